Context: an optimization exercise on an open-source flow, tuned for small area, a short achievable clock period and few clock cycles per item. The choices shown serve that exercise and are no tape-out recipe.
At most, simulation tests tie the RTL to the original design; equivalence was not proved.
The runs stand in the order in which they began. Some may have run side by side, so a run need not build on the results above it, and the first need not be the original design.
Not every run is shown, and edits may drop behaviour that the tests do not exercise.
The RTL of runs 2 and 3 was laid out without a check of its function.
Power figures rest on the tool's default switching activity, not on a simulated workload.

--- flow/run.sh ---
#!/bin/bash
# synth_recipe.tcl (not shown) runs the flow's synth.tcl, then flattens the netlist and writes it again
# the make line also repeats each setting of config.mk as NAME=value (left out here)
make -C /OpenROAD-flow-scripts/flow DESIGN_CONFIG=/design/flow/config.mk WORK_HOME=/design/flow/orfs CLKGATE_MAP_FILE= SYNTH_SCRIPT=/design/flow/synth_recipe.tcl finish
--- flow/config.mk ---
export PLATFORM = sky130hd
export DESIGN_NAME = axilite_s_v
export DESIGN_NICKNAME = axilite_s_v
export VERILOG_FILES = /design/flow/design.v
export SDC_FILE = /design/flow/constraint.sdc
export NUM_CORES = 4
export LEC_CHECK = 0
export CAP_MARGIN = 20
export CORE_MARGIN = 2
export CORE_UTILIZATION = 45
export SLEW_MARGIN = 20
export SYNTH_MEMORY_MAX_BITS = 8192
--- flow/constraint.sdc ---
create_clock -name core_clock -period 5.0 [get_ports {s_axi_aclk}]
set_input_delay 1.0000 -clock core_clock [delete_from_list [all_inputs] [get_ports {s_axi_aclk}]]
set_output_delay 1.0000 -clock core_clock [all_outputs]
set_load 0.01 [all_outputs]
--- flow/design.v ---
`timescale 1ns / 1ps
module axilite_s_v(
    input  wire         s_axi_aclk,
    input  wire         s_axi_aresetn,
    input  wire         s_axi_awvalid,
    output reg          s_axi_awready,
    input  wire [31: 0] s_axi_awaddr,
    input  wire         s_axi_wvalid,
    output reg          s_axi_wready,
    input  wire [31: 0] s_axi_wdata,
    output reg          s_axi_bvalid,
    input  wire         s_axi_bready,
    output reg  [1: 0]  s_axi_bresp,
    input  wire         s_axi_arvalid,
    output reg          s_axi_arready,
    input  wire [31: 0] s_axi_araddr,
    output reg          s_axi_rvalid,
    input  wire         s_axi_rready,
    output reg [31: 0]  s_axi_rdata,
    output reg  [1: 0]  s_axi_rresp
);
localparam idle            = 0, 
           send_wready     = 1,
           send_wdata      = 2,
           update_mem      = 3,
           send_wr_resp    = 4,
           send_wr_err     = 5,
           check_araddr    = 6,
           pop_data        = 7,
           send_rd_err     = 8;
reg [3:0] state;
reg [1:0] count;
integer i;
reg [31:0] waddr, raddr, wdata, rdata;
reg [31:0] mem [0:127];
always @(posedge s_axi_aclk) begin
    if (s_axi_aresetn == 1'b0) begin
        state <= idle;
        for (i = 0; i < 128; i=i+1) begin
            mem[i] <= 0;
        end
        s_axi_awready <= 0;
        s_axi_wready  <= 0;
        s_axi_bvalid  <= 0;
        s_axi_bresp   <= 0;
        s_axi_arready <= 0;
        s_axi_rvalid  <= 0;
        s_axi_rdata   <= 0;
        s_axi_rresp   <= 0;
        waddr         <= 0;
        raddr         <= 0;
        wdata         <= 0;
        rdata         <= 0;
    end else begin
        case (state)
            idle: begin
                s_axi_awready <= 0;
                s_axi_wready  <= 0;
                s_axi_bvalid  <= 0;
                s_axi_bresp   <= 0;
                s_axi_arready <= 0;
                s_axi_rvalid  <= 0;
                s_axi_rdata   <= 0;
                s_axi_rresp   <= 0;
                waddr         <= 0;
                raddr         <= 0;
                wdata         <= 0;
                rdata         <= 0;
                count         <= 0;
                s_axi_rvalid  <= 1'b0;
                if (s_axi_awvalid == 1'b1) begin
                    state         <= send_wready;
                    waddr         <= s_axi_awaddr;
                    s_axi_awready <= 1'b1;
                end else if (s_axi_arvalid == 1'b1) begin
                    state         <= check_araddr;
                    raddr         <= s_axi_araddr;
                    s_axi_arready <= 1'b1;
                end else begin
                    state         <= idle;
                end
            end
            send_wready: begin
                s_axi_awready <= 1'b0;
                if (s_axi_wvalid) begin
                    wdata        <= s_axi_wdata;
                    s_axi_wready <= 1'b1;
                    state        <= send_wdata;
                end else begin
                    state        <= send_wready;
                end
            end
            send_wdata: begin
                s_axi_wready <= 1'b0;
                if (waddr < 128) begin
                    state      <= update_mem;
                    mem[waddr] <= wdata;
                end else begin
                    state        <= send_wr_err;
                    s_axi_bresp  <= 2'b11;
                    s_axi_bvalid <= 1'b1;
                end
            end
            update_mem: begin
                mem[waddr] <= wdata;
                state      <= send_wr_resp;
            end
            send_wr_resp: begin
                s_axi_bresp  <= 2'b00;
                s_axi_bvalid <= 1'b1;
                if (s_axi_bvalid && s_axi_bready) begin
                    s_axi_bvalid <= 1'b0;
                    state <= idle;
                end else begin
                    state <= send_wr_resp;
                end
            end
            send_wr_err: begin
                if (s_axi_bready) begin
                    s_axi_bvalid <= 1'b0;
                    state <= idle;
                end else begin
                    state <= send_wr_err;
                end
            end
            check_araddr: begin
                s_axi_arready <= 1'b0;
                if (raddr < 128) begin
                    state <= pop_data;
                end else begin
                    s_axi_rvalid <= 1'b1;  
                    state        <= send_rd_err;
                    s_axi_rdata  <= 0;
                    s_axi_rresp  <= 2'b11;
                end
            end
            pop_data: begin
                if (count < 2) begin
                    rdata <= mem[raddr];
                    state <= pop_data;
                    count <= count + 1;
                end else begin
                    s_axi_rvalid <= 1'b1;  
                    s_axi_rdata  <= rdata; 
                    s_axi_rresp  <= 2'b00;
                    if (s_axi_rvalid && s_axi_rready) begin
                        s_axi_rvalid <= 1'b0;
                        s_axi_rdata  <= 0;
                        state <= idle;
                    end else begin
                        state <= pop_data;
                    end
                end
            end
            send_rd_err: begin
                if (s_axi_rready) begin
                    s_axi_rvalid <= 1'b0;
                    state <= idle;
                end else begin
                    state <= send_rd_err;
                end
            end
            default: state <= idle;
        endcase
    end
end
endmodule
==> results of run 1 <==
final cells by class:
| cell class | instances | area, um2 |
|---|---|---|
| flip-flops and latches | 4276 | 127000 |
| inverters | 7 | 27.5 |
| multi-input cells | 7452 | 62000 |
| diodes | 11 | 27.5 |
| fillers | 35325 | 210000 |
| clock buffers | 579 | 12200 |
| clock inverters | 259 | 2380 |
| repair buffers | 685 | 6280 |
| well taps | 5687 | 7120 |
registers in the layout, summed over array words and instances (netlist names), named ones only:
name,cells
s_axi_bresp,1
rdata,32
s_axi_rvalid,1
s_axi_bvalid,1
wdata,32
s_axi_rdata,32
count,2
s_axi_wready,1
raddr,32
state,4
s_axi_awready,1
waddr,32
mem,4096
s_axi_arready,1
s_axi_rresp,1
cell families (layout without fill, tap and decap cells):
logic type,count (synthesis),after routing,share of synthesized area
buf+inv,1369,1530,0.0302
simple gates,4993,4993,0.157
mux,1458,1458,0.121
flops,4276,4276,0.657
other cells,0,11,0
compound gates,1000,1000,0.0348
xor+xnor,1,1,0.0000454
cell usage after synthesis, types with 49 or more instances:
library cell     n
nand3_1        268
o21ai_0        163
nor2_2          49
mux2i_1        753
and2_1        4102
edfxtp_1      4098
buf_2          211
mux4_2         703
buf_4           53
nor2_1         181
clkbuf_1       968
a21oi_1        136
clkbuf_2        94
a22oi_1        483
nand4_1         50
o22ai_1         84
nand2_1        179
dfxtp_1        178
placed cells by master (no fill, tap or decap), types with 27 or more instances in the layout:
cell type	netlist	final
nand2_1	179	175
a211oi_1	29	29
o22ai_1	84	84
buf_4	53	479
clkdlybuf4s50_1	0	142
mux4_2	703	703
clkinv_1	1	107
a21oi_1	136	135
nand4_1	50	50
nor4_1	34	32
clkinv_2	0	79
bufinv_16	0	34
o21ai_4	0	121
mux2i_1	753	751
a31oi_1	27	27
o21ai_0	163	37
nand3_1	268	267
dfxtp_4	0	37
nor2_1	181	127
nor2_2	49	100
a22oi_1	483	483
clkbuf_16	0	466
edfxtp_1	4098	4098
dfxtp_1	178	141
and2_1	4102	4098
buf_12	0	62
clkbuf_1	968	101
per-layer routing:
metal / GRT usage / part of all wire
met5: 0 / 0.00020
met4: 0.117 / 0.048
met3: 0.0528 / 0.092
met2: 0.440 / 0.47
met1: 0.372 / 0.39
final timing paths:
path	end	cells after the start	slack, ns	start
setup reg to reg	rdata[3]	8	0.30	flip-flop
hold / removal	s_axi_rvalid	3	0.44	s_axi_aresetn
setup / recovery	rdata[3]	8	0.30	flip-flop
hold reg to reg	waddr[18]	2	0.46	waddr[18]
metrics by stage:
stage | std cells | worst slack [ns] | power (mW) | instance area [um2]
CTS | 18944 | 0.382 | 82.4 | 217000
global route | 18946 | 0.236 | 84.2 | 217000
floorplan | 13097 | 0.477 | 45.8 | 193000
global placement | 18105 | 0.371 | 49.3 | 202000
detailed placement | 18106 | 0.415 | 49.5 | 202000
finish | 18956 | 0.305 | 82.2 | 217000
critical path: stages (launching register included):
cell	delay [ns]
dfxtp_4	0.88
buf_4	0.61
buf_4	0.59
mux2i_1	0.30
a22oi_1	0.09
nand3_1	0.22
nand4_1	0.44
a22oi_1	1.13
nand3_1	0.21
report_power, final:
group	leakage, nW	internal, mW	total (mW)	switching, mW
clock network	7.10	19.0	33.4	14.4
logic	24.0	2.25	7.59	5.34
registers	43.8	40.4	41.2	0.840
==> results.json, run 1 <==
{
  "worstPathRequired_ns": 5.82,
  "hold_class": "input pin to flip-flop",
  "antenna_found_initial": 47,
  "wl_per_cell_um": 32.0,
  "leakagePower_nw": 74.9,
  "yosysWarningCount": 1,
  "place.gp.congestion": 0.865,
  "die_h_um": 658,
  "grt_pass1_wl_um": 856000,
  "ys_ff_latch": 4276,
  "syn_nets": 13200,
  "synth_edf_count": 4098,
  "synthArstFlopShare": 0,
  "ir_drop_v": 0.000309,
  "run_status": "finished clean",
  "insertion_delay_ns": 1.01,
  "final_layout_size_suffix_gt1_frac": 0.166,
  "synth_cells": 13097,
  "final_core_util": 0.508,
  "synth_top_area_frac": 0.638,
  "finalSetupViolations": 0,
  "ys_seq_area_frac": 0.657,
  "core_area_um2": 427000,
  "dieArea_um2": 434000,
  "crit_type": "flip-flop to flip-flop",
  "grt_pass1_vias": 113612,
  "routed_wl_um": 607000,
  "die_w_um": 658,
  "clock.fmax_ghz": 0.213,
  "grt_max_degree": 130,
  "finalSetupTns_ns": 0,
  "vias": 113031,
  "hold_viol": 0,
  "syn_area_per_cell_um2": 14.7,
  "finalNetCount": 12981,
  "synth_area_um2": 193000,
  "finalClockSkew_ns": 0.0487,
  "cts_hold_buffers": 0,
  "clk_pin_slew_ns": 0.06,
  "ios": 144,
  "fin_crit_sh": 0.939,
  "ant_nets": 0,
  "max-slew-margin-rel": 0.121,
  "cts_max_path_buffers": 4,
  "cts-resized-gates": 0,
  "power.density_nw_per_um2": 379,
  "drt_iter0_drc": 14509,
  "cp-start-kind": "flip-flop",
  "area_growth_pct": 12.5,
  "crit_fanout": 34,
  "period_needed_ns": 4.70,
  "whs_ns": 0.440,
  "clock_sinks": 4276,
  "viasPerCell": 5.96,
  "synth-main-ff-cell": "edfxtp_1",
  "rsz0062_at_grt": "false",
  "io_buffers": 143,
  "dp_hpwl_um": 362000,
  "h-tree-depth": 5,
  "maxCapViolations": 0,
  "drc": 0,
  "drt_pass1_iterations": 7,
  "grtUsageTotal": 0.276,
  "grt-ovfl-total": 0,
  "synthTopCellsByArea": "edfxtp_1, and2_1, mux4_2, mux2i_1, clkbuf_1",
  "critical_path_arrival_ns": 5.52,
  "synth_top_cell_by_area": "edfxtp_1",
  "cts_root_buf": "clkbuf_16",
  "rows": 240,
  "max_slew.worst_pin.slew_ns": 1.28,
  "cts_setup_buffers": 0,
  "initial_core_util": 0.451,
  "cts_tree": "yes",
  "ys_types": 63,
  "finalMaxSlewViolations": 0,
  "crit_path_end_kind": "flip-flop",
  "numCtsBuffers": 456
}
Testbench counts, summed over its fixed seeds: cycles 96,000, items 16,000.
==> run 2: changes to the inputs <==
==> flow/design.v (replaced) <==
`timescale 1ns / 1ps
module axilite_s_v(
    input  wire         s_axi_aclk,
    input  wire         s_axi_aresetn,
    input  wire         s_axi_awvalid,
    output reg          s_axi_awready,
    input  wire [31: 0] s_axi_awaddr,
    input  wire         s_axi_wvalid,
    output reg          s_axi_wready,
    input  wire [31: 0] s_axi_wdata,
    output reg          s_axi_bvalid,
    input  wire         s_axi_bready,
    output reg  [1: 0]  s_axi_bresp,
    input  wire         s_axi_arvalid,
    output reg          s_axi_arready,
    input  wire [31: 0] s_axi_araddr,
    output reg          s_axi_rvalid,
    input  wire         s_axi_rready,
    output reg [31: 0]  s_axi_rdata,
    output reg  [1: 0]  s_axi_rresp
);
wire rst = ~s_axi_aresetn;
reg  rst_q;                       
reg        awb_v;                 
reg  [6:0] awb_a;
reg        awb_oob;
reg        wb_v;                  
reg [31:0] wb_d;
reg        c_v;                   
reg  [6:0] c_a;
reg [31:0] c_d;
reg        b1_v;                  
reg        b1_err;
wire aw_hs  = s_axi_awvalid & s_axi_awready;
wire w_hs   = s_axi_wvalid  & s_axi_wready;
wire aw_oob = |s_axi_awaddr[31:7];
wire have_aw = awb_v | aw_hs;
wire have_w  = wb_v  | w_hs;
wire b_pop   = s_axi_bvalid & s_axi_bready;
wire b_room  = ~b1_v;             
wire pair    = have_aw & have_w & b_room;
wire        p_oob = awb_v ? awb_oob : aw_oob;
wire  [6:0] p_a   = awb_v ? awb_a   : s_axi_awaddr[6:0];
wire [31:0] p_d   = wb_v  ? wb_d    : s_axi_wdata;
always @(posedge s_axi_aclk) begin
    rst_q <= rst;
    if (rst) begin
        awb_v <= 1'b0;
        wb_v  <= 1'b0;
        c_v   <= 1'b0;
        s_axi_bvalid <= 1'b0;
        b1_v  <= 1'b0;
        s_axi_awready <= 1'b0;
        s_axi_wready  <= 1'b0;
    end else begin
        awb_v <= have_aw & ~pair;
        wb_v  <= have_w  & ~pair;
        s_axi_awready <= ~(have_aw & ~pair);
        s_axi_wready  <= ~(have_w  & ~pair);
        c_v   <= pair & ~p_oob;
        if (~s_axi_bvalid | b_pop) begin
            if (b1_v) begin
                s_axi_bvalid <= 1'b1;
                b1_v <= pair;
            end else begin
                s_axi_bvalid <= pair;
            end
        end else if (pair) begin
            b1_v <= 1'b1;
        end
    end
    if (aw_hs) begin
        awb_a   <= s_axi_awaddr[6:0];
        awb_oob <= aw_oob;
    end
    if (w_hs) wb_d <= s_axi_wdata;
    if (pair) begin
        c_a <= p_a;
        c_d <= p_d;
    end
    if (~s_axi_bvalid | b_pop) begin
        if (b1_v) s_axi_bresp <= {2{b1_err}};
        else      s_axi_bresp <= {2{p_oob}};
    end
    if (pair) b1_err <= p_oob;
end
reg  [4095:0] mem;
wire   [31:0] col_d = rst_q ? 32'd0 : c_d;
genvar g;
generate
    for (g = 0; g < 128; g = g + 1) begin : word
        always @(posedge s_axi_aclk)
            if (rst_q | (c_v & (c_a == g))) mem[g*32 +: 32] <= col_d;
    end
endgenerate
reg        q0_v, q1_v;            
reg  [6:0] q0_a, q1_a;
reg        q0_oob, q1_oob;
wire ar_hs  = s_axi_arvalid & s_axi_arready;
wire ar_oob = |s_axi_araddr[31:7];
wire r_take = q0_v & (~s_axi_rvalid | s_axi_rready);
wire [31:0] rd_word = mem[q0_a*32 +: 32];
always @(posedge s_axi_aclk) begin
    if (rst) begin
        q0_v <= 1'b0;
        q1_v <= 1'b0;
        s_axi_rvalid  <= 1'b0;
        s_axi_arready <= 1'b0;
    end else begin
        if (r_take)
            s_axi_rvalid <= 1'b1;
        else if (s_axi_rready)
            s_axi_rvalid <= 1'b0;
        if (r_take) begin
            q0_v <= q1_v | ar_hs;
            q1_v <= q1_v & ar_hs;
        end else begin
            q0_v <= q0_v | ar_hs;
            q1_v <= q1_v | (q0_v & ar_hs);
        end
        s_axi_arready <= r_take ? ~(q1_v & ar_hs) : ~(q1_v | (q0_v & ar_hs));
    end
    if (r_take) begin
        s_axi_rdata <= q0_oob ? 32'd0 : rd_word;
        s_axi_rresp <= {2{q0_oob}};
    end
    if (r_take) begin
        if (q1_v) begin
            q0_a <= q1_a; q0_oob <= q1_oob;
        end else begin
            q0_a <= s_axi_araddr[6:0]; q0_oob <= ar_oob;
        end
    end else if (~q0_v) begin
        q0_a <= s_axi_araddr[6:0]; q0_oob <= ar_oob;
    end
    if (ar_hs & (r_take ? q1_v : q0_v)) begin
        q1_a <= s_axi_araddr[6:0]; q1_oob <= ar_oob;
    end
end
endmodule
==> results.json, run 2 <==
{
  "synthTopCellsByArea": "edfxtp_1, mux4_2, mux2i_1, a22oi_1, nand2_1",
  "cts_tree": "yes",
  "insertion_delay_ns": 0.99,
  "antenna_found_initial": 22,
  "cts_max_path_buffers": 4,
  "die_h_um": 602,
  "period_needed_ns": 4.56,
  "r2r_setup_slack_ns": 0.44,
  "run_status": "finished clean",
  "cts_setup_buffers": 0,
  "ys_seq_area_frac": 0.789,
  "area_growth_pct": 14.6,
  "ys_ff_latch": 4238,
  "rsz0062_at_grt": "false",
  "cp-start-kind": "flip-flop",
  "dieArea_um2": 363000,
  "maxCapViolations": 0,
  "holdPathStages": 0,
  "min_to": "s_axi_rresp[0]",
  "p_int_mw": 60.9,
  "core_area_um2": 356000,
  "max_slew.worst_pin.slew_ns": 1.18,
  "synth_common_cells": "edfxtp_1, mux4_2, a22oi_1, mux2i_1, nand2_1",
  "synth_edf_count": 4226,
  "largest_register": "mem",
  "crit_type": "flip-flop to flip-flop",
  "synth-main-ff-cell": "edfxtp_1",
  "drt_iter0_drc": 11126,
  "fin_crit_sh": 0.911,
  "fillers": 27801,
  "synth.most_common_cell": "edfxtp_1",
  "max_stage_delay_ns": 0.99,
  "finalNetCount": 8035,
  "wl_per_cell_um": 34.4,
  "power_frac_comb": 0.067,
  "finalMaxSlewViolations": 0,
  "power.density_nw_per_um2": 423,
  "largest_register_ffs": 4096,
  "die_w_um": 602,
  "grt_pass1_wl_um": 625000,
  "swShare": 0.220,
  "cts_hold_buffers": 0,
  "worstHoldStart": "q0_oob",
  "dp_hpwl_um": 262000,
  "h-tree-depth": 5,
  "io_buffers": 143,
  "viasPerCell": 6.20,
  "clkPwrFrac": 0.396,
  "grt_max_degree": 129,
  "initial_core_util": 0.452,
  "final_common_cell": "edfxtp_1",
  "clock_sinks": 4238,
  "drc": 0,
  "multiInputGateArea_um2": 32500,
  "synth_cells": 7381,
  "grtUsageTotal": 0.245,
  "clock.fmax_ghz": 0.219,
  "ir_drop_v": 0.000275,
  "r2r_cells": 9,
  "clk_pin_slew_ns": 0.06,
  "hold_class": "flip-flop to flip-flop",
  "path_cells": "buf_12, buf_4, buf_12, mux4_2, a22oi_1, nand4_1, nor3_2, buf_4, a31oi_1",
  "place_ws_ns": 0.516,
  "ys_types": 58,
  "crit_path_end_kind": "flip-flop",
  "numCtsBuffers": 421,
  "critical_path_arrival_ns": 5.23,
  "worstPathRequired_ns": 5.68,
  "final_layout_size_suffix_gt1_frac": 0.240,
  "final_cell_mix": "edfxtp_1, mux4_2, a22oi_1",
  "r2r-start": "q0_a[0]",
  "grt-ovfl-total": 0,
  "vias": 80869,
  "regArea_um2": 127000,
  "fin_ws_ns": 0.443,
  "syn_nets": 7484,
  "max-slew-margin-rel": 0.213,
  "hold_viol": 0,
  "switchingPower_mw": 17.2,
  "place.gp.congestion": 0.870,
  "synth_area_um2": 161000,
  "seqPwrFrac": 0.537,
  "ant_nets": 0,
  "crit_fanout": 32,
  "synth_top_cell_by_area": "edfxtp_1",
  "yosysWarningCount": 1,
  "ios": 144,
  "rows": 219,
  "routed_wl_um": 449000,
  "r2r_end": "s_axi_rdata[20]",
  "synthArstFlopShare": 0,
  "finalSetupTns_ns": 0,
  "finalSetupViolations": 0,
  "worst_path_max_delay_cell": "nor3_2",
  "syn_area_per_cell_um2": 21.8,
  "grt_pass1_vias": 79440,
  "cts_root_buf": "clkbuf_16",
  "drt_pass1_iterations": 5,
  "cts-resized-gates": 0,
  "synth_top_area_frac": 0.788,
  "finalClockSkew_ns": 0.0378,
  "whs_ns": 0.450,
  "leakagePower_nw": 63.9
}
-- run 2: changes by cell type after synthesis, sizes merged, moves of 120 or more --
| cell | before | now |
|---|---|---|
| and2 | 4103 | 12 |
| clkbuf | 1062 | 159 |
| mux2i | 753 | 403 |
| nor2 | 243 | 42 |
| nand3 | 268 | 101 |
| dfxtp | 178 | 12 |
| edfxtp | 4098 | 4226 |
| o21ai | 163 | 38 |
| mux4 | 703 | 823 |
-- run 2: final cells by class --
cell class	count	area share
timing repair buffer	556	0.0297
inverter	7	0.000142
tap	4751	0.0322
antenna	13	0.000176
sequential	4238	0.689
clock inverter	253	0.0124
multi-input combinational	2708	0.176
clock buffer	524	0.0602
-- run 2: logic make-up after synthesis --
logic type             after synthesis  share of synthesized area
muxes                             1276                      0.144
AOI/OAI and AO/OA                  810                     0.0354
and+or+nand+nor                    622                     0.0189
DFF                               4238                      0.789
buffers and inverters              435                     0.0129
-- run 2: worst max path at each step --
stage / endpoint / from / cells past startpoint
2_1_floorplan: mem[0] / rst_q / 3
3_3_place_gp: s_axi_rdata[21] / q0_a[0] / 9
3_5_place_dp: s_axi_rdata[8] / q0_a[0] / 9
4_1_cts: s_axi_rdata[8] / q0_a[0] / 9
5_1_grt: s_axi_rdata[8] / q0_a[0] / 9
6_report: s_axi_rdata[20] / q0_a[0] / 9
-- run 2: metrics by stage --
stage	instance area (um2)	cells	util	power, mW
finish	185000	13050	0.518	78.1
floorplan	161000	7381	-	45.5
detailed placement	171000	12258	0.480	47.9
global route	185000	13047	0.518	80.2
global placement	171000	12258	0.480	47.7
CTS	184000	13035	0.518	78.5
-- run 2: power by group through the flow --
stage / logic, mW / clock network, mW / registers (mW)
detailed placement: 5.21 / 0 / 42.7
global route: 5.44 / 32.7 / 42.1
finish: 5.20 / 31.0 / 41.9
CTS: 5.22 / 31.4 / 41.9
floorplan: 2.97 / 0 / 42.5
global placement: 5.14 / 0 / 42.5
-- run 2: layer usage --
layer  share of wire  global-route usage  routed length (um)  vias to the layer above
met3           0.089              0.0395               39800                      599
met5        0.000087                   0                  39                        -
met1            0.39               0.345              177000                    43944
li1                -                   -                   -                    32326
met2            0.48               0.392              216000                     3994
met4           0.036              0.0807               16100                        6
-- run 2: critical path: cells and delay by family (launching register included) --
kind	cells	cell delay, ns
simple gates	2	1.55
mux	1	0.54
compound gates	2	0.54
flops	1	0.44
buf+inv	4	1.09
==> run 3: changes to the inputs <==
==> flow/design.v (replaced) <==
`timescale 1ns / 1ps
module axilite_s_v(
    input  wire         s_axi_aclk,
    input  wire         s_axi_aresetn,
    input  wire         s_axi_awvalid,
    output reg          s_axi_awready,
    input  wire [31: 0] s_axi_awaddr,
    input  wire         s_axi_wvalid,
    output reg          s_axi_wready,
    input  wire [31: 0] s_axi_wdata,
    output reg          s_axi_bvalid,
    input  wire         s_axi_bready,
    output reg  [1: 0]  s_axi_bresp,
    output reg          s_axi_arready,
    input  wire         s_axi_arvalid,
    input  wire [31: 0] s_axi_araddr,
    output reg          s_axi_rvalid,
    input  wire         s_axi_rready,
    output reg [31: 0]  s_axi_rdata,
    output reg  [1: 0]  s_axi_rresp
);
localparam NP = 7;                
wire rst = ~s_axi_aresetn;
reg  [2:0] t;                     
reg  [2:0] clr_cnt;               
wire       clearing = (clr_cnt != 3'd0);
wire [2:0] clr_next = rst ? 3'd4 : (clearing ? clr_cnt - 3'd1 : 3'd0);
wire       busy_next = (clr_next != 3'd0);
always @(posedge s_axi_aclk) begin
    t       <= rst ? 3'd0 : t + 3'd1;
    clr_cnt <= clr_next;
end
reg        awb_v;                 
reg  [6:0] awb_a;
reg        awb_oob;
reg        wb_v;                  
reg [31:0] wb_d;
reg        b1_v;                  
reg        b1_err;
reg  [NP-1:0] pv;                 
reg     [6:0] pa [0:NP-1];
reg    [31:0] pd [0:NP-1];
wire aw_hs  = s_axi_awvalid & s_axi_awready;
wire w_hs   = s_axi_wvalid  & s_axi_wready;
wire aw_oob = |s_axi_awaddr[31:7];
wire        p_oob = awb_v ? awb_oob : aw_oob;
wire  [6:0] p_a   = awb_v ? awb_a   : s_axi_awaddr[6:0];
wire [31:0] p_d   = wb_v  ? wb_d    : s_axi_wdata;
reg  [NP-1:0] hit;
reg  [NP-1:0] ins;
reg           free_seen;
integer e;
always @* begin
    for (e = 0; e < NP; e = e + 1)
        hit[e] = pv[e] & (pa[e] == p_a);
    free_seen = 1'b0;
    for (e = 0; e < NP; e = e + 1) begin
        ins[e] = (|hit) ? hit[e] : (~pv[e] & ~free_seen);
        free_seen = free_seen | ~pv[e];
    end
end
reg  [NP-1:0] ca, cb;
reg    [15:0] ra, rb;
reg  [31:0] ca_d, cb_d;
always @* begin
    ca_d = 32'd0;
    cb_d = 32'd0;
    for (e = 0; e < NP; e = e + 1) begin
        ca_d = ca_d | ({32{ca[e]}} & pd[e]);
        cb_d = cb_d | ({32{cb[e]}} & pd[e]);
    end
end
wire have_aw = awb_v | aw_hs;
wire have_w  = wb_v  | w_hs;
wire b_pop   = s_axi_bvalid & s_axi_bready;
wire b_room  = ~b1_v;             
wire pair    = have_aw & have_w & b_room & (p_oob | (|ins));
wire p_ins   = pair & ~p_oob;
wire [NP-1:0] pv_n = (pv & ~ca & ~cb) | ({NP{p_ins}} & ins);
wire [NP-1:0] pv_k = pv & ~ca & ~cb;
wire    [2:0] t_n  = t + 3'd1;
reg  [NP-1:0] ca_n, cb_n;
reg    [15:0] ra_n, rb_n;
reg           sa, sb;
always @* begin
    sa = 1'b0;
    sb = 1'b0;
    ra_n = 16'd0;
    rb_n = 16'd0;
    for (e = 0; e < NP; e = e + 1) begin
        ca_n[e] = pv_k[e] & (pa[e][2:0] == ~t_n) & ~sa;
        cb_n[e] = pv_k[e] & (pa[e][2:0] == (~t_n ^ 3'd4)) & ~sb;
        sa = sa | ca_n[e];
        sb = sb | cb_n[e];
        ra_n = ra_n | ({16{ca_n[e]}} & (16'd1 << pa[e][6:3]));
        rb_n = rb_n | ({16{cb_n[e]}} & (16'd1 << pa[e][6:3]));
    end
end
always @(posedge s_axi_aclk) begin
    if (rst) begin
        awb_v <= 1'b0;
        wb_v  <= 1'b0;
        s_axi_bvalid <= 1'b0;
        b1_v  <= 1'b0;
        s_axi_awready <= 1'b0;
        s_axi_wready  <= 1'b0;
        pv    <= {NP{1'b0}};
        ca    <= {NP{1'b0}};
        cb    <= {NP{1'b0}};
        ra    <= 16'd0;
        rb    <= 16'd0;
    end else begin
        awb_v <= have_aw & ~pair;
        wb_v  <= have_w  & ~pair;
        s_axi_awready <= ~(have_aw & ~pair) & ~busy_next;
        s_axi_wready  <= ~(have_w  & ~pair) & ~busy_next;
        if (~s_axi_bvalid | b_pop) begin
            if (b1_v) begin
                s_axi_bvalid <= 1'b1;
                b1_v <= pair;
            end else begin
                s_axi_bvalid <= pair;
            end
        end else if (pair) begin
            b1_v <= 1'b1;
        end
        pv <= pv_n;
        ca <= ca_n;
        cb <= cb_n;
        ra <= ra_n;
        rb <= rb_n;
    end
    if (aw_hs) begin
        awb_a   <= s_axi_awaddr[6:0];
        awb_oob <= aw_oob;
    end
    if (w_hs) wb_d <= s_axi_wdata;
    if (~s_axi_bvalid | b_pop) begin
        if (b1_v) s_axi_bresp <= {2{b1_err}};
        else      s_axi_bresp <= {2{p_oob}};
    end
    if (pair) b1_err <= p_oob;
end
genvar g;
generate
    for (g = 0; g < NP; g = g + 1) begin : pend
        always @(posedge s_axi_aclk)
            if (p_ins & ins[g]) begin
                pa[g] <= p_a;
                pd[g] <= p_d;
            end
    end
endgenerate
reg  [4095:0] mem;
wire   [31:0] bus_a = clearing ? 32'd0 : ca_d;
wire   [31:0] bus_b = clearing ? 32'd0 : cb_d;
generate
    for (g = 0; g < 16; g = g + 1) begin : ring
        always @(posedge s_axi_aclk) begin
            mem[(g*8+1)*32 +: 32] <= mem[(g*8+0)*32 +: 32];
            mem[(g*8+2)*32 +: 32] <= mem[(g*8+1)*32 +: 32];
            mem[(g*8+3)*32 +: 32] <= mem[(g*8+2)*32 +: 32];
            mem[(g*8+5)*32 +: 32] <= mem[(g*8+4)*32 +: 32];
            mem[(g*8+6)*32 +: 32] <= mem[(g*8+5)*32 +: 32];
            mem[(g*8+7)*32 +: 32] <= mem[(g*8+6)*32 +: 32];
            if (clearing | ra[g])
                mem[(g*8+0)*32 +: 32] <= bus_a;
            else
                mem[(g*8+0)*32 +: 32] <= mem[(g*8+7)*32 +: 32];
            if (clearing | rb[g])
                mem[(g*8+4)*32 +: 32] <= bus_b;
            else
                mem[(g*8+4)*32 +: 32] <= mem[(g*8+3)*32 +: 32];
        end
    end
endgenerate
reg        q0_v, q1_v;            
reg [127:0] q0_sel;               
reg  [6:0] q0_a, q1_a;
reg        q0_oob, q1_oob;
wire ar_hs  = s_axi_arvalid & s_axi_arready;
wire ar_oob = |s_axi_araddr[31:7];
reg        a_v;                   
reg [31:0] a_lo, a_hi;
reg        a_oob;
wire b_take = a_v & (~s_axi_rvalid | s_axi_rready);
wire r_take = q0_v & (~a_v | b_take);
wire q0_load = r_take | ~q0_v;
wire  [6:0] nq_a   = (r_take & q1_v) ? q1_a   : s_axi_araddr[6:0];
wire        nq_oob = (r_take & q1_v) ? q1_oob : ar_oob;
wire  [2:0] nq_s   = nq_a[2:0] + t + 3'd1;
wire [127:0] nq_sel = {127'd0, ~nq_oob} << {nq_a[6:3], nq_s};
reg [127:0] q0_rot;
integer k;
always @* begin
    for (k = 0; k < 16; k = k + 1)
        q0_rot[k*8 +: 8] = {q0_sel[k*8 +: 7], q0_sel[k*8 + 7]};
end
reg [31:0] rd_lo, rd_hi;
reg [31:0] fw_d;
reg        fw_hit;
always @* begin
    rd_lo = 32'd0;
    rd_hi = 32'd0;
    for (k = 0; k < 64; k = k + 1) begin
        rd_lo = rd_lo | ({32{q0_sel[k]}} & mem[k*32 +: 32]);
        rd_hi = rd_hi | ({32{q0_sel[k+64]}} & mem[(k+64)*32 +: 32]);
    end
    fw_d = 32'd0;
    fw_hit = 1'b0;
    for (e = 0; e < NP; e = e + 1) begin
        fw_d   = fw_d | ({32{pv[e] & (pa[e] == q0_a)}} & pd[e]);
        fw_hit = fw_hit | (pv[e] & (pa[e] == q0_a));
    end
end
always @(posedge s_axi_aclk) begin
    if (rst) begin
        q0_v <= 1'b0;
        q1_v <= 1'b0;
        a_v  <= 1'b0;
        s_axi_rvalid  <= 1'b0;
        s_axi_arready <= 1'b0;
    end else begin
        if (b_take)
            s_axi_rvalid <= 1'b1;
        else if (s_axi_rready)
            s_axi_rvalid <= 1'b0;
        if (r_take)
            a_v <= 1'b1;
        else if (b_take)
            a_v <= 1'b0;
        if (r_take) begin
            q0_v <= q1_v | ar_hs;
            q1_v <= q1_v & ar_hs;
        end else begin
            q0_v <= q0_v | ar_hs;
            q1_v <= q1_v | (q0_v & ar_hs);
        end
        s_axi_arready <= (r_take ? ~(q1_v & ar_hs) : ~(q1_v | (q0_v & ar_hs))) & ~busy_next;
    end
    if (r_take) begin
        a_lo  <= (fw_hit | q0_oob) ? 32'd0 : rd_lo;
        a_hi  <= (fw_hit & ~q0_oob) ? fw_d : rd_hi;
        a_oob <= q0_oob;
    end
    if (b_take) begin
        s_axi_rdata <= a_lo | a_hi;
        s_axi_rresp <= {2{a_oob}};
    end
    if (q0_load) begin
        q0_sel <= nq_sel; q0_a <= nq_a; q0_oob <= nq_oob;
    end else begin
        q0_sel <= q0_rot;
    end
    if (ar_hs & (r_take ? q1_v : q0_v)) begin
        q1_a <= s_axi_araddr[6:0]; q1_oob <= ar_oob;
    end
end
endmodule
--- a/flow/config.mk
+++ b/flow/config.mk
@@ -7,6 +7,10 @@
 export LEC_CHECK = 0
 export CAP_MARGIN = 20
 export CORE_MARGIN = 2
-export CORE_UTILIZATION = 45
+export CORE_UTILIZATION = 35
+export CTS_CLUSTER_DIAMETER = 70
+export CTS_CLUSTER_SIZE = 24
+export PLACE_DENSITY = 0.45
+export SETUP_SLACK_MARGIN = 2.4
 export SLEW_MARGIN = 20
 export SYNTH_MEMORY_MAX_BITS = 8192
==> results.json, run 3 <==
{
  "r2r_end": "pd[4][27]",
  "finalSetupTns_ns": 0,
  "ios": 144,
  "max-slew-margin-rel": 0.142,
  "cp-start-kind": "flip-flop",
  "io_buffers": 143,
  "finalNetCount": 11461,
  "numCtsBuffers": 240,
  "syn_area_per_cell_um2": 13.3,
  "crit_path_end_kind": "flip-flop",
  "ir_drop_v": 0.000386,
  "finalMaxSlewViolations": 0,
  "synthArstFlopShare": 0,
  "run_status": "finished clean",
  "drt_iter0_drc": 20937,
  "grt_max_degree": 73,
  "ys_seq_area_frac": 0.697,
  "grt_pass1_vias": 109600,
  "core_area_um2": 403000,
  "holdPathStages": 0,
  "drc": 0,
  "final_cell_mix": "dfxtp_1, a22o_1, a221oi_1",
  "h-tree-depth": 4,
  "synth_top_area_frac": 0.606,
  "synth-main-ff-cell": "dfxtp_1",
  "max_slew.worst_pin.slew_ns": 1.29,
  "die_w_um": 640,
  "finalClockSkew_ns": 0.0677,
  "ys_ff_latch": 4723,
  "r2r_cells": 16,
  "wl_per_cell_um": 49.8,
  "hold_viol": 0,
  "r2r_setup_slack_ns": 1.98,
  "antenna_found_initial": 116,
  "r2r-start": "awb_v",
  "final_layout_size_suffix_gt1_frac": 0.208,
  "largest_register": "mem",
  "crit_fanout": 5,
  "period_needed_ns": 3.02,
  "clk_pin_slew_ns": 0.10,
  "dp_hpwl_um": 456000,
  "drt_pass1_iterations": 10,
  "regArea_um2": 99500,
  "hold_class": "flip-flop to flip-flop",
  "critical_path_arrival_ns": 3.78,
  "multiInputGateArea_um2": 44100,
  "fillers": 36717,
  "whs_ns": 0.322,
  "place.gp.congestion": 0.957,
  "fin_crit_sh": 0.603,
  "min_to": "mem[1604]",
  "syn_nets": 10763,
  "synth_top_cell_by_area": "dfxtp_1",
  "cts_max_path_buffers": 4,
  "power.density_nw_per_um2": 367,
  "insertion_delay_ns": 1.07,
  "viasPerCell": 6.91,
  "dieArea_um2": 410000,
  "cts_tree": "yes",
  "ant_nets": 0,
  "cts_root_buf": "clkbuf_16",
  "ys_types": 88,
  "synth.most_common_cell": "dfxtp_1",
  "die_h_um": 640,
  "maxCapViolations": 0,
  "rows": 233,
  "largest_register_ffs": 4096,
  "final-instance-count-excl-fill": 16922,
  "crit_type": "flip-flop to flip-flop",
  "synthTopCellsByArea": "dfxtp_1, a22o_1, edfxtp_1, a221oi_1, a22oi_1",
  "clock_sinks": 4723,
  "routed_wl_um": 842000,
  "largestRegisters": "mem: 4096 flops, pd: 224 flops, q0_sel: 128 flops",
  "worstHoldStart": "mem[1572]",
  "grt-ovfl-total": 0,
  "placed_cells": 15709,
  "synth_cells": 10655,
  "grt_pass1_wl_um": 1080000,
  "clock.fmax_ghz": 0.332,
  "cts_hold_buffers": 0,
  "initial_core_util": 0.352,
  "synth_area_um2": 142000,
  "grtUsageTotal": 0.393,
  "worstPathRequired_ns": 5.76,
  "vias": 116993,
  "yosysWarningCount": 3,
  "rsz0062_at_grt": "true",
  "leakagePower_nw": 62.7,
  "finalSetupViolations": 0,
  "synth_common_cells": "dfxtp_1, a22o_1, a221oi_1, clkbuf_1, a22oi_1",
  "synth_edf_count": 429,
  "area_growth_pct": 22.7,
  "final_common_cell": "dfxtp_1"
}
[run 3: changes by cell type in the layout (fill, tap and decap cells not counted), moves of 400 or more]
cell and change:
dfxtp_1 +4100, edfxtp_1 -3797, a22o_1 +1960, mux4_2 -823, a221oi_1 +798, mux2i_1 -400
[run 3: critical path: stages (launching register included)]
cell	delay, ns
dfxtp_4	0.36
buf_8	0.14
mux2i_4	0.19
buf_12	0.13
buf_12	0.12
xor2_1	0.13
nand4_1	0.16
nor4_4	0.05
buf_6	0.13
buf_6	0.11
nor4_4	0.22
buf_4	0.18
nand4b_1	0.15
a21oi_4	0.21
buf_12	0.17
buf_12	0.12
buf_16	0.14
[run 3: power by group]
group	leakage (nW)	switching [mW]	internal [mW]
Sequential	38.6	0.0477	38.1
Combinational	20.6	2.06	0.767
Clock	3.50	13.3	9.51
[run 3: area by class of cell]
type	instances	area share
inverter	37	0.000950
sequential	4723	0.572
clock buffer	280	0.0366
antenna	61	0.000878
timing repair buffer	1360	0.0924
tap	5405	0.0389
clock inverter	65	0.00450
timing repair inverter	1	0.0000504
multi-input combinational	4990	0.254
[run 3: per-layer routing]
metal  global-route usage  share of wire
met1                0.479           0.36
met2                0.568           0.41
met3                0.139           0.13
met4                0.293          0.095
met5                    0        0.00090
[run 3: how the worst max path moves through the flow]
stage / start / endpoint / slack [ns] / cells after the start
2_1_floorplan: s_axi_awaddr[0] / pa[6][0] / 1.64 / 7
6_report: awb_v / pd[4][27] / 1.98 / 16
5_1_grt: awb_v / pd[4][9] / 1.90 / 15
4_1_cts: awb_v / pd[4][5] / 2.07 / 15
3_3_place_gp: s_axi_rready / q0_sel[87] / 0.77 / 11
3_5_place_dp: s_axi_rready / q0_sel[99] / 0.71 / 9
[run 3: kinds of logic (layout without fill, tap and decap cells)]
| family | Yosys count | after routing | share of synthesized area |
|---|---|---|---|
| flops | 4723 | 4723 | 0.697 |
| simple gates | 1061 | 1062 | 0.0410 |
| compound gates | 3756 | 3756 | 0.224 |
| buf+inv | 943 | 1743 | 0.0255 |
| fa+ha+maj | 5 | 5 | 0.000494 |
| other cells | 0 | 61 | 0 |
| mux | 47 | 47 | 0.00379 |
| xor+xnor | 120 | 120 | 0.00778 |
[run 3: timing repair]
| item | CTS | global route |
|---|---|---|
| gates resized for setup | 924 | 310 |
| gates cloned | 44 | 15 |
| buffers inserted | 581 | 167 |
| pin swaps | 254 | 180 |
| endpoints found under the setup margin | 1521 | 685 |
[run 3: stage by stage]
| step | setup WS [ns] | utilization | total power, mW | instance area, um2 |
|---|---|---|---|---|
| global route | 1.90 | 0.431 | 64.8 | 174000 |
| floorplan | 1.64 | - | 39.8 | 142000 |
| CTS | 2.07 | 0.423 | 63.4 | 170000 |
| global placement | 0.768 | 0.378 | 41.2 | 152000 |
| detailed placement | 0.709 | 0.378 | 41.2 | 152000 |
| finish | 1.98 | 0.432 | 63.8 | 174000 |
==> run 4: changes to the inputs <==
--- a/flow/design.v
+++ b/flow/design.v
@@ -55,7 +55,7 @@
         hit[e] = pv[e] & (pa[e] == p_a);
     free_seen = 1'b0;
     for (e = 0; e < NP; e = e + 1) begin
-        ins[e] = (|hit) ? hit[e] : (~pv[e] & ~free_seen);
+        ins[e] = ~pv[e] & ~free_seen;
         free_seen = free_seen | ~pv[e];
     end
 end
@@ -74,9 +74,9 @@
 wire have_w  = wb_v  | w_hs;
 wire b_pop   = s_axi_bvalid & s_axi_bready;
 wire b_room  = ~b1_v;             
-wire pair    = have_aw & have_w & b_room & (p_oob | (|ins));
+wire pair    = have_aw & have_w & b_room & (p_oob | free_seen);
 wire p_ins   = pair & ~p_oob;
-wire [NP-1:0] pv_n = (pv & ~ca & ~cb) | ({NP{p_ins}} & ins);
+wire [NP-1:0] pv_n = (pv & ~ca & ~cb & ~({NP{p_ins}} & hit)) | ({NP{p_ins}} & ins);
 wire [NP-1:0] pv_k = pv & ~ca & ~cb;
 wire    [2:0] t_n  = t + 3'd1;
 reg  [NP-1:0] ca_n, cb_n;
@@ -175,7 +175,8 @@
     end
 endgenerate
 reg        q0_v, q1_v;            
-reg [127:0] q0_sel;               
+reg  [15:0] q0_ring;              
+reg   [7:0] q0_slot;              
 reg  [6:0] q0_a, q1_a;
 reg        q0_oob, q1_oob;
 wire ar_hs  = s_axi_arvalid & s_axi_arready;
@@ -189,22 +190,24 @@
 wire  [6:0] nq_a   = (r_take & q1_v) ? q1_a   : s_axi_araddr[6:0];
 wire        nq_oob = (r_take & q1_v) ? q1_oob : ar_oob;
 wire  [2:0] nq_s   = nq_a[2:0] + t + 3'd1;
-wire [127:0] nq_sel = {127'd0, ~nq_oob} << {nq_a[6:3], nq_s};
-reg [127:0] q0_rot;
+wire [15:0] nq_ring = {15'd0, ~nq_oob} << nq_a[6:3];
+wire  [7:0] nq_slot = 8'd1 << nq_s;
 integer k;
-always @* begin
-    for (k = 0; k < 16; k = k + 1)
-        q0_rot[k*8 +: 8] = {q0_sel[k*8 +: 7], q0_sel[k*8 + 7]};
-end
+reg [31:0] ring_q [0:15];
 reg [31:0] rd_lo, rd_hi;
 reg [31:0] fw_d;
 reg        fw_hit;
 always @* begin
+    for (k = 0; k < 16; k = k + 1) begin
+        ring_q[k] = 32'd0;
+        for (e = 0; e < 8; e = e + 1)
+            ring_q[k] = ring_q[k] | ({32{q0_slot[e]}} & mem[(k*8+e)*32 +: 32]);
+    end
     rd_lo = 32'd0;
     rd_hi = 32'd0;
-    for (k = 0; k < 64; k = k + 1) begin
-        rd_lo = rd_lo | ({32{q0_sel[k]}} & mem[k*32 +: 32]);
-        rd_hi = rd_hi | ({32{q0_sel[k+64]}} & mem[(k+64)*32 +: 32]);
+    for (k = 0; k < 8; k = k + 1) begin
+        rd_lo = rd_lo | ({32{q0_ring[k]}} & ring_q[k]);
+        rd_hi = rd_hi | ({32{q0_ring[k+8]}} & ring_q[k+8]);
     end
     fw_d = 32'd0;
     fw_hit = 1'b0;
@@ -248,9 +251,9 @@
         s_axi_rresp <= {2{a_oob}};
     end
     if (q0_load) begin
-        q0_sel <= nq_sel; q0_a <= nq_a; q0_oob <= nq_oob;
+        q0_ring <= nq_ring; q0_slot <= nq_slot; q0_a <= nq_a; q0_oob <= nq_oob;
     end else begin
-        q0_sel <= q0_rot;
+        q0_slot <= {q0_slot[6:0], q0_slot[7]};
     end
     if (ar_hs & (r_take ? q1_v : q0_v)) begin
         q1_a <= s_axi_araddr[6:0]; q1_oob <= ar_oob;
==> results.json, run 4 <==
{
  "largest_register": "mem",
  "p_int_mw": 51.0,
  "worstHoldStart": "mem[1458]",
  "h-tree-depth": 5,
  "drt_iter0_drc": 13453,
  "hold_viol": 0,
  "synth_edf_count": 445,
  "die_w_um": 636,
  "fin_crit_sh": 0.615,
  "cp-start-kind": "flip-flop",
  "syn_nets": 10921,
  "crit_fanout": 33,
  "initial_core_util": 0.351,
  "die_h_um": 636,
  "clock.fmax_ghz": 0.325,
  "ios": 144,
  "rows": 232,
  "holdPathStages": 0,
  "power.density_nw_per_um2": 413,
  "ant_nets": 0,
  "dieArea_um2": 405000,
  "area_growth_pct": 20.5,
  "r2r_cells": 7,
  "finalMaxSlewViolations": 0,
  "crit_path_end_kind": "flip-flop",
  "cts_max_path_buffers": 4,
  "wl_per_cell_um": 37.9,
  "numCtsBuffers": 265,
  "synth_top_area_frac": 0.597,
  "crit_type": "flip-flop to flip-flop",
  "synthTopCellsByArea": "dfxtp_1, a22oi_1, edfxtp_1, a22o_1, nand4_1",
  "viasPerCell": 6.30,
  "synth_common_cells": "dfxtp_1, a22oi_1, a22o_1, clkbuf_1, nand4_1",
  "ys_types": 77,
  "leakagePower_nw": 58.7,
  "finalSetupViolations": 0,
  "clk_pin_slew_ns": 0.10,
  "switchingPower_mw": 18.7,
  "dp_hpwl_um": 334000,
  "grt_pass1_vias": 102930,
  "final_common_cell": "dfxtp_1",
  "syn_area_per_cell_um2": 12.9,
  "grt-ovfl-total": 0,
  "r2r-start": "q0_slot[0]",
  "clkPwrFrac": 0.355,
  "seqPwrFrac": 0.538,
  "rsz0062_at_grt": "true",
  "final_layout_size_suffix_gt1_frac": 0.177,
  "place.gp.congestion": 0.873,
  "core_area_um2": 399000,
  "finalNetCount": 11231,
  "cts_root_buf": "clkbuf_16",
  "synth.most_common_cell": "dfxtp_1",
  "drc": 0,
  "synth-main-ff-cell": "dfxtp_1",
  "run_status": "finished clean",
  "min_to": "mem[1490]",
  "insertion_delay_ns": 0.97,
  "hold_class": "flip-flop to flip-flop",
  "yosysWarningCount": 4,
  "routed_wl_um": 628000,
  "grt_pass1_wl_um": 848000,
  "largest_register_ffs": 4096,
  "r2r_end": "a_hi[31]",
  "clock_sinks": 4619,
  "synth_top_cell_by_area": "dfxtp_1",
  "power_frac_comb": 0.106,
  "ys_ff_latch": 4619,
  "maxCapViolations": 0,
  "synth_cells": 10813,
  "synthArstFlopShare": 0,
  "r2r_setup_slack_ns": 1.93,
  "drt_pass1_iterations": 12,
  "synth_area_um2": 140000,
  "period_needed_ns": 3.07,
  "antenna_found_initial": 44,
  "io_buffers": 143,
  "finalClockSkew_ns": 0.0847,
  "vias": 104455,
  "ys_seq_area_frac": 0.692,
  "whs_ns": 0.303,
  "final_cell_mix": "dfxtp_1, a22oi_1, a22o_1",
  "finalSetupTns_ns": 0,
  "largestRegisters": "mem: 4096 flops, pd: 224 flops, pa: 49 flops",
  "grt_max_degree": 107,
  "cts_tree": "yes",
  "grtUsageTotal": 0.294,
  "max-slew-margin-rel": 0.184,
  "swShare": 0.268,
  "max_slew.worst_pin.slew_ns": 1.22,
  "critical_path_arrival_ns": 3.78,
  "ir_drop_v": 0.000261,
  "worstPathRequired_ns": 5.71
}
[run 4: worst max-delay path by stage]
stage	end	cells after the start	start	slack (ns)
floorplan	pa[3][0]	6	s_axi_wvalid	1.21
global placement	pd[1][15]	8	s_axi_awaddr[24]	0.96
detailed placement	pd[3][16]	7	s_axi_awaddr[27]	1.10
CTS	a_hi[31]	9	q0_slot[2]	2.11
global route	a_hi[5]	9	q0_slot[5]	2.03
finish	a_hi[31]	7	q0_slot[0]	1.93
[run 4: final cells by class]
type	count	area, um2
multi-input cells	5197	42900
repair buffers	1006	13200
fillers	36446	230000
well taps	5265	6590
flip-flops and latches	4619	97100
inverters	33	153
diodes	21	52.6
clock inverters	114	1520
repair inverters	1	8.76
clock buffers	321	7190
[run 4: repair_timing]
| item | CTS | global route |
|---|---|---|
| endpoints found under the setup margin | 1348 | 159 |
| buffers inserted | 264 | 140 |
| resized for setup | 683 | 293 |
| gates cloned | 86 | 23 |
| pin swaps | 245 | 212 |
| hold buffers | 0 | 0 |
[run 4: cells by family (layout without fill, tap and decap cells)]
family | count (synthesis) | in the layout | synth area share
and+or+nand+nor | 1131 | 1133 | 0.0475
other | 0 | 21 | 0
muxes | 78 | 78 | 0.00616
buffers and inverters | 1000 | 1475 | 0.0272
DFF | 4619 | 4619 | 0.692
AOI/OAI and AO/OA | 3849 | 3850 | 0.217
xor gates and xnor gates | 131 | 131 | 0.00910
adders and majority gates | 5 | 5 | 0.000500
[run 4: metrics by stage]
| step | utilization | setup WS [ns] | total power, mW | area, um2 | cells |
|---|---|---|---|---|---|
| finish | 0.423 | 1.93 | 69.7 | 169000 | 16577 |
| global route | 0.423 | 2.03 | 71.2 | 169000 | 16557 |
| CTS | 0.415 | 2.11 | 69.3 | 166000 | 16393 |
| detailed placement | 0.374 | 1.10 | 43.2 | 149000 | 15608 |
| global placement | 0.374 | 0.963 | 43.2 | 149000 | 15604 |
| floorplan | - | 1.21 | 40.2 | 140000 | 10813 |
[run 4: worst max-delay path: stages (launching register included)]
cell and delay [ns]:
dfxtp_4 0.43, buf_12 0.18, buf_12 0.17, a22oi_1 0.23
nand4_1 0.13, a22oi_2 0.29, nand4_1 0.74, mux2_4 0.56
[run 4: power by group through the flow]
stage	Sequential [mW]	Clock [mW]	Combinational [mW]
2_1_floorplan	38.3	0	1.91
3_3_place_gp	38.5	0	4.72
3_5_place_dp	38.5	0	4.70
4_1_cts	37.5	25.1	6.74
5_1_grt	37.5	26.4	7.32
6_report	37.5	24.8	7.39
[run 4: per-layer routing]
metal	vias to the layer above	part of all wire	track usage
li1	42754	-	-
met5	-	0.00018	0
met1	54114	0.41	0.386
met2	6194	0.44	0.457
met4	14	0.059	0.146
met3	1379	0.093	0.0634
Testbench counts for the RTL of run 4, summed over its fixed seeds: cycles 9,673, items 16,000.
==> run 5: changes to the inputs <==
--- a/flow/design.v
+++ b/flow/design.v
@@ -181,11 +181,7 @@
 reg        q0_oob, q1_oob;
 wire ar_hs  = s_axi_arvalid & s_axi_arready;
 wire ar_oob = |s_axi_araddr[31:7];
-reg        a_v;                   
-reg [31:0] a_lo, a_hi;
-reg        a_oob;
-wire b_take = a_v & (~s_axi_rvalid | s_axi_rready);
-wire r_take = q0_v & (~a_v | b_take);
+wire r_take = q0_v & (~s_axi_rvalid | s_axi_rready);
 wire q0_load = r_take | ~q0_v;
 wire  [6:0] nq_a   = (r_take & q1_v) ? q1_a   : s_axi_araddr[6:0];
 wire        nq_oob = (r_take & q1_v) ? q1_oob : ar_oob;
@@ -194,7 +190,7 @@
 wire  [7:0] nq_slot = 8'd1 << nq_s;
 integer k;
 reg [31:0] ring_q [0:15];
-reg [31:0] rd_lo, rd_hi;
+reg [31:0] rd_word;
 reg [31:0] fw_d;
 reg        fw_hit;
 always @* begin
@@ -203,12 +199,9 @@
         for (e = 0; e < 8; e = e + 1)
             ring_q[k] = ring_q[k] | ({32{q0_slot[e]}} & mem[(k*8+e)*32 +: 32]);
     end
-    rd_lo = 32'd0;
-    rd_hi = 32'd0;
-    for (k = 0; k < 8; k = k + 1) begin
-        rd_lo = rd_lo | ({32{q0_ring[k]}} & ring_q[k]);
-        rd_hi = rd_hi | ({32{q0_ring[k+8]}} & ring_q[k+8]);
-    end
+    rd_word = 32'd0;
+    for (k = 0; k < 16; k = k + 1)
+        rd_word = rd_word | ({32{q0_ring[k]}} & ring_q[k]);
     fw_d = 32'd0;
     fw_hit = 1'b0;
     for (e = 0; e < NP; e = e + 1) begin
@@ -220,18 +213,13 @@
     if (rst) begin
         q0_v <= 1'b0;
         q1_v <= 1'b0;
-        a_v  <= 1'b0;
         s_axi_rvalid  <= 1'b0;
         s_axi_arready <= 1'b0;
     end else begin
-        if (b_take)
+        if (r_take)
             s_axi_rvalid <= 1'b1;
         else if (s_axi_rready)
             s_axi_rvalid <= 1'b0;
-        if (r_take)
-            a_v <= 1'b1;
-        else if (b_take)
-            a_v <= 1'b0;
         if (r_take) begin
             q0_v <= q1_v | ar_hs;
             q1_v <= q1_v & ar_hs;
@@ -242,13 +230,8 @@
         s_axi_arready <= (r_take ? ~(q1_v & ar_hs) : ~(q1_v | (q0_v & ar_hs))) & ~busy_next;
     end
     if (r_take) begin
-        a_lo  <= (fw_hit | q0_oob) ? 32'd0 : rd_lo;
-        a_hi  <= (fw_hit & ~q0_oob) ? fw_d : rd_hi;
-        a_oob <= q0_oob;
-    end
-    if (b_take) begin
-        s_axi_rdata <= a_lo | a_hi;
-        s_axi_rresp <= {2{a_oob}};
+        s_axi_rdata <= (fw_hit & ~q0_oob) ? fw_d : rd_word;
+        s_axi_rresp <= {2{q0_oob}};
     end
     if (q0_load) begin
         q0_ring <= nq_ring; q0_slot <= nq_slot; q0_a <= nq_a; q0_oob <= nq_oob;
--- a/flow/config.mk
+++ b/flow/config.mk
@@ -11,6 +11,6 @@
 export CTS_CLUSTER_DIAMETER = 70
 export CTS_CLUSTER_SIZE = 24
 export PLACE_DENSITY = 0.45
-export SETUP_SLACK_MARGIN = 2.4
+export SETUP_SLACK_MARGIN = 2.2
 export SLEW_MARGIN = 20
 export SYNTH_MEMORY_MAX_BITS = 8192
==> results.json, run 5 <==
{
  "finalSetupViolations": 0,
  "place_ws_ns": 1.03,
  "cts_root_buf": "clkbuf_16",
  "run_status": "finished clean",
  "maxCapViolations": 0,
  "area_growth_pct": 16.6,
  "vias": 102205,
  "fin_crit_sh": 0.634,
  "crit_type": "flip-flop to flip-flop",
  "crit_path_end_kind": "flip-flop",
  "core_area_um2": 392000,
  "hold_viol": 0,
  "final_common_cell": "dfxtp_1",
  "largestRegisters": "mem: 4096 flops, pd: 224 flops, pa: 49 flops",
  "r2r_end": "s_axi_rdata[7]",
  "critical_path_arrival_ns": 3.82,
  "whs_ns": 0.312,
  "max-slew-margin-rel": 0.156,
  "drt_pass1_iterations": 11,
  "holdPathStages": 0,
  "ys_ff_latch": 4553,
  "finalNetCount": 10970,
  "hold_class": "flip-flop to flip-flop",
  "period_needed_ns": 3.17,
  "drc": 0,
  "max_slew.worst_pin.slew_ns": 1.27,
  "synth-main-ff-cell": "dfxtp_1",
  "dieArea_um2": 398000,
  "grt_max_degree": 91,
  "largest_register": "mem",
  "ios": 144,
  "power.density_nw_per_um2": 419,
  "synth_top_cell_by_area": "dfxtp_1",
  "synthArstFlopShare": 0,
  "viasPerCell": 6.29,
  "grtUsageTotal": 0.289,
  "synth_area_um2": 138000,
  "largest_register_ffs": 4096,
  "rows": 230,
  "numCtsBuffers": 264,
  "cts_tree": "yes",
  "finalMaxSlewViolations": 0,
  "placed_cells": 15599,
  "cts_hold_buffers": 0,
  "synth_edf_count": 380,
  "ant_nets": 0,
  "cp-start-kind": "flip-flop",
  "synth.most_common_cell": "dfxtp_1",
  "wl_per_cell_um": 37.3,
  "place.gp.congestion": 0.906,
  "leakagePower_nw": 56.2,
  "final_layout_size_suffix_gt1_frac": 0.132,
  "r2r_cells": 9,
  "antenna_found_initial": 60,
  "grt_pass1_vias": 100182,
  "drt_iter0_drc": 14076,
  "clock_sinks": 4553,
  "dp_hpwl_um": 347000,
  "h-tree-depth": 5,
  "synth_cells": 10752,
  "synthTopCellsByArea": "dfxtp_1, a22oi_1, edfxtp_1, a22o_1, nand4_1",
  "initial_core_util": 0.351,
  "yosysWarningCount": 4,
  "synth_common_cells": "dfxtp_1, a22oi_1, a22o_1, clkbuf_1, nand4_1",
  "final-instance-count-excl-fill": 16248,
  "ir_drop_v": 0.000280,
  "clock.fmax_ghz": 0.316,
  "worstHoldStart": "mem[1700]",
  "fin_ws_ns": 1.83,
  "syn_area_per_cell_um2": 12.8,
  "crit_fanout": 83,
  "finalClockSkew_ns": 0.0499,
  "ys_seq_area_frac": 0.690,
  "worstPathRequired_ns": 5.65,
  "clk_pin_slew_ns": 0.09,
  "cts_max_path_buffers": 4,
  "r2r-start": "q0_slot[6]",
  "finalSetupTns_ns": 0,
  "die_w_um": 631,
  "rsz0062_at_grt": "true",
  "routed_wl_um": 606000,
  "io_buffers": 143,
  "insertion_delay_ns": 0.97,
  "grt-ovfl-total": 0,
  "final_cell_mix": "dfxtp_1, a22oi_1, a22o_1",
  "r2r_setup_slack_ns": 1.83,
  "min_to": "mem[1732]",
  "die_h_um": 631,
  "grt_pass1_wl_um": 819000,
  "synth_top_area_frac": 0.607,
  "syn_nets": 10860,
  "ys_types": 78
}
[run 5: worst max-delay path by stage]
stage / from / end / cells past startpoint
after global placement: s_axi_awaddr[8] / pd[5][20] / 8
after detailed placement: s_axi_awaddr[8] / pd[5][29] / 8
after global routing: q0_slot[6] / s_axi_rdata[7] / 9
after floorplan: s_axi_awaddr[19] / pa[4][0] / 5
final: q0_slot[6] / s_axi_rdata[7] / 9
after CTS: q0_slot[1] / s_axi_rdata[19] / 9
[run 5: timing repair]
| item | CTS | global route |
|---|---|---|
| setup buffers | 122 | 64 |
| cloned | 9 | 22 |
| endpoints found under the setup margin | 941 | 515 |
| gates resized for setup | 193 | 161 |
| pin swaps | 53 | 101 |
[run 5: per-layer routing]
| metal | up-vias | global-route usage | part of all wire |
|---|---|---|---|
| met5 | - | 0.00362 | 0.00015 |
| li1 | 41931 | - | - |
| met3 | 1237 | 0.0609 | 0.093 |
| met4 | 14 | 0.118 | 0.048 |
| met2 | 5995 | 0.450 | 0.44 |
| met1 | 53028 | 0.390 | 0.42 |
[run 5: cell type report]
type | instances | area, um2
repair buffers | 801 | 9310
diodes | 11 | 27.5
well taps | 5220 | 6530
inverters | 29 | 140
clock inverters | 117 | 1530
fillers | 36287 | 232000
clock buffers | 304 | 7030
flip-flops and latches | 4553 | 95100
multi-input cells | 5213 | 40700
[run 5: logic make-up after synthesis]
family,count (synthesis),share of synthesized area
buf+inv,990,0.0275
simple gates,1157,0.0481
compound gates,3872,0.221
flops,4553,0.690
mux,48,0.00380
xor+xnor,127,0.00905
fa+ha+maj,5,0.000509
[run 5: metrics by stage]
stage / total power [mW] / cell area [um2] / utilization
after global placement: 42.9 / 148000 / 0.376
after global routing: 68.8 / 160000 / 0.409
after floorplan: 39.5 / 138000 / -
final: 67.2 / 160000 / 0.409
after detailed placement: 42.9 / 148000 / 0.377
after CTS: 67.2 / 159000 / 0.405
[run 5: critical path, stage by stage, from the launching register on]
cell	delay, ns
dfxtp_4	0.40
buf_4	0.15
buf_12	0.18
a22oi_2	0.36
nand4_1	0.19
a22oi_1	0.22
nand4_1	0.45
nor2_1	0.22
buf_4	0.22
a21oi_1	0.13
[run 5: power by group]
group / internal [mW] / switching (mW) / total (mW)
sequential: 36.8 / 0.0686 / 36.8
clock: 11.1 / 13.2 / 24.3
combinational: 1.32 / 4.73 / 6.05
total: 49.2 / 18.0 / 67.2
Testbench counts for the RTL of run 5, summed over its fixed seeds: cycles 9,393, items 16,000.
==> run 6: changes to the inputs <==
--- a/flow/design.v
+++ b/flow/design.v
@@ -22,12 +22,14 @@
 localparam NP = 7;                
 wire rst = ~s_axi_aresetn;
 reg  [2:0] t;                     
+reg  [2:0] t_n;                   
 reg  [2:0] clr_cnt;               
 wire       clearing = (clr_cnt != 3'd0);
 wire [2:0] clr_next = rst ? 3'd4 : (clearing ? clr_cnt - 3'd1 : 3'd0);
 wire       busy_next = (clr_next != 3'd0);
 always @(posedge s_axi_aclk) begin
-    t       <= rst ? 3'd0 : t + 3'd1;
+    t       <= rst ? 3'd0 : t_n;
+    t_n     <= rst ? 3'd1 : t_n + 3'd1;
     clr_cnt <= clr_next;
 end
 reg        awb_v;                 
@@ -77,8 +79,7 @@
 wire pair    = have_aw & have_w & b_room & (p_oob | free_seen);
 wire p_ins   = pair & ~p_oob;
 wire [NP-1:0] pv_n = (pv & ~ca & ~cb & ~({NP{p_ins}} & hit)) | ({NP{p_ins}} & ins);
-wire [NP-1:0] pv_k = pv & ~ca & ~cb;
-wire    [2:0] t_n  = t + 3'd1;
+wire [NP-1:0] pv_k = pv;
 reg  [NP-1:0] ca_n, cb_n;
 reg    [15:0] ra_n, rb_n;
 reg           sa, sb;
@@ -177,7 +178,9 @@
 reg        q0_v, q1_v;            
 reg  [15:0] q0_ring;              
 reg   [7:0] q0_slot;              
-reg  [6:0] q0_a, q1_a;
+reg   [7:0] q0_slot_n;            
+reg  [31:0] q0_fwd;               
+reg  [6:0] q1_a;
 reg        q0_oob, q1_oob;
 wire ar_hs  = s_axi_arvalid & s_axi_arready;
 wire ar_oob = |s_axi_araddr[31:7];
@@ -186,28 +189,33 @@
 wire  [6:0] nq_a   = (r_take & q1_v) ? q1_a   : s_axi_araddr[6:0];
 wire        nq_oob = (r_take & q1_v) ? q1_oob : ar_oob;
 wire  [2:0] nq_s   = nq_a[2:0] + t + 3'd1;
-wire [15:0] nq_ring = {15'd0, ~nq_oob} << nq_a[6:3];
 wire  [7:0] nq_slot = 8'd1 << nq_s;
+reg  [31:0] nq_fwd;
+reg         nq_hit;
 integer k;
+always @* begin
+    nq_fwd = 32'd0;
+    nq_hit = 1'b0;
+    for (e = 0; e < NP; e = e + 1) begin
+        nq_fwd = nq_fwd | ({32{pv[e] & (pa[e] == nq_a)}} & pd[e]);
+        nq_hit = nq_hit | (pv[e] & (pa[e] == nq_a));
+    end
+end
+wire [15:0] nq_ring = {15'd0, ~nq_oob & ~nq_hit} << nq_a[6:3];
 reg [31:0] ring_q [0:15];
 reg [31:0] rd_word;
-reg [31:0] fw_d;
-reg        fw_hit;
-always @* begin
-    for (k = 0; k < 16; k = k + 1) begin
+always @* begin
+    for (k = 0; k < 8; k = k + 1) begin
         ring_q[k] = 32'd0;
-        for (e = 0; e < 8; e = e + 1)
-            ring_q[k] = ring_q[k] | ({32{q0_slot[e]}} & mem[(k*8+e)*32 +: 32]);
-    end
-    rd_word = 32'd0;
+        ring_q[k+8] = 32'd0;
+        for (e = 0; e < 8; e = e + 1) begin
+            ring_q[k]   = ring_q[k]   | ({32{ q0_slot[e]}}   & mem[(k*8+e)*32 +: 32]);
+            ring_q[k+8] = ring_q[k+8] | ({32{~q0_slot_n[e]}} & mem[((k+8)*8+e)*32 +: 32]);
+        end
+    end
+    rd_word = q0_fwd;
     for (k = 0; k < 16; k = k + 1)
         rd_word = rd_word | ({32{q0_ring[k]}} & ring_q[k]);
-    fw_d = 32'd0;
-    fw_hit = 1'b0;
-    for (e = 0; e < NP; e = e + 1) begin
-        fw_d   = fw_d | ({32{pv[e] & (pa[e] == q0_a)}} & pd[e]);
-        fw_hit = fw_hit | (pv[e] & (pa[e] == q0_a));
-    end
 end
 always @(posedge s_axi_aclk) begin
     if (rst) begin
@@ -230,13 +238,15 @@
         s_axi_arready <= (r_take ? ~(q1_v & ar_hs) : ~(q1_v | (q0_v & ar_hs))) & ~busy_next;
     end
     if (r_take) begin
-        s_axi_rdata <= (fw_hit & ~q0_oob) ? fw_d : rd_word;
+        s_axi_rdata <= rd_word;
         s_axi_rresp <= {2{q0_oob}};
     end
     if (q0_load) begin
-        q0_ring <= nq_ring; q0_slot <= nq_slot; q0_a <= nq_a; q0_oob <= nq_oob;
+        q0_ring <= nq_ring; q0_slot <= nq_slot; q0_slot_n <= ~nq_slot;
+        q0_oob <= nq_oob; q0_fwd <= (nq_hit & ~nq_oob) ? nq_fwd : 32'd0;
     end else begin
-        q0_slot <= {q0_slot[6:0], q0_slot[7]};
+        q0_slot   <= {q0_slot[6:0], q0_slot[7]};
+        q0_slot_n <= {q0_slot_n[6:0], q0_slot_n[7]};
     end
     if (ar_hs & (r_take ? q1_v : q0_v)) begin
         q1_a <= s_axi_araddr[6:0]; q1_oob <= ar_oob;
--- a/flow/config.mk
+++ b/flow/config.mk
@@ -11,6 +11,6 @@
 export CTS_CLUSTER_DIAMETER = 70
 export CTS_CLUSTER_SIZE = 24
 export PLACE_DENSITY = 0.45
-export SETUP_SLACK_MARGIN = 2.2
+export SETUP_SLACK_MARGIN = 2.3
 export SLEW_MARGIN = 20
 export SYNTH_MEMORY_MAX_BITS = 8192
==> results.json, run 6 <==
{
  "run_status": "finished clean",
  "finalMaxSlewViolations": 0,
  "largest_register_ffs": 4096,
  "drc": 0,
  "hold_class": "flip-flop to flip-flop",
  "finalNetCount": 10972,
  "area_growth_pct": 15.3,
  "finalClockSkew_ns": 0.0834,
  "drt_iter0_drc": 15060,
  "grt_pass1_vias": 102423,
  "final_core_util": 0.405,
  "finalSetupViolations": 0,
  "final_layout_size_suffix_gt1_frac": 0.133,
  "finalSetupTns_ns": 0,
  "largest_register": "mem",
  "cts_root_buf": "clkbuf_16",
  "max_stage_delay_ns": 0.85,
  "synth_common_cells": "dfxtp_1, a22oi_1, a22o_1, clkbuf_1, edfxtp_1",
  "core_area_um2": 396000,
  "path_cells": "buf_6",
  "dieArea_um2": 403000,
  "synth_cells": 10793,
  "antenna_found_initial": 61,
  "wl_per_cell_um": 39.7,
  "synthArstFlopShare": 0,
  "clk_pin_slew_ns": 0.10,
  "cp_top_family": "flip-flops",
  "routed_wl_um": 647000,
  "crit_type": "flip-flop to output pin",
  "ys_seq_area_frac": 0.690,
  "crit_path_end_kind": "output pin",
  "synth-main-ff-cell": "dfxtp_1",
  "max_slew.worst_pin.slew_ns": 1.27,
  "dp_hpwl_um": 377000,
  "leakagePower_nw": 54.0,
  "fin_ws_ns": 1.93,
  "rsz0062_at_grt": "true",
  "die_h_um": 634,
  "drt_pass1_iterations": 13,
  "period_needed_ns": 3.07,
  "grt_max_degree": 67,
  "h-tree-depth": 4,
  "syn_nets": 10901,
  "fin_crit_sh": 0.613,
  "worstPathRequired_ns": 4.00,
  "ios": 144,
  "ant_nets": 0,
  "vias": 104419,
  "synth_top_area_frac": 0.602,
  "power.density_nw_per_um2": 408,
  "die_w_um": 634,
  "largestRegisters": "mem: 4096 flops, pd: 224 flops, pa: 49 flops",
  "max-slew-margin-rel": 0.156,
  "grt_pass1_wl_um": 871000,
  "initial_core_util": 0.352,
  "ys_ff_latch": 4589,
  "syn_area_per_cell_um2": 12.9,
  "cp_num_buf_inv": 1,
  "worst_path_max_delay_cell": "edfxtp_1",
  "final_common_cell": "dfxtp_1",
  "yosysWarningCount": 4,
  "place_ws_ns": 0.685,
  "ir_drop_v": 0.000304,
  "cts_max_path_buffers": 4,
  "insertion_delay_ns": 1.02,
  "viasPerCell": 6.41,
  "cp-start-kind": "flip-flop",
  "synthTopCellsByArea": "dfxtp_1, a22oi_1, edfxtp_1, a22o_1, clkbuf_1",
  "ys_types": 88,
  "hold_viol": 0,
  "clock_sinks": 4589,
  "place.gp.congestion": 0.885,
  "synth.most_common_cell": "dfxtp_1",
  "synth_area_um2": 139000,
  "fillers": 36530,
  "critical_path_arrival_ns": 2.07,
  "crit_fanout": 1,
  "grtUsageTotal": 0.309,
  "final_cell_mix": "dfxtp_1, a22oi_1, a22o_1",
  "numCtsBuffers": 238,
  "grt-ovfl-total": 0,
  "synth_edf_count": 405,
  "cts_tree": "yes",
  "io_buffers": 143,
  "maxCapViolations": 0,
  "rows": 231,
  "clock.fmax_ghz": 0.326,
  "synth_top_cell_by_area": "dfxtp_1"
}
[run 6: changes by cell type in the layout (fill, tap and decap cells not counted), sizes merged, moves of 31 or more]
| cell | previous run | this run |
|---|---|---|
| diode | 11 | 45 |
| a21oi | 54 | 153 |
| a2111oi | 0 | 31 |
| a41oi | 0 | 280 |
| a221oi | 0 | 39 |
| nand2 | 68 | 112 |
| nand4 | 628 | 289 |
| a22oi | 2498 | 2201 |
| nor2 | 188 | 139 |
[run 6: what timing repair did]
action                                  in CTS  in global routing
pin swaps                                   41                 47
buffers inserted                           165                 71
hold endpoints to repair                     0                  0
resized for setup                          373                146
endpoints found under the setup margin    1170                534
hold buffers                                 0                  0
cloned                                      19                  9
[run 6: power by group]
group	internal (mW)	leakage, nW	switching (mW)
logic	1.15	12.9	4.77
clock network	9.55	3.56	12.8
registers	37.1	37.6	0.126
total	47.8	54.0	17.7
[run 6: logic make-up after synthesis]
family,share of synthesized area
multiplexers,0.00335
buffers and inverters,0.0288
adder cells (fa/ha/maj),0.000504
flip-flops,0.690
AND/OR/NAND/NOR,0.0347
XOR/XNOR,0.00730
AO/OA/AOI/OAI,0.236
[run 6: path summary, 6_finish.rpt]
check	start	endpoint	slack (ns)	depth (start not counted)
max	s_axi_rdata[14]	s_axi_rdata[14]	1.93	1
min	mem[2199]	mem[2231]	0.31	0
max reg2reg	q0_slot_n[6]	s_axi_rdata[22]	2.20	6
min reg2reg	mem[2199]	mem[2231]	0.31	0
[run 6: metrics by stage]
step	power, mW	hold slack, ns	instance area (um2)	instances
after global placement	43.1	0.333	149000	15598
after global routing	66.9	0.309	160000	16259
after CTS	65.4	0.292	159000	16166
final	65.5	0.314	160000	16291
after floorplan	39.8	0.331	139000	10793
after detailed placement	43.1	0.335	149000	15602
[run 6: layout make-up]
class / instances / area [um2] / area share
diodes: 45 / 113 / 0.000702
clock buffers: 301 / 6380 / 0.0398
clock inverters: 79 / 940 / 0.00586
inverters: 70 / 444 / 0.00277
multi-input cells: 5166 / 41100 / 0.256
flip-flops and latches: 4589 / 96100 / 0.599
well taps: 5242 / 6560 / 0.0409
repair buffers: 797 / 8730 / 0.0544
repair inverters: 2 / 17.5 / 0.000109
[run 6: per-layer routing]
metal | up-vias | share of wire | GRT usage
met5 | - | 0.00018 | 0
met4 | 16 | 0.057 | 0.152
met3 | 1445 | 0.091 | 0.0613
met2 | 6671 | 0.44 | 0.481
met1 | 54104 | 0.41 | 0.409
li1 | 42183 | - | -
[run 6: worst reg2reg max path, cell delays in order (launching register included)]
cell and delay (ns):
dfxtp_4 0.42, inv_16 0.10, bufbuf_16 0.51, a22oi_1 0.16, nand4_1 0.15, a222oi_1 0.55
nand4_1 0.52
Testbench counts for the RTL of run 6, summed over its fixed seeds: cycles 9,393, items 16,000.
==> run 7: changes to the inputs <==
--- a/flow/design.v
+++ b/flow/design.v
@@ -39,6 +39,7 @@
 reg [31:0] wb_d;
 reg        b1_v;                  
 reg        b1_err;
+reg        b_err;                 
 reg  [NP-1:0] pv;                 
 reg     [6:0] pa [0:NP-1];
 reg    [31:0] pd [0:NP-1];
@@ -46,6 +47,7 @@
 wire w_hs   = s_axi_wvalid  & s_axi_wready;
 wire aw_oob = |s_axi_awaddr[31:7];
 wire        p_oob = awb_v ? awb_oob : aw_oob;
+wire        b_new = b1_v ? b1_err : p_oob;
 wire  [6:0] p_a   = awb_v ? awb_a   : s_axi_awaddr[6:0];
 wire [31:0] p_d   = wb_v  ? wb_d    : s_axi_wdata;
 reg  [NP-1:0] hit;
@@ -75,8 +77,9 @@
 wire have_aw = awb_v | aw_hs;
 wire have_w  = wb_v  | w_hs;
 wire b_pop   = s_axi_bvalid & s_axi_bready;
+wire b_load  = ~s_axi_bvalid | b_pop;
 wire b_room  = ~b1_v;             
-wire pair    = have_aw & have_w & b_room & (p_oob | free_seen);
+wire pair    = have_aw & have_w & b_room & free_seen;
 wire p_ins   = pair & ~p_oob;
 wire [NP-1:0] pv_n = (pv & ~ca & ~cb & ~({NP{p_ins}} & hit)) | ({NP{p_ins}} & ins);
 wire [NP-1:0] pv_k = pv;
@@ -136,17 +139,15 @@
         awb_oob <= aw_oob;
     end
     if (w_hs) wb_d <= s_axi_wdata;
-    if (~s_axi_bvalid | b_pop) begin
-        if (b1_v) s_axi_bresp <= {2{b1_err}};
-        else      s_axi_bresp <= {2{p_oob}};
-    end
+    if (b_load) b_err <= b_new;
+    s_axi_bresp <= {2{b_load ? (b_new & (b1_v | pair)) : b_err}};
     if (pair) b1_err <= p_oob;
 end
 genvar g;
 generate
     for (g = 0; g < NP; g = g + 1) begin : pend
         always @(posedge s_axi_aclk)
-            if (p_ins & ins[g]) begin
+            if (pair & ins[g]) begin
                 pa[g] <= p_a;
                 pd[g] <= p_d;
             end
@@ -177,15 +178,17 @@
 endgenerate
 reg        q0_v, q1_v;            
 reg  [15:0] q0_ring;              
-reg   [7:0] q0_slot;              
-reg   [7:0] q0_slot_n;            
+reg  [31:0] q0_slot;              
 reg  [31:0] q0_fwd;               
 reg  [6:0] q1_a;
 reg        q0_oob, q1_oob;
+reg [31:0] r_hold;                
+reg        r_err;                 
 wire ar_hs  = s_axi_arvalid & s_axi_arready;
 wire ar_oob = |s_axi_araddr[31:7];
 wire r_take = q0_v & (~s_axi_rvalid | s_axi_rready);
 wire q0_load = r_take | ~q0_v;
+wire r_keep  = s_axi_rvalid & ~s_axi_rready;
 wire  [6:0] nq_a   = (r_take & q1_v) ? q1_a   : s_axi_araddr[6:0];
 wire        nq_oob = (r_take & q1_v) ? q1_oob : ar_oob;
 wire  [2:0] nq_s   = nq_a[2:0] + t + 3'd1;
@@ -205,13 +208,10 @@
 reg [31:0] ring_q [0:15];
 reg [31:0] rd_word;
 always @* begin
-    for (k = 0; k < 8; k = k + 1) begin
+    for (k = 0; k < 16; k = k + 1) begin
         ring_q[k] = 32'd0;
-        ring_q[k+8] = 32'd0;
-        for (e = 0; e < 8; e = e + 1) begin
-            ring_q[k]   = ring_q[k]   | ({32{ q0_slot[e]}}   & mem[(k*8+e)*32 +: 32]);
-            ring_q[k+8] = ring_q[k+8] | ({32{~q0_slot_n[e]}} & mem[((k+8)*8+e)*32 +: 32]);
-        end
+        for (e = 0; e < 8; e = e + 1)
+            ring_q[k] = ring_q[k] | ({32{q0_slot[(k/4)*8 + e]}} & mem[(k*8+e)*32 +: 32]);
     end
     rd_word = q0_fwd;
     for (k = 0; k < 16; k = k + 1)
@@ -238,15 +238,17 @@
         s_axi_arready <= (r_take ? ~(q1_v & ar_hs) : ~(q1_v | (q0_v & ar_hs))) & ~busy_next;
     end
     if (r_take) begin
-        s_axi_rdata <= rd_word;
-        s_axi_rresp <= {2{q0_oob}};
-    end
+        r_hold <= rd_word;
+        r_err  <= q0_oob;
+    end
+    s_axi_rdata <= r_take ? rd_word : (r_hold & {32{r_keep}});
+    s_axi_rresp <= {2{r_take ? q0_oob : (r_err & r_keep)}};
     if (q0_load) begin
-        q0_ring <= nq_ring; q0_slot <= nq_slot; q0_slot_n <= ~nq_slot;
+        q0_ring <= nq_ring; q0_slot <= {4{nq_slot}};
         q0_oob <= nq_oob; q0_fwd <= (nq_hit & ~nq_oob) ? nq_fwd : 32'd0;
     end else begin
-        q0_slot   <= {q0_slot[6:0], q0_slot[7]};
-        q0_slot_n <= {q0_slot_n[6:0], q0_slot_n[7]};
+        for (k = 0; k < 4; k = k + 1)
+            q0_slot[k*8 +: 8] <= {q0_slot[k*8 +: 7], q0_slot[k*8 + 7]};
     end
     if (ar_hs & (r_take ? q1_v : q0_v)) begin
         q1_a <= s_axi_araddr[6:0]; q1_oob <= ar_oob;
--- a/flow/config.mk
+++ b/flow/config.mk
@@ -11,6 +11,6 @@
 export CTS_CLUSTER_DIAMETER = 70
 export CTS_CLUSTER_SIZE = 24
 export PLACE_DENSITY = 0.45
-export SETUP_SLACK_MARGIN = 2.3
+export SETUP_SLACK_MARGIN = 2.35
 export SLEW_MARGIN = 20
 export SYNTH_MEMORY_MAX_BITS = 8192
==> results.json, run 7 <==
{
  "fin_ws_ns": 1.96,
  "fin_crit_sh": 0.609,
  "largest_register": "mem",
  "final-instance-count-excl-fill": 16370,
  "finalSetupTns_ns": 0,
  "final_common_cell": "dfxtp_1",
  "syn_area_per_cell_um2": 12.9,
  "clk_pin_slew_ns": 0.09,
  "drt_iter0_drc": 15918,
  "grt-ovfl-total": 0,
  "grtUsageTotal": 0.304,
  "worstPathRequired_ns": 5.80,
  "run_status": "finished clean",
  "finalMaxSlewViolations": 0,
  "vias": 105752,
  "r2r_setup_slack_ns": 1.96,
  "ios": 144,
  "wl_per_cell_um": 39.3,
  "routed_wl_um": 643000,
  "synthArstFlopShare": 0,
  "drt_pass1_iterations": 12,
  "drc": 0,
  "cts_tree": "yes",
  "grt_pass1_vias": 103421,
  "area_growth_pct": 15.6,
  "place_area_um2": 149000,
  "synth-main-ff-cell": "dfxtp_1",
  "grt_max_degree": 66,
  "whs_ns": 0.315,
  "fillers": 36906,
  "cp-start-kind": "flip-flop",
  "hold_viol": 0,
  "period_needed_ns": 3.04,
  "max_stage_delay_ns": 0.55,
  "ir_drop_v": 0.000306,
  "yosysWarningCount": 4,
  "grt_pass1_wl_um": 871000,
  "maxCapViolations": 0,
  "place_ws_ns": 0.416,
  "synth_top_area_frac": 0.604,
  "core_area_um2": 399000,
  "synth_top_cell_by_area": "dfxtp_1",
  "die_h_um": 637,
  "cts_root_buf": "clkbuf_16",
  "power_mw": 68.7,
  "largest_register_ffs": 4096,
  "initial_core_util": 0.351,
  "synthTopCellsByArea": "dfxtp_1, a22oi_1, edfxtp_1, a22o_1, nand4_1",
  "crit_fanout": 12,
  "final_cell_mix": "dfxtp_1, a22oi_1, a22o_1",
  "ant_nets": 0,
  "cp_top_family": "compound AO/OA/AOI/OAI gates",
  "ys_seq_area_frac": 0.690,
  "largestRegisters": "mem: 4096 flops, pd: 224 flops, pa: 49 flops",
  "synth_area_um2": 140000,
  "hold_class": "flip-flop to flip-flop",
  "crit_path_end_kind": "flip-flop",
  "cp_num_buf_inv": 3,
  "synth_edf_count": 405,
  "ys_ff_latch": 4639,
  "place.gp.congestion": 0.886,
  "max-slew-margin-rel": 0.122,
  "numCtsBuffers": 266,
  "clock_sinks": 4639,
  "synth_cells": 10882,
  "finalNetCount": 11042,
  "placed_cells": 15667,
  "final_layout_size_suffix_gt1_frac": 0.129,
  "viasPerCell": 6.46,
  "h-tree-depth": 5,
  "insertion_delay_ns": 1.00,
  "synth_common_cells": "dfxtp_1, a22oi_1, a22o_1, clkbuf_1, nand4_1",
  "finalSetupViolations": 0,
  "rsz0062_at_grt": "true",
  "design_area_um2": 162000,
  "max_slew.worst_pin.slew_ns": 1.32,
  "antenna_found_initial": 68,
  "rows": 232,
  "io_buffers": 143,
  "dieArea_um2": 406000,
  "path_cells": "buf_6, a222oi_1, o2111ai_1, a2111oi_2, buf_4, nor3b_4, nor4_4, a31o_4, buf_12, a31oi_4",
  "cts_max_path_buffers": 4,
  "ys_types": 76,
  "worst_path_max_delay_cell": "a2111oi_2",
  "finalClockSkew_ns": 0.0778,
  "clock.fmax_ghz": 0.328,
  "leakagePower_nw": 56.5,
  "dp_hpwl_um": 370000,
  "die_w_um": 637,
  "final_core_util": 0.406,
  "syn_nets": 10990,
  "crit_type": "flip-flop to flip-flop",
  "power.density_nw_per_um2": 423,
  "synth.most_common_cell": "dfxtp_1",
  "critical_path_arrival_ns": 3.84
}
-- run 7: changes by cell type after synthesis, sizes merged, moves of 26 or more --
cell / delta
a41oi: -279
a22o: +45
buf: -106
clkbuf: +112
nor2: -26
a32oi: +45
dfxtp: +50
and3: -29
a2111oi: -27
a22oi: +149
nand4: +275
a21oi: -83
a31oi: +55
-- run 7: path summary, 6_finish.rpt --
path / cells past startpoint / endpoint / start
min reg2reg: 0 / mem[3835] / mem[3803]
max reg2reg: 10 / q0_fwd[26] / pa[1][1]
max: 10 / q0_fwd[26] / pa[1][1]
min: 0 / mem[3835] / mem[3803]
-- run 7: worst reg2reg max path: stages (launching register included) --
cell       delay [ns]
edfxtp_1         0.43
buf_6            0.16
a222oi_1         0.33
o2111ai_1        0.20
a2111oi_2        0.55
buf_4            0.19
nor3b_4          0.25
nor4_4           0.06
a31o_4           0.35
buf_12           0.21
a31oi_4          0.18
-- run 7: area by class of cell --
class,count,area [um2],share of cell area
Clock buffer,310,7210,0.0444
Inverter,53,226,0.00140
Multi-Input combinational cell,5216,41200,0.254
Sequential cell,4639,97200,0.599
Timing Repair Buffer,758,8300,0.0512
Antenna cell,21,52.6,0.000324
Tap cell,5265,6590,0.0406
Clock inverter,108,1470,0.00906
-- run 7: power breakdown --
group	internal [mW]	total (mW)	switching, mW
clock	11.3	24.9	13.5
sequential	37.5	37.9	0.361
combinational	1.16	5.91	4.76
-- run 7: kinds of logic (layout without fill, tap and decap cells) --
group / count (synthesis) / after routing / share of synthesized area
and+or+nand+nor: 1059 / 1061 / 0.0436
adders and majority gates: 5 / 5 / 0.000499
buffers and inverters: 1029 / 1229 / 0.0281
AOI/OAI and AO/OA: 3997 / 3997 / 0.227
other: 0 / 21 / 0
DFF: 4639 / 4639 / 0.690
xor gates and xnor gates: 112 / 112 / 0.00699
muxes: 41 / 41 / 0.00322
-- run 7: per-layer routing --
metal / up-vias / share of wire / track usage
met5: - / 0.00018 / 0
met1: 54612 / 0.41 / 0.404
li1: 42442 / - / -
met3: 1569 / 0.10 / 0.0752
met2: 7113 / 0.43 / 0.461
met4: 16 / 0.056 / 0.151
-- run 7: repair_timing --
item,CTS,global route
hold buffers,0,0
buffers inserted,187,66
pin swaps,57,45
gates cloned,8,3
setup endpoints to repair,1354,499
resized for setup,208,86
Testbench counts for the RTL of run 7, summed over its fixed seeds: cycles 9,393, items 16,000.
==> run 8: changes to the inputs <==
--- a/flow/design.v
+++ b/flow/design.v
@@ -24,13 +24,14 @@
 reg  [2:0] t;                     
 reg  [2:0] t_n;                   
 reg  [2:0] clr_cnt;               
-wire       clearing = (clr_cnt != 3'd0);
+reg        clearing;              
 wire [2:0] clr_next = rst ? 3'd4 : (clearing ? clr_cnt - 3'd1 : 3'd0);
 wire       busy_next = (clr_next != 3'd0);
 always @(posedge s_axi_aclk) begin
     t       <= rst ? 3'd0 : t_n;
     t_n     <= rst ? 3'd1 : t_n + 3'd1;
     clr_cnt <= clr_next;
+    clearing <= busy_next;
 end
 reg        awb_v;                 
 reg  [6:0] awb_a;
@@ -189,8 +190,8 @@
 wire r_take = q0_v & (~s_axi_rvalid | s_axi_rready);
 wire q0_load = r_take | ~q0_v;
 wire r_keep  = s_axi_rvalid & ~s_axi_rready;
-wire  [6:0] nq_a   = (r_take & q1_v) ? q1_a   : s_axi_araddr[6:0];
-wire        nq_oob = (r_take & q1_v) ? q1_oob : ar_oob;
+wire  [6:0] nq_a   = q1_v ? q1_a   : s_axi_araddr[6:0];
+wire        nq_oob = q1_v ? q1_oob : ar_oob;
 wire  [2:0] nq_s   = nq_a[2:0] + t + 3'd1;
 wire  [7:0] nq_slot = 8'd1 << nq_s;
 reg  [31:0] nq_fwd;
==> results.json, run 8 <==
{
  "synth_cells": 10758,
  "cp_num_buf_inv": 2,
  "run_status": "finished clean",
  "syn_area_per_cell_um2": 13.0,
  "final_core_util": 0.407,
  "crit_end": "mem[2335]",
  "drt_iter0_drc": 16108,
  "ys_types": 61,
  "dp_hpwl_um": 375000,
  "ios": 144,
  "drt_pass1_iterations": 13,
  "syn_nets": 10865,
  "ir_drop_v": 0.000305,
  "initial_core_util": 0.351,
  "cts_max_path_buffers": 4,
  "numCtsBuffers": 268,
  "clock_sinks": 4640,
  "cp-start-kind": "flip-flop",
  "hold_class": "flip-flop to flip-flop",
  "ant_nets": 0,
  "final_common_cell": "dfxtp_1",
  "fin_ws_ns": 2.23,
  "vias": 105612,
  "wl_per_cell_um": 40.2,
  "path_cells": "buf_6, a222oi_1, a31oi_4, buf_4, a22o_1",
  "place.gp.congestion": 0.897,
  "area_growth_pct": 16.1,
  "crit_fanout": 23,
  "largestRegisters": "mem: 4096 flops, pd: 224 flops, pa: 49 flops",
  "synth_edf_count": 405,
  "largest_register": "mem",
  "r2r_end": "mem[2335]",
  "insertion_delay_ns": 0.98,
  "cp.depth": 5,
  "rows": 232,
  "grt_pass1_wl_um": 881000,
  "finalMaxSlewViolations": 0,
  "final_layout_size_suffix_gt1_frac": 0.136,
  "place_ws_ns": 0.787,
  "largest_register_ffs": 4096,
  "antenna_found_initial": 71,
  "crit_path_end_kind": "flip-flop",
  "r2r_cells": 5,
  "synthTopCellsByArea": "dfxtp_1, a22oi_1, edfxtp_1, a22o_1, nand4_1",
  "synthArstFlopShare": 0,
  "synth-main-ff-cell": "dfxtp_1",
  "grt-ovfl-total": 0,
  "final_cell_mix": "dfxtp_1, a22oi_1, a22o_1",
  "routed_wl_um": 655000,
  "h-tree-depth": 5,
  "ys_ff_latch": 4640,
  "whs_ns": 0.300,
  "critical_path_arrival_ns": 3.64,
  "final-instance-count-excl-fill": 16305,
  "synth_area_um2": 140000,
  "finalClockSkew_ns": 0.0779,
  "finalNetCount": 10948,
  "rsz0062_at_grt": "true",
  "synth_top_area_frac": 0.606,
  "period_needed_ns": 2.77,
  "cp_top_family": "compound AO/OA/AOI/OAI gates",
  "finalSetupTns_ns": 0,
  "cts_root_buf": "clkbuf_16",
  "io_buffers": 143,
  "yosysWarningCount": 4,
  "core_area_um2": 399000,
  "synth_top_cell_by_area": "dfxtp_1",
  "leakagePower_nw": 56.6,
  "dieArea_um2": 405000,
  "max-slew-margin-rel": 0.144,
  "ys_seq_area_frac": 0.693,
  "worst_path_max_delay_cell": "a31oi_4",
  "max_stage_delay_ns": 0.91,
  "finalSetupViolations": 0,
  "fin_crit_sh": 0.554,
  "synth.most_common_cell": "dfxtp_1",
  "max_slew.worst_pin.slew_ns": 1.28,
  "grt_pass1_vias": 102419,
  "die_w_um": 636,
  "grt_max_degree": 72,
  "cts_hold_buffers": 0,
  "hold_viol": 0,
  "grtUsageTotal": 0.310,
  "drc": 0,
  "placed_cells": 15587,
  "r2r-start": "ca[5]",
  "synth_common_cells": "dfxtp_1, a22oi_1, a22o_1, clkbuf_1, nand4_1",
  "worstPathRequired_ns": 5.88,
  "r2r_setup_slack_ns": 2.23,
  "crit_type": "flip-flop to flip-flop",
  "viasPerCell": 6.48,
  "die_h_um": 636,
  "cts_tree": "yes",
  "clock.fmax_ghz": 0.361,
  "power.density_nw_per_um2": 450,
  "clk_pin_slew_ns": 0.10,
  "startpoint": "ca[5]",
  "maxCapViolations": 0
}
-- run 8: how the worst min path moves through the flow --
stage / cells past startpoint / startpoint / end
3_3_place_gp: 0 / mem[1566] / mem[1598]
6_report: 0 / mem[418] / mem[450]
5_1_grt: 0 / mem[2988] / mem[3020]
2_1_floorplan: 0 / mem[968] / mem[1000]
4_1_cts: 0 / mem[2988] / mem[3020]
3_5_place_dp: 0 / mem[1930] / mem[1962]
-- run 8: worst reg2reg max path: cells and delay by family (launching register included) --
family | cells | cell delay (ns)
compound gates | 3 | 1.27
buf+inv | 2 | 0.73
flops | 1 | 0.71
-- run 8: logic make-up after synthesis --
family	share of synthesized area
compound gates	0.224
xor+xnor	0.00764
fa+ha+maj	0.000412
buf+inv	0.0266
flops	0.693
mux	0.00447
simple gates	0.0433
-- run 8: timing repair --
item                                    in CTS  in global routing
endpoints found under the setup margin     796                179
gates cloned                                14                  0
pin swaps                                   79                 45
buffers inserted                           152                 83
gates resized for setup                    346                118
-- run 8: power breakdown --
part / switching (mW) / internal, mW / leakage [nW]
logic: 8.14 / 1.60 / 14.3
registers: 0.601 / 37.7 / 38.0
clock network: 13.4 / 11.5 / 4.25
-- run 8: metrics by stage --
| step | power (mW) | cell area (um2) |
|---|---|---|
| final | 73.0 | 162000 |
| after floorplan | 41.5 | 140000 |
| after global placement | 47.5 | 149000 |
| after detailed placement | 47.6 | 149000 |
| after global routing | 74.2 | 162000 |
| after CTS | 72.6 | 161000 |
-- run 8: cell type report --
cell class	instances	area (um2)
Clock inverter	102	1240
Multi-Input combinational cell	5147	41100
Clock buffer	336	7520
Tap cell	5265	6590
Fill cell	36761	236000
Timing Repair Buffer	757	8380
Antenna cell	31	77.6
Inverter	27	105
Sequential cell	4640	97300
-- run 8: per-layer routing --
| metal | up-vias | GRT usage | routed length, um |
|---|---|---|---|
| met2 | 7444 | 0.467 | 282000 |
| met1 | 54357 | 0.411 | 264000 |
| li1 | 42094 | - | - |
| met3 | 1689 | 0.0766 | 69800 |
| met5 | - | 0 | 244 |
| met4 | 28 | 0.158 | 38600 |
Testbench counts for the RTL of run 8, summed over its fixed seeds: cycles 9,393, items 16,000.
==> run 9: changes to the inputs <==
--- a/flow/design.v
+++ b/flow/design.v
@@ -110,10 +110,6 @@
         s_axi_awready <= 1'b0;
         s_axi_wready  <= 1'b0;
         pv    <= {NP{1'b0}};
-        ca    <= {NP{1'b0}};
-        cb    <= {NP{1'b0}};
-        ra    <= 16'd0;
-        rb    <= 16'd0;
     end else begin
         awb_v <= have_aw & ~pair;
         wb_v  <= have_w  & ~pair;
@@ -130,11 +126,11 @@
             b1_v <= 1'b1;
         end
         pv <= pv_n;
-        ca <= ca_n;
-        cb <= cb_n;
-        ra <= ra_n;
-        rb <= rb_n;
-    end
+    end
+    ca <= ca_n;
+    cb <= cb_n;
+    ra <= ra_n;
+    rb <= rb_n;
     if (aw_hs) begin
         awb_a   <= s_axi_awaddr[6:0];
         awb_oob <= aw_oob;
==> results.json, run 9 <==
{
  "holdPathStages": 0,
  "period_needed_ns": 2.74,
  "crit_fanout": 68,
  "finalSetupTns_ns": 0,
  "cts_tree": "yes",
  "synthTopCellsByArea": "dfxtp_1, a22oi_1, edfxtp_1, a22o_1, nand4_1",
  "largest_register": "mem",
  "finalMaxSlewViolations": 0,
  "leakagePower_nw": 54.7,
  "clock_sinks": 4640,
  "cts_max_path_buffers": 4,
  "worstPathRequired_ns": 5.91,
  "insertion_delay_ns": 1.05,
  "startpoint": "q0_slot[31]",
  "synth-main-ff-cell": "dfxtp_1",
  "r2r_setup_slack_ns": 2.26,
  "rows": 231,
  "finalSetupViolations": 0,
  "synth.most_common_cell": "dfxtp_1",
  "final_cell_mix": "dfxtp_1, a22oi_1, a22o_1",
  "maxCapViolations": 0,
  "whs_ns": 0.291,
  "grt_max_degree": 71,
  "grt-ovfl-total": 0,
  "die_h_um": 635,
  "antenna_found_initial": 57,
  "drc": 0,
  "place_ws_ns": 0.982,
  "final_common_cell": "dfxtp_1",
  "cp_top_family": "compound AO/OA/AOI/OAI gates",
  "synth_top_area_frac": 0.608,
  "final_core_util": 0.400,
  "clock.fmax_ghz": 0.365,
  "crit_path_frequent_cell": "nand4_1",
  "fin_crit_sh": 0.548,
  "finalClockSkew_ns": 0.119,
  "run_status": "finished clean",
  "area_growth_pct": 13.6,
  "r2r_cells": 6,
  "grtUsageTotal": 0.303,
  "synth_common_cells": "dfxtp_1, a22oi_1, a22o_1, clkbuf_1, nand4_1",
  "critical_path_arrival_ns": 3.65,
  "ant_nets": 0,
  "clk_pin_slew_ns": 0.10,
  "dieArea_um2": 403000,
  "synth_edf_count": 405,
  "ys_ff_latch": 4640,
  "place_area_um2": 148000,
  "die_w_um": 635,
  "hold_class": "flip-flop to flip-flop",
  "max_stage_delay_ns": 0.55,
  "viasPerCell": 6.46,
  "largestRegisters": "mem: 4096 flops, pd: 224 flops, pa: 49 flops",
  "crit_end": "s_axi_rdata[30]",
  "final_layout_size_suffix_gt1_frac": 0.114,
  "power_mw": 71.3,
  "max-slew-margin-rel": 0.151,
  "r2r-start": "q0_slot[31]",
  "core_area_um2": 396000,
  "routed_wl_um": 646000,
  "rsz0062_at_grt": "true",
  "final-instance-count-excl-fill": 15955,
  "cp_num_buf_inv": 1,
  "wl_per_cell_um": 40.5,
  "synth_cells": 10677,
  "path_cells": "buf_12, a22oi_1, nand4_1, a222oi_1, nand4_1, a22o_1",
  "crit_type": "flip-flop to flip-flop",
  "cts_root_buf": "clkbuf_16",
  "ir_drop_v": 0.000361,
  "worst_path_max_delay_cell": "a222oi_1",
  "cp.depth": 6,
  "ios": 144,
  "syn_area_per_cell_um2": 13.0,
  "dp_hpwl_um": 366000,
  "synth_area_um2": 139000,
  "initial_core_util": 0.352,
  "place.gp.congestion": 0.903,
  "synth_top_cell_by_area": "dfxtp_1",
  "largest_register_ffs": 4096,
  "finalNetCount": 10664,
  "hold_viol": 0,
  "yosysWarningCount": 4,
  "fin_ws_ns": 2.26,
  "design_area_um2": 158000,
  "io_buffers": 143,
  "h-tree-depth": 4,
  "drt_iter0_drc": 14567,
  "numCtsBuffers": 239,
  "cp-start-kind": "flip-flop",
  "grt_pass1_vias": 100707,
  "vias": 103113,
  "crit_path_end_kind": "flip-flop",
  "ys_types": 62,
  "synthArstFlopShare": 0,
  "max_slew.worst_pin.slew_ns": 1.27,
  "r2r_end": "s_axi_rdata[30]",
  "placed_cells": 15432,
  "grt_pass1_wl_um": 860000,
  "power.density_nw_per_um2": 450,
  "drt_pass1_iterations": 11,
  "ys_seq_area_frac": 0.696,
  "syn_nets": 10784
}
==> run 9: how the worst min path moves through the flow <==
stage           endpoint      start
3_5_place_dp   mem[1471]  mem[1439]
3_3_place_gp   mem[2242]  mem[2210]
6_report        mem[637]   mem[605]
4_1_cts         mem[347]   mem[315]
2_1_floorplan  mem[1000]   mem[968]
5_1_grt         mem[347]   mem[315]
==> run 9: cell type report <==
| cell class | count | area [um2] |
|---|---|---|
| multi-input combinational | 5054 | 40100 |
| antenna | 25 | 62.6 |
| inverter | 30 | 116 |
| sequential | 4640 | 97300 |
| clock inverter | 78 | 1130 |
| timing repair buffer | 591 | 6500 |
| clock buffer | 294 | 6480 |
| fill | 36579 | 238000 |
| timing repair inverter | 1 | 7.51 |
| tap | 5242 | 6560 |
==> run 9: kinds of logic after synthesis <==
kind of cell | Yosys count | synth area share
muxes | 49 | 0.00428
adders and majority gates | 4 | 0.000413
xor gates and xnor gates | 123 | 0.00773
AOI/OAI and AO/OA | 3925 | 0.224
and+or+nand+nor | 953 | 0.0410
buffers and inverters | 983 | 0.0270
DFF | 4640 | 0.696
==> run 9: per-layer routing <==
metal | track usage | vias up | part of all wire
met5 | 0 | - | 0.00023
met4 | 0.161 | 22 | 0.063
met3 | 0.0709 | 1660 | 0.10
met2 | 0.470 | 6959 | 0.44
met1 | 0.391 | 53143 | 0.40
li1 | - | 41329 | -
==> run 9: power by group <==
group	switching, mW	total (mW)	internal, mW
registers	0.675	38.4	37.7
logic	8.28	9.76	1.48
clock network	12.9	23.1	10.3
total	21.8	71.3	49.4
==> run 9: repair_timing <==
action                                  CTS  global route
gates cloned                              1            10
endpoints found under the setup margin  669           206
endpoints found under the hold margin     0             0
gates resized for setup                 300            84
setup buffers                            46            69
hold buffers                              0             0
pin swaps                                10            48
Testbench counts for the RTL of run 9, summed over its fixed seeds: cycles 9,393, items 16,000.
==> run 10: changes to the inputs <==
--- a/flow/config.mk
+++ b/flow/config.mk
@@ -11,6 +11,6 @@
 export CTS_CLUSTER_DIAMETER = 70
 export CTS_CLUSTER_SIZE = 24
 export PLACE_DENSITY = 0.45
-export SETUP_SLACK_MARGIN = 2.35
+export SETUP_SLACK_MARGIN = 2.5
 export SLEW_MARGIN = 20
 export SYNTH_MEMORY_MAX_BITS = 8192
==> results.json, run 10 <==
{
  "syn_nets": 10784,
  "largest_register": "mem",
  "yosysWarningCount": 4,
  "synth-simple-area-share": 0.0410,
  "hold_class": "flip-flop to flip-flop",
  "synth_xor_area_frac": 0.00773,
  "ys_seq_area_frac": 0.696,
  "rows": 231,
  "synth.most_common_cell": "dfxtp_1",
  "highest-signal-layer": "met5",
  "cts_max_path_buffers": 4,
  "clock_sinks": 4640,
  "synth_area_um2": 139000,
  "multiInputGateArea_um2": 41500,
  "crit_path_end_kind": "flip-flop",
  "final_cell_mix": "dfxtp_1, a22oi_1, a22o_1",
  "r2r_setup_slack_ns": 2.25,
  "ios": 144,
  "clock.fmax_ghz": 0.363,
  "period_needed_ns": 2.75,
  "fillers": 36068,
  "final_layout_size_suffix_gt1_frac": 0.166,
  "power.density_nw_per_um2": 451,
  "hold_viol": 0,
  "antenna_found_initial": 66,
  "rsz0062_at_grt": "true",
  "routed_wl_um": 690000,
  "wl_met1_um": 269000,
  "wl_per_cell_um": 42.2,
  "grt_max_degree": 78,
  "ant_nets": 0,
  "synth_top_area_frac": 0.608,
  "synth_top_family_by_area": "compound AO/OA/AOI/OAI gates",
  "wl_met2_um": 294000,
  "grt-ovfl-total": 0,
  "maxCapViolations": 0,
  "drc": 0,
  "grtUsageTotal": 0.323,
  "worst_path_max_delay_cell": "a222oi_1",
  "synth_mux_area_frac": 0.00428,
  "synth_top_cell_by_area": "dfxtp_1",
  "cp-start-kind": "flip-flop",
  "max-slew-margin-rel": 0.209,
  "synth-main-ff-cell": "dfxtp_1",
  "regArea_um2": 97400,
  "max_slew.worst_pin.slew_ns": 1.19,
  "synth_cells": 10677,
  "core_area_um2": 396000,
  "fin_crit_sh": 0.551,
  "synth_compound_area_frac": 0.224,
  "synth_edf_count": 405,
  "cts_tree": "yes",
  "place.gp.congestion": 0.883,
  "dr_wl_met3_um": 77200,
  "area_growth_pct": 19.0,
  "numCtsBuffers": 264,
  "synthArstFlopShare": 0,
  "synthAdderAreaFrac": 0.000413,
  "finalMaxSlewViolations": 0,
  "syn_area_per_cell_um2": 13.0,
  "run_status": "finished clean",
  "h-tree-depth": 5,
  "drt_pass1_iterations": 9,
  "synthTopCellsByArea": "dfxtp_1, a22oi_1, edfxtp_1, a22o_1, nand4_1",
  "crit_type": "flip-flop to flip-flop",
  "largestRegisters": "mem: 4096 flops, pd: 224 flops, pa: 49 flops",
  "finalSetupViolations": 0,
  "dieArea_um2": 403000,
  "ys_ff_latch": 4640,
  "initial_core_util": 0.352,
  "grt_pass1_vias": 103672,
  "final-instance-count-excl-fill": 16353,
  "cts_root_buf": "clkbuf_16",
  "worstPathRequired_ns": 5.70,
  "ys_types": 62,
  "dp_hpwl_um": 387000,
  "critical_path_arrival_ns": 3.45,
  "drt_iter0_drc": 16820,
  "insertion_delay_ns": 1.00,
  "grt_pass1_wl_um": 909000,
  "vias": 107073,
  "final_common_cell": "dfxtp_1",
  "viasPerCell": 6.55,
  "ir_drop_v": 0.000383,
  "placed_cells": 15506,
  "crit_fanout": 32,
  "die_h_um": 635,
  "largest_register_ffs": 4096,
  "die_w_um": 635,
  "io_buffers": 143,
  "cp_top_family": "buffers and inverters",
  "max_stage_delay_ns": 0.59,
  "leakagePower_nw": 58.1,
  "synth_common_cells": "dfxtp_1, a22oi_1, a22o_1, clkbuf_1, nand4_1",
  "cts_hold_buffers": 0,
  "clk_pin_slew_ns": 0.10,
  "finalSetupTns_ns": 0,
  "finalClockSkew_ns": 0.0513,
  "finalNetCount": 11030,
  "path_cells": "buf_12, buf_12, mux2i_4, buf_6, buf_4, xor2_1, nand4_1, nor2_4, buf_6, a222oi_1, a31oi_4",
  "cp_num_buf_inv": 5
}
[run 10: cell count changes in the layout (fill, tap and decap cells not counted), moves of 20 or more]
| cell | previous run | this run |
|---|---|---|
| clkbuf_16 | 254 | 303 |
| a22oi_2 | 18 | 151 |
| buf_6 | 47 | 98 |
| buf_16 | 10 | 61 |
| bufbuf_16 | 0 | 20 |
| buf_12 | 102 | 144 |
| a22oi_1 | 2350 | 2217 |
| a221oi_1 | 36 | 13 |
| buf_4 | 294 | 464 |
[run 10: metrics by stage]
step	utilization	setup WS, ns	power (mW)	cell area [um2]	hold WS [ns]
after CTS	0.412	2.18	73.8	163000	0.333
final	0.419	2.25	74.7	166000	0.330
after detailed placement	0.376	1.09	48.3	149000	0.335
after floorplan	-	1.85	41.6	140000	0.331
after global routing	0.419	2.13	75.8	166000	0.335
after global placement	0.376	0.982	48.2	149000	0.332
[run 10: area by class of cell]
| class | instances | share of cell area |
|---|---|---|
| tap | 5242 | 0.0396 |
| multi-input combinational | 5054 | 0.250 |
| sequential | 4640 | 0.587 |
| timing repair buffer | 933 | 0.0698 |
| antenna | 30 | 0.000453 |
| clock inverter | 95 | 0.00712 |
| clock buffer | 329 | 0.0447 |
| inverter | 30 | 0.000717 |
[run 10: logic make-up (layout without fill, tap and decap cells)]
kind of cell / after synthesis / in the layout
DFF: 4640 / 4640
AOI/OAI and AO/OA: 3925 / 3925
buffers and inverters: 983 / 1387
and+or+nand+nor: 953 / 953
xor gates and xnor gates: 123 / 123
muxes: 49 / 49
adders and majority gates: 4 / 4
other: 0 / 30
[run 10: timing repair]
| action | CTS | global route |
|---|---|---|
| pin swaps | 143 | 190 |
| gates cloned | 32 | 18 |
| endpoints found under the setup margin | 1165 | 254 |
| gates resized for setup | 572 | 276 |
| setup buffers | 244 | 99 |
[run 10: routing by layer]
metal  vias to the layer above  track usage
met5                         -            0
met4                        34        0.197
met3                      1865       0.0885
met2                      7806        0.480
met1                     55221        0.418
li1                      42147            -
[run 10: worst paths after layout]
| kind | startpoint | end | cells after the start |
|---|---|---|---|
| worst max-delay path | q1_v | q0_fwd[22] | 11 |
| worst min-delay path | mem[2204] | mem[2236] | 0 |
| worst max register to register | q1_v | q0_fwd[22] | 11 |
| worst min register to register | mem[2204] | mem[2236] | 0 |
[run 10: worst reg2reg max path: stages (launching register included)]
cell and delay (ns):
dfxtp_4 0.37, buf_12 0.14, buf_12 0.13, mux2i_4 0.17, buf_6 0.14, buf_4 0.14
xor2_1 0.14, nand4_1 0.18, nor2_4 0.06, buf_6 0.24, a222oi_1 0.61, a31oi_4 0.14
[run 10: where the power goes]
group          leakage, nW  internal [mW]  switching (mW)
sequential            38.0           37.7           0.350
clock                 4.19           11.3            13.4
combinational         15.9           2.44            9.50
total                 58.1           51.5            23.2
==> run 11: changes to the inputs <==
--- a/flow/config.mk
+++ b/flow/config.mk
@@ -11,6 +11,6 @@
 export CTS_CLUSTER_DIAMETER = 70
 export CTS_CLUSTER_SIZE = 24
 export PLACE_DENSITY = 0.45
-export SETUP_SLACK_MARGIN = 2.5
+export SETUP_SLACK_MARGIN = 2.25
 export SLEW_MARGIN = 20
 export SYNTH_MEMORY_MAX_BITS = 8192
==> results.json, run 11 <==
{
  "run_status": "finished clean",
  "place_area_um2": 149000,
  "drc": 0,
  "synth_mux_area_frac": 0.00428,
  "crit_fanout": 21,
  "ys_ff_latch": 4640,
  "synth_top_cell_by_area": "dfxtp_1",
  "finalMaxSlewViolations": 0,
  "antenna_found_initial": 84,
  "synth_edf_count": 405,
  "synthTopCellsByArea": "dfxtp_1, a22oi_1, edfxtp_1, a22o_1, nand4_1",
  "finalClockSkew_ns": 0.0783,
  "hold_viol": 0,
  "worstPathRequired_ns": 5.88,
  "dr_wl_met3_um": 73500,
  "grt_pass1_wl_um": 882000,
  "ios": 144,
  "ir_drop_v": 0.000490,
  "vias": 104836,
  "synth.most_common_cell": "dfxtp_1",
  "clock_sinks": 4640,
  "place.gp.congestion": 0.886,
  "cts_tree": "yes",
  "fin_crit_sh": 0.568,
  "cts_root_buf": "clkbuf_16",
  "synth_top_family_by_area": "compound AO/OA/AOI/OAI gates",
  "synth-simple-area-share": 0.0410,
  "synth_common_cells": "dfxtp_1, a22oi_1, a22o_1, clkbuf_1, nand4_1",
  "whs_ns": 0.325,
  "ys_seq_area_frac": 0.696,
  "synthAdderAreaFrac": 0.000413,
  "final_common_cell": "dfxtp_1",
  "cp_top_family": "compound AO/OA/AOI/OAI gates",
  "synth_cells": 10677,
  "power_mw": 71.6,
  "final-instance-count-excl-fill": 16048,
  "design_area_um2": 158000,
  "routed_wl_um": 664000,
  "final_core_util": 0.400,
  "yosysWarningCount": 4,
  "place_ws_ns": 0.995,
  "dp_hpwl_um": 388000,
  "finalSetupTns_ns": 0,
  "cp_num_buf_inv": 2,
  "highest-signal-layer": "met5",
  "h-tree-depth": 4,
  "insertion_delay_ns": 1.05,
  "largestRegisters": "mem: 4096 flops, pd: 224 flops, pa: 49 flops",
  "io_buffers": 143,
  "synth_xor_area_frac": 0.00773,
  "dieArea_um2": 403000,
  "synthArstFlopShare": 0,
  "die_w_um": 635,
  "critical_path_arrival_ns": 3.72,
  "worst_path_max_delay_cell": "a21oi_1",
  "syn_nets": 10784,
  "power.density_nw_per_um2": 452,
  "crit_type": "flip-flop to flip-flop",
  "grt_max_degree": 67,
  "grt_pass1_vias": 101831,
  "period_needed_ns": 2.84,
  "final_cell_mix": "dfxtp_1, a22oi_1, a22o_1",
  "initial_core_util": 0.352,
  "wl_per_cell_um": 41.4,
  "core_area_um2": 396000,
  "synth_compound_area_frac": 0.224,
  "grt-ovfl-total": 0,
  "cts_max_path_buffers": 4,
  "finalSetupViolations": 0,
  "maxCapViolations": 0,
  "crit_path_end_kind": "flip-flop",
  "area_growth_pct": 13.6,
  "max_slew.worst_pin.slew_ns": 1.23,
  "fillers": 36641,
  "synth_area_um2": 139000,
  "synth-main-ff-cell": "dfxtp_1",
  "clk_pin_slew_ns": 0.10,
  "clock.fmax_ghz": 0.352,
  "ant_nets": 0,
  "ys_types": 62,
  "finalNetCount": 10726,
  "wl_met2_um": 282000,
  "drt_pass1_iterations": 10,
  "viasPerCell": 6.53,
  "drt_iter0_drc": 15789,
  "rows": 231,
  "wl_met1_um": 264000,
  "syn_area_per_cell_um2": 13.0,
  "hold_class": "flip-flop to flip-flop",
  "synth_top_area_frac": 0.608,
  "max_stage_delay_ns": 0.68,
  "numCtsBuffers": 241,
  "cp-start-kind": "flip-flop",
  "leakagePower_nw": 55.0,
  "largest_register_ffs": 4096,
  "path_cells": "buf_4, a22oi_1, nand4_1, a21oi_1, nand4_1, buf_4, a22o_1",
  "rsz0062_at_grt": "true",
  "die_h_um": 635,
  "final_layout_size_suffix_gt1_frac": 0.113,
  "largest_register": "mem",
  "fin_ws_ns": 2.16,
  "grtUsageTotal": 0.312,
  "placed_cells": 15509,
  "max-slew-margin-rel": 0.183
}
## run 11: cell counts after synthesis
Identical to the previous run, type by type.
## run 11: report_power, final
part,switching (mW),internal [mW]
Clock,13.0,10.2
Sequential,0.783,37.7
Combinational,8.53,1.45
Total,22.3,49.3
## run 11: kinds of logic after synthesis
group / Yosys count
DFF: 4640
AOI/OAI and AO/OA: 3925
buffers and inverters: 983
and+or+nand+nor: 953
xor gates and xnor gates: 123
muxes: 49
adders and majority gates: 4
## run 11: metal layers
| metal | up-vias | global-route usage |
|---|---|---|
| li1 | 41433 | - |
| met1 | 54282 | 0.412 |
| met2 | 7458 | 0.468 |
| met3 | 1637 | 0.0778 |
| met4 | 26 | 0.171 |
| met5 | - | 0.00213 |
## run 11: repair_timing
item                       CTS  global route
pin swaps                   12            14
cloned                       0             1
hold buffers                 0             0
buffers inserted            53            53
setup endpoints to repair  483           141
gates resized for setup    159            51
hold endpoints to repair     0             0
## run 11: layout make-up
type                       count  area, um2  area share
antenna                       45        113    0.000711
clock buffer                 301       6570      0.0415
clock inverter                84       1140     0.00717
inverter                      30        116    0.000735
multi-input combinational   5054      39900       0.252
sequential                  4640      97300       0.614
tap                         5242       6560      0.0414
timing repair buffer         652       6710      0.0424
## run 11: worst paths after layout
check,startpoint,end,slack (ns),depth (start not counted)
hold / removal,mem[1243],mem[1275],0.32,0
hold reg to reg,mem[1243],mem[1275],0.32,0
setup / recovery,q0_slot[29],s_axi_rdata[18],2.16,7
setup reg to reg,q0_slot[29],s_axi_rdata[18],2.16,7

==> static timing again, ports no longer ideal <==
Ports are ideal in the flow. The routed layouts listed here were re-timed in OpenROAD.
Step 1 sets driving cells, clkbuf_16 on the clock port and buf_2 on the other inputs (assumed; they add their load-dependent delay and slew).
Step 2 moves the port delays by t, midway between the first and last clock arrival at a register: inputs arrive t later, outputs are due t later. That takes back most of the time a late clock gives input paths.
Slacks: ideal ports / drivers / drivers and shift; pairs: ideal ports / drivers.
run	shift t [ns]	setup WS [ns]	cell pins on the clock port's net
run 1	1.105	0.305 / 0.305 / 0.305	1
run 2	1.074	0.443 / 0.443 / 0.443	1
run 3	1.155	1.983 / 1.983 / 0.989	1
run 4	1.050	1.926 / 1.926 / 1.500	1
run 5	1.051	1.831 / 1.831 / 1.147	1
run 6	1.098	1.934 / 1.809 / 1.300	1
run 7	1.065	1.956 / 1.956 / 1.038	1
run 8	1.051	2.232 / 2.232 / 1.289	1
run 9	1.095	2.260 / 2.219 / 1.375	1
run 10	1.070	2.247 / 2.242 / 1.334	1
run 11	1.111	2.161 / 2.158 / 1.259	1
After both steps every run listed still meets setup and hold. The setup slack of run 3, which loses most, moves by 0.000 ns with the drivers and by -0.994 ns with both steps.
